Background: an optimization exercise with open tools, aiming at small area and a short achievable clock period. Do not read the settings as production practice.
Function was checked by simulation only, so behaviour that the tests miss may differ from the original.
The runs stand in the order in which they began. Some may have run side by side, so a run need not build on the results above it, and the first need not be the original design.
The series may have gaps, and a smaller design here may also do less where the tests do not look.
Power figures rest on the tool's default switching activity, not on a simulated workload.

[flow/design.v]
module processor(clk,rst,start,data_in,data_out);
input clk;
input rst;
input start;
input [7:0]data_in;
output [7:0]data_out;
reg [7:0] mem [0:255];
reg [7:0] A;
reg [15:0] row;      
reg [15:0] col;      
reg state;           
reg c1, c2;          
reg [7:0] tq [0:3];  
reg [3:0] tqs;       
wire [7:0] temp = (tq[0] & {8{tqs[0]}}) | (tq[1] & {8{tqs[1]}}) |
                  (tq[2] & {8{tqs[2]}}) | (tq[3] & {8{tqs[3]}});
wire wr = rst & ~state & ~start & (c1 | c2);
reg [7:0] rd [0:3];
integer i, q;
always @* begin
    for (q = 0; q < 4; q = q + 1) begin
        rd[q] = 8'b0;
        for (i = 0; i < 64; i = i + 1)
            rd[q] = rd[q] | (mem[q*64+i] & {8{row[q*4+i/16] & col[i%16]}});
    end
end
integer j;
always @(posedge clk) begin
    for (j = 0; j < 256; j = j + 1)
        if (wr & row[j/16] & col[j%16]) mem[j] <= data_in;
    if (rst & state) begin
        for (q = 0; q < 4; q = q + 1) begin
            tq[q] <= rd[q];
            tqs[q] <= |row[q*4 +: 4];
        end
    end
end
always @(posedge clk) begin
    if (!rst) begin
        state <= 1'b0;
        A <= 8'b0;
        row <= 16'b1;
        col <= 16'b1;
        c1 <= 1'b0;
        c2 <= 1'b0;
    end else if (!state) begin
        if (start) begin
            state <= 1'b1;
        end else begin
            col <= {col[14:0], col[15]};
            if (col[15]) row <= {row[14:0], row[15]};
            c1 <= ~c1;
            c2 <= c1;
        end
    end else begin
        col <= {col[14:0], col[15]};
        if (col[15]) row <= {row[14:0], row[15]};
        if (c1) A <= temp;
        c1 <= ~c1 & ~c2;
        c2 <= c1;
    end
end
assign data_out = A;
endmodule
[flow/run.sh]
#!/bin/bash
# synth_recipe.tcl (not shown) runs the flow's synth.tcl, then flattens the netlist and writes it again
# the make line also repeats each setting of config.mk as NAME=value (left out here)
make -C /OpenROAD-flow-scripts/flow DESIGN_CONFIG=/design/flow/config.mk WORK_HOME=/design/flow/orfs CLKGATE_MAP_FILE= SYNTH_SCRIPT=/design/flow/synth_recipe.tcl finish
[flow/constraint.sdc]
create_clock -name core_clock -period 5.0 [get_ports {clk}]
set_input_delay 1.0000 -clock core_clock [delete_from_list [all_inputs] [get_ports {clk}]]
set_output_delay 1.0000 -clock core_clock [all_outputs]
set_load 0.01 [all_outputs]
[flow/config.mk]
export PLATFORM = sky130hd
export DESIGN_NAME = processor
export DESIGN_NICKNAME = processor
export VERILOG_FILES = /design/flow/design.v
export SDC_FILE = /design/flow/constraint.sdc
export NUM_CORES = 4
export LEC_CHECK = 0
export ABC_CLOCK_PERIOD_IN_PS = 2000
export CAP_MARGIN = 20
export CORE_MARGIN = 2
export CORE_UTILIZATION = 40
export CTS_BUF_LIST = sky130_fd_sc_hd__clkbuf_4 sky130_fd_sc_hd__clkbuf_8
export SETUP_SLACK_MARGIN = 2.7
export SLEW_MARGIN = 20
==> flow_summary_export.csv, run 1 <==
group,metric,value,unit
clock_network,cts_buffer_depth,4,
timing,tightest_slew,1.04,ns
synthesis,synth_compound_area_share,12.0,%
synthesis,synth_adder_area_share,0,%
critical_path,critPathMaxStageDelay,0.39,ns
drt,drt_iter0_markers,8318,
floorplanning,start_util,40.1,%
synthesis,yosysTopAreaCell,"edfxtp_1",
clock_network,h-tree-depth,5,
timing,hold_violations,0,
critical_path,cp_num_buf_inv,1,
floorplanning,die_height,448,um
timing,fin_crit_sh,51.1,%
drt,dr.pass1.iters,6,
cells_and_area,layout_common_cells,"edfxtp_1 (2084), a22oi_1 (565), clkbuf_8 (355)",
cells_and_area,drive_gt1_share,24.2,%
synthesis,async_flop_share,0,%
timing,hold_ws,0.451,ns
placement,io_buffers,18,
drt,wl_per_cell,32.6,um
worst_hold_path,min_path_cells,1,
critical_path,worst_path_max_delay_cell,"dfxtp_4",
timing,drv_slew,0,
clock_network,clock_latency,1.07,ns
power_and_ir_drop,p_switching,7.52,mW
drt,drtAntennaViolNets,0,
synthesis,yosys_warnings,4,
global_route,grt_pass1_wl,344000,um
synthesis,synth_top_family_by_area,"compound AO/OA/AOI/OAI gates",
critical_path,path_max_fanout,2,
timing,slew_headroom,30.4,%
critical_path,rr_worst_depth,7,
timing,setup_viol,0,
synthesis,synth_xor_area_share,0,%
critical_path,cp.required,4.00,ns
power_and_ir_drop,ir_drop,0.286,mV
global_route,grt_pass1_vias,45600,
synthesis,synthMuxAreaShare,0,%
power_and_ir_drop,power_density,384,nW/um2
critical_path,path_depth,1,
cells_and_area,synthToLayoutAreaGrowth,16.8,%
power_and_ir_drop,total_power,35.4,mW
critical_path,cp_cell_sequence,"buf_6",
global_route,grt_max_degree,130,
clock_network,cts_root_buf,"clkbuf_8",
synthesis,synth.cell_area,79000,um2
placement,gp_congestion,0.855,
power_and_ir_drop,swShare,21.2,%
critical_path,path_class,"flip-flop to primary output",
synthesis,yosys-top-cells-area,"edfxtp_1 (79%), a22oi_1 (5.8%), a22o_1 (2.2%)",
clock_network,hold_buffers,0,
clock_network,cts_tree,"yes",
synthesis,synth.distinct_cells,46,
floorplanning,fp.coreArea,197000,um2
critical_path,crit_family,"flip-flops",
flow_run,drv_cap,0,
timing,fin_crit,2.55,ns
floorplanning,dieWidth,448,um
global_route,antenna_found_initial,17,
floorplanning,floorplan.rows,163,
global_route,grt_overflow_total,0,
synthesis,synth_top_area_share,79.2,%
clock_network,cts_buffers,349,
timing,skew,0.0859,ns
synthesis,synth_cells,4492,
timing,final.setup.tns,0,ns
power_and_ir_drop,internal-power,27.9,mW
critical_path,crit_path_start_kind,"flip-flop",
floorplanning,dieArea,201000,um2
timing,rsz0062_at_grt,"true",
synthesis,yosysSeqAreaShare,80.3,%
power_and_ir_drop,power_frac_clock,42.0,%
power_and_ir_drop,p_comb_share,2.7,%
power_and_ir_drop,leakage,29.2,nW
cells_and_area,mostFrequentLayoutCell,"edfxtp_1",
drt,routed_wl,247000,um
critical_path,crit_arrival,1.55,ns
placement,dp_hpwl,127000,um
cells_and_area,nets,4716,
status,status,"no timing/DRC/antenna violations",
timing,fmax,0.392,GHz
worst_hold_path,hold_class,"input port to flip-flop",
global_route,grt_usage,24.0,%
clock_network,clk_pin_slew,0.07,ns
synthesis,synthSimpleGateAreaFrac,5.42,%
synthesis,synth-seq-cells,2127,
clock_network,clkSinkCount,2127,
synthesis,syn_avg_cell_area,17.6,um2
drt,route.detailed.drc,0,
synthesis,synth_nets,4503,
drt,vias,47400,
synthesis,synthFlopType,"edfxtp_1",
drt,viasPerCell,6.24,
synthesis,synth_edf_count,2084,
power_and_ir_drop,power_frac_seq,55.4,%
critical_path,worst_setup_path_end_kind,"primary output",
floorplanning,ios,19,
## through the flow
step                      util, %  instances  instance area [um2]  setup slack [ns]
after floorplan                 -       4492                79300              2.69
after global placement       41.8       6860                82200              1.76
after detailed placement     41.8       6860                82200              1.77
after CTS                    46.5       7567                91600              2.38
after global routing         46.9       7587                92200              2.40
final                        46.9       7589                92200              2.45
## area by class of cell
cell class / instances / area (um2)
fillers: 16300 / 105000
flip-flops and latches: 2127 / 63500
multi-input cells: 1966 / 15000
clock buffers: 453 / 5620
repair buffers: 251 / 3700
well taps: 2640 / 3300
clock inverters: 137 / 1020
inverters: 10 / 45.0
diodes: 5 / 12.5
## sequential cells by signal (all words and copies together) (netlist names)
register,count
A,8
c1,1
c2,1
col,16
mem,2048
row,16
state,1
tq,32
tqs,4
## per-layer routing
| layer | up-vias | GRT usage (%) | wire (um) |
|---|---|---|---|
| li1 | 19300 | - | - |
| met1 | 24300 | 34.1 | 96900 |
| met2 | 3276 | 36.4 | 112000 |
| met3 | 507 | 5.20 | 29000 |
| met4 | 8 | 8.65 | 9050 |
| met5 | - | 0 | 51 |
## final timing paths
| path | start | to | slack [ns] |
|---|---|---|---|
| setup reg to reg | col[13]$_SDFFE_PN0N_ | tq[1][4]$_DFFE_PP_ | 2.54 |
| setup / recovery | A[4]$_SDFFE_PN0P_ | data_out[4] | 2.45 |
| hold / removal | data_in[7] | mem[197][7]$_DFFE_PP_ | 0.45 |
| hold reg to reg | c2$_SDFFE_PN0N_ | c2$_SDFFE_PN0N_ | 0.50 |
## power by group through the flow
stage          Sequential (mW)  Clock [mW]  Combinational, mW
3_3_place_gp              20.0           0              0.818
6_report                  19.6        14.9              0.946
2_1_floorplan             20.0           0              0.255
4_1_cts                   19.6        15.0              0.926
5_1_grt                   19.6        15.8              0.977
3_5_place_dp              20.0           0              0.817
## what timing repair did
action / in CTS / in global routing
hold endpoints to repair: 0 / 0
gates resized for setup: 237 / 99
cloned: 11 / 3
setup buffers: 106 / 14
setup endpoints to repair: 144 / 41
pin swaps: 98 / 122
## cell usage after synthesis, drive strengths merged (4+ instances only)
cell,n
a211oi,7
inv,10
a31oi,14
and2,43
dfxtp,43
nand2,149
nor4,15
nor2,5
and3,252
clkbuf,229
a21boi,34
edfxtp,2084
a221oi,80
and4,17
or4,4
nand4,115
nand3,160
a32oi,44
o22a,15
a22oi,615
o21ai,54
a21oi,18
buf,160
a22o,202
a222oi,96
## kinds of logic after synthesis
group / after synthesis
AOI/OAI and AO/OA: 1196
buffers and inverters: 399
DFF: 2127
and+or+nand+nor: 770
==> inputs of run 2 (changes only) <==
--- a/flow/config.mk
+++ b/flow/config.mk
@@ -11,3 +11,5 @@
 export CORE_UTILIZATION = 40
-export CTS_BUF_LIST = sky130_fd_sc_hd__clkbuf_4 sky130_fd_sc_hd__clkbuf_8
+export CTS_BUF_LIST = sky130_fd_sc_hd__clkbuf_8 sky130_fd_sc_hd__clkbuf_16
+export CTS_CLUSTER_DIAMETER = 50
+export CTS_CLUSTER_SIZE = 20
 export SETUP_SLACK_MARGIN = 2.7
==> flow_summary_export.csv, run 2 <==
group,metric,value,unit
synthesis,synthFlopType,"edfxtp_1",
timing,tightest_slew,1.03,ns
global_route,antenna_found_initial,11,
clock_network,cts_tree,"yes",
power_and_ir_drop,ir_drop,0.387,mV
clock_network,cts_buffer_depth,3,
clock_network,hold_buffers,0,
synthesis,yosys_warnings,4,
floorplanning,fp.coreArea,197000,um2
critical_path,worst_setup_path_end_kind,"flip-flop",
critical_path,critPathMaxStageDelay,0.62,ns
global_route,grt_usage,23.2,%
global_route,grt_max_degree,130,
cells_and_area,utilization,46.4,%
critical_path,path_max_fanout,6,
cells_and_area,largest_register_ffs,2048,
worst_hold_path,min_path_cells,2,
drt,drtAntennaViolNets,0,
critical_path,worst_path_max_delay_cell,"a222oi_1",
critical_path,path_class,"flip-flop to flip-flop",
power_and_ir_drop,total_power,34.5,mW
synthesis,synth_top_area_share,79.2,%
floorplanning,dieWidth,448,um
timing,setup_viol,0,
worst_hold_path,hold_class,"flip-flop to flip-flop",
floorplanning,dieArea,201000,um2
status,status,"no timing/DRC/antenna violations",
placement,dp_hpwl,127000,um
cells_and_area,reg_top3,"mem: 2048 flops, tq: 32 flops",
clock_network,clk_pin_slew,0.07,ns
drt,routed_wl,246000,um
synthesis,synthTopCellsByCount,"edfxtp_1 (2084), a22oi_1 (615), and3_1 (252)",
critical_path,crit_arrival,3.02,ns
synthesis,async_flop_share,0,%
global_route,grt_overflow_total,0,
clock_network,clock_latency,0.84,ns
synthesis,synth.distinct_cells,46,
synthesis,yosys-top-cells-area,"edfxtp_1 (79%), a22oi_1 (5.8%), a22o_1 (2.2%)",
floorplanning,floorplan.rows,163,
cells_and_area,layout_common_cells,"edfxtp_1 (2084), a22oi_1 (578), a22o_1 (200)",
synthesis,synth_nets,4503,
power_and_ir_drop,leakage,28.4,nW
clock_network,clkSinkCount,2127,
clock_network,h-tree-depth,4,
synthesis,synth_edf_count,2084,
drt,dr.pass1.iters,8,
synthesis,synth-seq-cells,2127,
drt,viasPerCell,6.35,
global_route,grt_pass1_vias,43800,
critical_path,cp_cell_sequence,"buf_12 -> a222oi_1 -> nand3_1 -> a222oi_1 -> nand3_1",
drt,route.detailed.drc,0,
cells_and_area,synthToLayoutAreaGrowth,15.7,%
timing,hold_violations,0,
clock_network,cts_root_buf,"clkbuf_16",
drt,vias,46400,
timing,fin_crit,2.53,ns
timing,slew_headroom,31.2,%
critical_path,cp.required,5.49,ns
placement,io_buffers,18,
flow_run,drv_cap,0,
critical_path,crit_path_start_kind,"flip-flop",
synthesis,yosysTopAreaCell,"edfxtp_1",
timing,hold_ws,0.505,ns
cells_and_area,mostFrequentLayoutCell,"edfxtp_1",
cells_and_area,fillers,16300,
drt,wl_per_cell,33.6,um
global_route,grt_pass1_wl,333000,um
timing,fmax,0.396,GHz
synthesis,synth_cells,4492,
cells_and_area,nets,4550,
power_and_ir_drop,power_density,377,nW/um2
clock_network,cts_buffers,165,
floorplanning,die_height,448,um
floorplanning,ios,19,
drt,drt_iter0_markers,8273,
synthesis,synth.cell_area,79000,um2
critical_path,rr_worst_depth,5,
cells_and_area,regMostFlops,"mem",
timing,final.setup.tns,0,ns
cells_and_area,drive_gt1_share,20.7,%
timing,drv_slew,0,
timing,fin_crit_sh,50.6,%
placement,gp_congestion,0.855,
synthesis,syn_avg_cell_area,17.6,um2
timing,skew,0.0592,ns
floorplanning,start_util,40.1,%
synthesis,yosysMostFrequentCell,"edfxtp_1",
synthesis,yosysSeqAreaShare,80.3,%
timing,rsz0062_at_grt,"true",
## run 2: changes by cell type in the layout (fill, tap and decap cells not counted), moves of 22 or more
cell,previous run,this run
clkinv_2,43,11
buf_4,85,107
and3_4,13,53
inv_6,0,33
clkinv_1,71,9
clkbuf_8,355,4
clkbuf_16,3,181
and3_2,214,187
clkbuf_4,99,0
## run 2: worst max-delay path: cells and delay by family (launching register included)
family | cells | cell delay, ns
flops | 1 | 0.42
simple gates | 2 | 0.55
buf+inv | 1 | 0.16
compound gates | 2 | 1.04
## run 2: layout make-up
| type | count | area (um2) | area share, % |
|---|---|---|---|
| diodes | 4 | 10.0 | 0.0110 |
| clock buffers | 170 | 4220 | 4.62 |
| clock inverters | 132 | 1470 | 1.61 |
| inverters | 10 | 45.0 | 0.0493 |
| multi-input cells | 1966 | 15000 | 16.4 |
| flip-flops and latches | 2127 | 63600 | 69.6 |
| well taps | 2640 | 3300 | 3.62 |
| repair buffers | 269 | 3740 | 4.09 |
## run 2: logic make-up after synthesis
family          after synthesis  synth area share (%)
compound gates             1196                  12.0
buf+inv                     399                  2.20
flops                      2127                  80.3
simple gates                770                  5.42
## run 2: power by group
part | leakage, nW | total [mW] | internal, mW | switching [mW]
Sequential | 19.1 | 19.6 | 19.5 | 0.0346
Combinational | 6.58 | 0.996 | 0.235 | 0.760
Clock | 2.77 | 13.9 | 7.03 | 6.86
## run 2: path summary, 6_finish.rpt
check,to,startpoint,slack [ns]
worst min register to register,c2$_SDFFE_PN0N_,c2$_SDFFE_PN0N_,0.51
worst max-delay path,tq[0][0]$_DFFE_PP_,col[6]$_SDFFE_PN0N_,2.47
worst min-delay path,c2$_SDFFE_PN0N_,c2$_SDFFE_PN0N_,0.51
worst max register to register,tq[0][0]$_DFFE_PP_,col[6]$_SDFFE_PN0N_,2.47
## run 2: per-stage QoR
| stage | std cells | worst slack [ns] | area, um2 |
|---|---|---|---|
| 2_1_floorplan | 4492 | 2.69 | 79300 |
| 3_3_place_gp | 6860 | 1.76 | 82200 |
| 3_5_place_dp | 6860 | 1.77 | 82200 |
| 4_1_cts | 7251 | 2.60 | 89800 |
| 5_1_grt | 7315 | 2.47 | 91400 |
| 6_report | 7318 | 2.47 | 91400 |
## run 2: layer usage
layer	GRT usage, %	share of wire, %	vias to the layer above	routed length, um
met5	0	0.0045	-	11
li1	-	-	18900	-
met3	4.65	11	405	27600
met1	33.2	39	24100	96900
met2	35.4	46	3039	113000
met4	7.69	3.4	2	8330
## run 2: timing repair
item	CTS	global route
setup endpoints to repair	785	1109
setup buffers	86	46
pin swaps	54	117
resized for setup	173	189
gates cloned	3	17
==> inputs of run 3 (changes only) <==
--- a/flow/config.mk
+++ b/flow/config.mk
@@ -11,5 +11,5 @@
 export CORE_UTILIZATION = 40
-export CTS_BUF_LIST = sky130_fd_sc_hd__clkbuf_8 sky130_fd_sc_hd__clkbuf_16
-export CTS_CLUSTER_DIAMETER = 50
-export CTS_CLUSTER_SIZE = 20
+export CTS_BUF_LIST = sky130_fd_sc_hd__clkbuf_16
+export CTS_CLUSTER_DIAMETER = 60
+export CTS_CLUSTER_SIZE = 30
 export SETUP_SLACK_MARGIN = 2.7
==> flow_summary_export.csv, run 3 <==
group,metric,value,unit
worst_hold_path,min_from,"c2$_SDFFE_PN0N_",
clock_network,clock_latency,0.83,ns
placement,place_inst,6860,
floorplanning,ios,19,
critical_path,worst_path_max_delay_cell,"a222oi_1",
synthesis,yosys-top-cells-area,"edfxtp_1 (79%), a22oi_1 (5.8%), a22o_1 (2.2%)",
timing,fmax,0.395,GHz
floorplanning,floorplan.rows,163,
timing,hold_ws,0.508,ns
synthesis,synth.distinct_cells,46,
synthesis,synth.cell_area,79000,um2
synthesis,synth_cells,4492,
cells_and_area,reg_top3,"mem: 2048 flops, tq: 32 flops",
critical_path,cp-startpoint,"col[13]$_SDFFE_PN0N_",
cells_and_area,largest_register_ffs,2048,
timing,hold_violations,0,
power_and_ir_drop,power_density,363,nW/um2
timing,slew_headroom,33.4,%
drt,routed_wl,241000,um
cells_and_area,synthToLayoutAreaGrowth,14.4,%
worst_hold_path,hold_class,"flip-flop to flip-flop",
cells_and_area,drive_gt1_share,19.5,%
global_route,grt_pass1_vias,43300,
drt,drtAntennaViolNets,0,
global_route,grt_max_degree,130,
clock_network,clk_pin_slew,0.08,ns
clock_network,h-tree-depth,4,
critical_path,critPathMaxStageDelay,0.49,ns
placement,dp_hpwl,127000,um
synthesis,synth_nets,4503,
timing,skew,0.0516,ns
synthesis,synth_edf_count,2084,
synthesis,async_flop_share,0,%
power_and_ir_drop,leakage,27.9,nW
global_route,grt_pass1_wl,331000,um
critical_path,worst_setup_path_end_kind,"flip-flop",
synthesis,yosys_warnings,4,
synthesis,syn_avg_cell_area,17.6,um2
cells_and_area,mostFrequentLayoutCell,"edfxtp_1",
drt,wl_per_cell,33.2,um
drt,route.detailed.drc,0,
global_route,grt_overflow_total,0,
critical_path,path_max_fanout,54,
drt,vias,46000,
floorplanning,start_util,40.1,%
cells_and_area,regMostFlops,"mem",
critical_path,cp_cell_sequence,"buf_12 -> a22o_1 -> a221oi_2 -> nand4_1 -> a222oi_1 -> nand3_1",
synthesis,yosysMostFrequentCell,"edfxtp_1",
drt,dr.pass1.iters,12,
placement,io_buffers,18,
synthesis,synth-seq-cells,2127,
timing,setup_viol,0,
cells_and_area,nets,4516,
timing,rsz0062_at_grt,"true",
timing,tightest_slew,0.999,ns
power_and_ir_drop,ir_drop,0.373,mV
status,status,"no timing/DRC/antenna violations",
synthesis,yosysSeqAreaShare,80.3,%
clock_network,cts_buffer_depth,3,
floorplanning,dieWidth,448,um
timing,fin_crit,2.53,ns
timing,drv_slew,0,
critical_path,path_class,"flip-flop to flip-flop",
floorplanning,fp.coreArea,197000,um2
clock_network,cts_root_buf,"clkbuf_16",
placement,gp_congestion,0.855,
global_route,grt_usage,23.1,%
critical_path,regToRegStartpoint,"col[13]$_SDFFE_PN0N_",
critical_path,crit_path_start_kind,"flip-flop",
synthesis,yosysTopAreaCell,"edfxtp_1",
timing,fin_crit_sh,50.6,%
synthesis,synthTopCellsByCount,"edfxtp_1 (2084), a22oi_1 (615), and3_1 (252)",
flow_run,drv_cap,0,
floorplanning,dieArea,201000,um2
clock_network,cts_tree,"yes",
critical_path,crit_arrival,3.02,ns
synthesis,synthFlopType,"edfxtp_1",
floorplanning,die_height,448,um
global_route,antenna_found_initial,10,
clock_network,cts_buffers,133,
cells_and_area,layout_common_cells,"edfxtp_1 (2084), a22oi_1 (581), a22o_1 (200)",
cells_and_area,fin_cells,7257,
synthesis,synth_top_area_share,79.2,%
critical_path,cp.required,5.49,ns
timing,final.setup.tns,0,ns
drt,drt_iter0_markers,8018,
power_and_ir_drop,total_power,32.7,mW
drt,viasPerCell,6.34,
clock_network,clkSinkCount,2127,
run 3: cell counts after synthesis:
No cell type changed its count.
run 3: power by group:
part | total (mW) | switching, mW | internal [mW] | leakage, nW
clock network | 12.2 | 6.41 | 5.80 | 2.30
logic | 0.960 | 0.740 | 0.220 | 6.55
registers | 19.6 | 0.0362 | 19.5 | 19.1
total | 32.7 | 7.18 | 25.6 | 27.9
run 3: layer usage:
layer / wire length [um] / track usage (%) / vias up
li1: - / - / 18800
met1: 95800 / 33.2 / 23900
met2: 110000 / 35.3 / 2892
met3: 26200 / 4.58 / 409
met4: 8320 / 7.82 / 12
met5: 81 / 0 / -
run 3: layout make-up:
| class | count | area [um2] |
|---|---|---|
| inverters | 10 | 48.8 |
| multi-input cells | 1966 | 15000 |
| fillers | 16400 | 106000 |
| diodes | 3 | 7.51 |
| well taps | 2640 | 3300 |
| clock buffers | 139 | 3480 |
| repair buffers | 267 | 3680 |
| flip-flops and latches | 2127 | 63600 |
| clock inverters | 105 | 1210 |
run 3: what timing repair did:
| item | 4_1_cts | 5_1_grt |
|---|---|---|
| gates resized for setup | 174 | 189 |
| buffers inserted | 89 | 47 |
| pin swaps | 58 | 94 |
| setup endpoints to repair | 800 | 1210 |
| hold buffers | 0 | 0 |
| gates cloned | 4 | 10 |
run 3: critical path, delay by kind of cell, from the launching register on:
family / cells / cell delay (ns)
simple gates: 2 / 0.47
compound gates: 3 / 1.00
buf+inv: 1 / 0.20
flops: 1 / 0.44
run 3: kinds of logic (layout without fill, tap and decap cells):
family / count (synthesis) / after routing / synth area share [%]
compound gates: 1196 / 1196 / 12.0
other cells: 0 / 3 / 0
buf+inv: 399 / 521 / 2.20
simple gates: 770 / 770 / 5.42
flops: 2127 / 2127 / 80.3
run 3: stage by stage:
stage	instance area, um2	util (%)	worst slack [ns]
final	90300	45.9	2.47
after global routing	90300	45.9	2.50
after CTS	88900	45.2	2.60
after detailed placement	82200	41.8	1.77
after global placement	82200	41.8	1.76
after floorplan	79300	-	2.69
run 3: final timing paths:
check	cells after the start	slack, ns	endpoint
max	6	2.47	tq[0][1]$_DFFE_PP_
min	2	0.51	c2$_SDFFE_PN0N_
max reg2reg	6	2.47	tq[0][1]$_DFFE_PP_
min reg2reg	2	0.51	c2$_SDFFE_PN0N_
==> inputs of run 4 (changes only) <==
--- a/flow/config.mk
+++ b/flow/config.mk
@@ -10,3 +10,3 @@
 export CORE_MARGIN = 2
-export CORE_UTILIZATION = 40
+export CORE_UTILIZATION = 65
 export CTS_BUF_LIST = sky130_fd_sc_hd__clkbuf_16
@@ -14,2 +14,3 @@
 export CTS_CLUSTER_SIZE = 30
+export PLACE_DENSITY = 0.75
 export SETUP_SLACK_MARGIN = 2.7
==> flow_summary_export.csv, run 4 <==
group,metric,value,unit
drt,dr.pass1.iters,9,
timing,setup_viol,0,
cells_and_area,utilization,73.6,%
critical_path,worst_path_max_delay_cell,"a222oi_1",
placement,place_inst,5826,
cells_and_area,largest_register_ffs,2048,
floorplanning,dieArea,124000,um2
power_and_ir_drop,leakage,27.8,nW
floorplanning,floorplan.rows,127,
drt,drtAntennaViolNets,0,
global_route,grt_pass1_wl,314000,um
synthesis,synth.distinct_cells,46,
synthesis,async_flop_share,0,%
synthesis,syn_avg_cell_area,17.6,um2
critical_path,cp.required,5.45,ns
timing,drv_slew,0,
synthesis,yosysSeqAreaShare,80.3,%
clock_network,h-tree-depth,4,
clock_network,cts_buffer_depth,3,
synthesis,synth.cell_area,79000,um2
floorplanning,die_height,353,um
clock_network,cts_buffers,131,
placement,dp_hpwl,116000,um
critical_path,path_class,"flip-flop to flip-flop",
clock_network,hold_buffers,0,
cells_and_area,drive_gt1_share,19.1,%
critical_path,crit_arrival,3.08,ns
drt,wl_per_cell,36.3,um
critical_path,critPathMaxStageDelay,0.60,ns
cells_and_area,synthToLayoutAreaGrowth,12.2,%
synthesis,yosys-top-cells-area,"edfxtp_1 (79%), a22oi_1 (5.8%), a22o_1 (2.2%)",
cells_and_area,layout_common_cells,"edfxtp_1 (2084), a22oi_1 (584), and3_2 (216)",
cells_and_area,fin_cells,6184,
timing,tightest_slew,1.05,ns
power_and_ir_drop,power_density,368,nW/um2
worst_hold_path,hold_class,"flip-flop to flip-flop",
synthesis,synthFlopType,"edfxtp_1",
synthesis,synth_nets,4503,
placement,io_buffers,18,
drt,top_layer,"met5",
critical_path,cp_cell_sequence,"buf_12 -> a22o_1 -> a221oi_2 -> nand4_1 -> a222oi_1 -> nand3_1",
drt,drt_iter0_markers,9682,
placement,placed_area,80900,um2
floorplanning,fp.coreArea,120000,um2
synthesis,synth-seq-cells,2127,
synthesis,synth_top_area_share,79.2,%
drt,routed_wl,225000,um
timing,fmax,0.380,GHz
cells_and_area,nets,4471,
timing,rsz0062_at_grt,"true",
timing,fin_crit,2.63,ns
drt,met2_wirelength,102000,um
cells_and_area,regMostFlops,"mem",
global_route,antenna_found_initial,7,
timing,hold_violations,0,
clock_network,clk_pin_slew,0.11,ns
floorplanning,start_util,65.6,%
critical_path,worst_setup_path_end_kind,"flip-flop",
synthesis,yosysTopAreaCell,"edfxtp_1",
cells_and_area,regArea,63500,um2
synthesis,synthTopCellsByCount,"edfxtp_1 (2084), a22oi_1 (615), and3_1 (252)",
synthesis,synth_edf_count,2084,
cells_and_area,reg_top3,"mem: 2048 flops, tq: 32 flops",
cells_and_area,fillers,6778,
critical_path,regToRegStartpoint,"col[12]$_SDFFE_PN0N_",
drt,route.detailed.drc,0,
worst_hold_path,min_path_cells,2,
drt,met3WireLength,33200,um
drt,vias,47000,
critical_path,path_max_fanout,7,
timing,fin_ws,2.37,ns
synthesis,synth_cells,4492,
global_route,grt_max_degree,114,
status,status,"no timing/DRC/antenna violations",
cells_and_area,multi_input_area,15000,um2
timing,final.setup.tns,0,ns
clock_network,cts_tree,"yes",
global_route,grt_overflow_total,0,
power_and_ir_drop,ir_drop,0.467,mV
worst_hold_path,min_to,"row[10]$_SDFFE_PN0P_",
global_route,grt_usage,35.2,%
timing,slew_headroom,29.8,%
critical_path,rr_worst_depth,6,
synthesis,yosys_warnings,4,
clock_network,clkSinkCount,2127,
cells_and_area,stdcell_area,88600,um2
placement,gp_congestion,0.899,
clock_network,cts_root_buf,"clkbuf_16",
global_route,grt_pass1_vias,44000,
critical_path,reg2reg_to,"tq[1][7]$_DFFE_PP_",
critical_path,crit_path_start_kind,"flip-flop",
floorplanning,ios,19,
timing,hold_ws,0.470,ns
timing,skew,0.0702,ns
floorplanning,dieWidth,353,um
drt,wl_met1,78700,um
flow_run,drv_cap,0,
worst_hold_path,min_from,"row[9]$_SDFFE_PN0P_",
drt,viasPerCell,7.60,
timing,fin_crit_sh,52.7,%
clock_network,clock_latency,0.79,ns
cells_and_area,mostFrequentLayoutCell,"edfxtp_1",
placement,place_worst_setup_slack,1.19,ns
critical_path,reg2reg_slack,2.37,ns
synthesis,yosysMostFrequentCell,"edfxtp_1",
power_and_ir_drop,total_power,32.6,mW
-- run 4: cell counts after synthesis --
Identical to the previous run, type by type.
-- run 4: worst max-delay path, delay by kind of cell (launching register included) --
kind | cells | cell delay [ns]
DFF | 1 | 0.45
and+or+nand+nor | 2 | 0.58
AOI/OAI and AO/OA | 3 | 1.06
buffers and inverters | 1 | 0.20
-- run 4: metal layers --
metal	vias up	track usage (%)
met5	-	0
met4	2	14.5
met3	588	8.25
met2	4280	52.8
met1	23400	50.5
li1	18700	-
-- run 4: logic make-up after synthesis --
logic type	count (synthesis)	synth area share (%)
simple gates	770	5.42
buf+inv	399	2.20
flops	2127	80.3
compound gates	1196	12.0
-- run 4: layout make-up --
cell class	count	area share, %
repair buffers	223	3.65
multi-input cells	1967	17.0
diodes	7	0.0198
clock inverters	100	1.35
flip-flops and latches	2127	71.8
inverters	10	0.0593
clock buffers	138	3.90
well taps	1612	2.28
-- run 4: how the worst max path moves through the flow --
stage / from / endpoint / slack [ns] / depth (start not counted)
6_report: col[12]$_SDFFE_PN0N_ / tq[1][7]$_DFFE_PP_ / 2.37 / 6
5_1_grt: col[12]$_SDFFE_PN0N_ / tq[2][7]$_DFFE_PP_ / 2.46 / 7
4_1_cts: col[13]$_SDFFE_PN0N_ / tq[1][7]$_DFFE_PP_ / 2.54 / 6
3_5_place_dp: rst / mem[117][5]$_DFFE_PP_ / 1.19 / 5
3_3_place_gp: rst / mem[117][4]$_DFFE_PP_ / 1.19 / 5
2_1_floorplan: rst / mem[26][0]$_DFFE_PP_ / 2.69 / 5
-- run 4: report_power, final --
group / leakage (nW) / total, mW / internal, mW / switching, mW
sequential: 19.1 / 19.6 / 19.5 / 0.0361
combinational: 6.43 / 0.959 / 0.229 / 0.730
clock: 2.27 / 12.0 / 5.70 / 6.34
-- run 4: repair_timing --
item	4_1_cts	5_1_grt
gates cloned	9	6
gates resized for setup	224	95
pin swaps	78	87
setup endpoints to repair	2102	273
buffers inserted	78	20
==> inputs of run 5 (changes only) <==
--- a/flow/design.v
+++ b/flow/design.v
@@ -12,14 +12,19 @@
 reg c1, c2;          
-reg [7:0] tq [0:3];  
-reg [3:0] tqs;       
-wire [7:0] temp = (tq[0] & {8{tqs[0]}}) | (tq[1] & {8{tqs[1]}}) |
-                  (tq[2] & {8{tqs[2]}}) | (tq[3] & {8{tqs[3]}});
+reg [7:0] tq [0:7];  
+reg [7:0] tqs;       
+reg [7:0] temp;
+integer k;
+always @* begin
+    temp = 8'b0;
+    for (k = 0; k < 8; k = k + 1)
+        temp = temp | (tq[k] & {8{tqs[k]}});
+end
 wire wr = rst & ~state & ~start & (c1 | c2);
-reg [7:0] rd [0:3];
+reg [7:0] rd [0:7];
 integer i, q;
 always @* begin
-    for (q = 0; q < 4; q = q + 1) begin
+    for (q = 0; q < 8; q = q + 1) begin
         rd[q] = 8'b0;
-        for (i = 0; i < 64; i = i + 1)
-            rd[q] = rd[q] | (mem[q*64+i] & {8{row[q*4+i/16] & col[i%16]}});
+        for (i = 0; i < 32; i = i + 1)
+            rd[q] = rd[q] | (mem[q*32+i] & {8{row[q*2+i/16] & col[i%16]}});
     end
@@ -31,5 +36,5 @@
     if (rst & state) begin
-        for (q = 0; q < 4; q = q + 1) begin
+        for (q = 0; q < 8; q = q + 1) begin
             tq[q] <= rd[q];
-            tqs[q] <= |row[q*4 +: 4];
+            tqs[q] <= |row[q*2 +: 2];
         end
--- a/flow/config.mk
+++ b/flow/config.mk
@@ -7,6 +7,6 @@
 export LEC_CHECK = 0
-export ABC_CLOCK_PERIOD_IN_PS = 2000
+export ABC_CLOCK_PERIOD_IN_PS = 1500
 export CAP_MARGIN = 20
 export CORE_MARGIN = 2
-export CORE_UTILIZATION = 65
+export CORE_UTILIZATION = 40
 export CTS_BUF_LIST = sky130_fd_sc_hd__clkbuf_16
@@ -14,4 +14,3 @@
 export CTS_CLUSTER_SIZE = 30
-export PLACE_DENSITY = 0.75
-export SETUP_SLACK_MARGIN = 2.7
+export SETUP_SLACK_MARGIN = 3.2
 export SLEW_MARGIN = 20
==> flow_summary_export.csv, run 5 <==
group,metric,value,unit
drt,route.detailed.drc,0,
global_route,met1_usage,33.4,%
timing,fin_crit_sh,46.1,%
drt,dr.pass1.iters,6,
synthesis,synthTopCellsByCount,"edfxtp_1 (2120), a22o_1 (592), a221oi_1 (490)",
placement,place_worst_setup_slack,1.48,ns
timing,skew,0.0501,ns
synthesis,yosys_warnings,4,
critical_path,crit_family,"flip-flops",
synthesis,yosysMostFrequentCell,"edfxtp_1",
critical_path,worst_setup_path_end_kind,"primary output",
clock_network,clk_pin_slew,0.09,ns
synthesis,yosys-top-cells-area,"edfxtp_1 (80%), a22o_1 (6.5%), a221oi_1 (5.4%)",
timing,setup_viol,0,
cells_and_area,reg_top3,"mem: 2048 flops, tq: 64 flops",
global_route,grt_usage,24.6,%
critical_path,path_max_fanout,2,
critical_path,cp_cell_sequence,"buf_6",
drt,drtAntennaViolNets,0,
drt,routed_wl,262000,um
status,status,"no timing/DRC/antenna violations",
critical_path,crit_arrival,1.31,ns
placement,dp_hpwl,112000,um
power_and_ir_drop,ir_drop,0.391,mV
global_route,grt_pass1_wl,350000,um
global_route,grt.busiest_layer,"met2",
synthesis,yosysTopAreaCell,"edfxtp_1",
cells_and_area,drive_gt1_share,29.4,%
critical_path,reg2reg_slack,2.78,ns
drt,wl_per_cell,37.1,um
cells_and_area,largest_register_ffs,2048,
synthesis,async_flop_share,0,%
placement,io_buffers,18,
global_route,grt.met2_usage,38.0,%
synthesis,synthMuxAreaShare,0,%
synthesis,synth_top_area_share,80.4,%
floorplanning,dieArea,202000,um2
synthesis,synth-seq-cells,2163,
critical_path,cp.required,4.00,ns
power_and_ir_drop,total_power,33.7,mW
global_route,grt_overflow_total,0,
drt,vias,45700,
floorplanning,die_height,449,um
global_route,met3_usage,5.37,%
timing,tightest_slew,1.05,ns
cells_and_area,layout_common_cells,"edfxtp_1 (2120), a22o_1 (548), a221oi_2 (324)",
worst_hold_path,min_path_cells,2,
clock_network,clkSinkCount,2163,
cells_and_area,mostFrequentLayoutCell,"edfxtp_1",
flow_run,drv_cap,0,
critical_path,reg2reg_to,"tq[6][6]$_DFFE_PP_",
critical_path,rr_worst_depth,7,
timing,final.setup.tns,0,ns
timing,fin_crit,2.31,ns
worst_hold_path,hold_class,"flip-flop to flip-flop",
synthesis,synthFlopType,"edfxtp_1",
critical_path,critPathMaxStageDelay,0.38,ns
placement,gp_congestion,0.834,
clock_network,clock_latency,0.82,ns
critical_path,crit_path_start_kind,"flip-flop",
synthesis,synth_cells,4154,
global_route,grt_pass1_vias,43600,
cells_and_area,regMostFlops,"mem",
cells_and_area,nets,4306,
synthesis,synth_top_family_by_area,"compound AO/OA/AOI/OAI gates",
critical_path,path_class,"flip-flop to primary output",
floorplanning,start_util,40.2,%
synthesis,synth_compound_area_share,13.1,%
timing,drv_slew,0,
timing,fin_ws,2.69,ns
clock_network,cts_buffer_depth,3,
timing,hold_violations,0,
power_and_ir_drop,leakage,30.2,nW
floorplanning,fp.coreArea,197000,um2
timing,fmax,0.434,GHz
synthesis,synth_edf_count,2120,
worst_hold_path,min_from,"row[10]$_SDFFE_PN0P_",
power_and_ir_drop,power_density,349,nW/um2
clock_network,cts_buffers,136,
critical_path,worst_path_max_delay_cell,"dfxtp_4",
drt,drt_iter0_markers,6976,
cells_and_area,synthToLayoutAreaGrowth,22.0,%
timing,slew_headroom,29.9,%
synthesis,syn_avg_cell_area,19.1,um2
floorplanning,ios,19,
synthesis,synth_xor_area_share,0,%
synthesis,synthSimpleGateAreaFrac,3.48,%
synthesis,synth.cell_area,79200,um2
drt,viasPerCell,6.48,
worst_hold_path,min_to,"row[11]$_SDFFE_PN0P_",
floorplanning,dieWidth,449,um
clock_network,h-tree-depth,4,
global_route,antenna_found_initial,11,
floorplanning,floorplan.rows,163,
clock_network,cts_tree,"yes",
synthesis,synth_nets,4165,
synthesis,yosysSeqAreaShare,81.5,%
critical_path,regToRegStartpoint,"col[2]$_SDFFE_PN0N_",
global_route,grt_max_degree,105,
clock_network,cts_root_buf,"clkbuf_16",
synthesis,synth.distinct_cells,26,
synthesis,synth_adder_area_share,0,%
timing,rsz0062_at_grt,"true",
critical_path,cp_num_buf_inv,1,
[run 5: changes by cell type after synthesis, moves of 83 or more]
cell and change:
a221oi_1 +415, nand3_1 -158, a222oi_1 -96, nand2_1 -83, a22oi_1 -615, a22o_1 +390
[run 5: where the power goes]
part / switching, mW / internal (mW)
clock: 6.69 / 5.71
sequential: 0.0471 / 19.9
combinational: 0.931 / 0.460
[run 5: metal layers]
metal  share of wire [%]  vias up
met5              0.0073        -
met4                 5.1        4
met3                  11      554
met2                  46     2917
met1                  38    24000
li1                    -    18300
[run 5: kinds of logic after synthesis]
| family | after synthesis |
|---|---|
| AO/OA/AOI/OAI | 1169 |
| AND/OR/NAND/NOR | 468 |
| buffers and inverters | 354 |
| flip-flops | 2163 |
[run 5: metrics by stage]
stage	cells	hold WS, ns	area, um2	util, %
after detailed placement	6531	0.457	83500	42.4
after global placement	6531	0.467	83500	42.4
after global routing	7047	0.507	96600	49.0
final	7054	0.487	96600	49.0
after CTS	6990	0.476	95000	48.2
after floorplan	4154	0.468	80800	-
[run 5: worst max path at each step]
stage	startpoint	end	slack [ns]	cells after the start
4_1_cts	A[4]$_SDFFE_PN0P_	data_out[4]	2.65	1
2_1_floorplan	rst	tq[0][0]$_DFFE_PP_	2.77	3
3_3_place_gp	rst	mem[221][0]$_DFFE_PP_	1.52	5
6_report	A[7]$_SDFFE_PN0P_	data_out[7]	2.69	1
3_5_place_dp	rst	mem[193][1]$_DFFE_PP_	1.48	5
5_1_grt	A[1]$_SDFFE_PN0P_	data_out[1]	2.67	1
[run 5: area by class of cell]
| cell class | count | area, um2 |
|---|---|---|
| Sequential cell | 2163 | 64600 |
| Fill cell | 15600 | 100000 |
| Clock buffer | 141 | 3530 |
| Antenna cell | 7 | 17.5 |
| Multi-Input combinational cell | 1638 | 17200 |
| Tap cell | 2640 | 3300 |
| Timing Repair Buffer | 356 | 6730 |
| Clock inverter | 109 | 1230 |
[run 5: repair_timing]
action	CTS	global route
pin swaps	181	119
cloned	72	32
hold buffers	0	0
setup endpoints to repair	2212	1184
buffers inserted	137	25
resized for setup	564	102
==> inputs of run 6 (changes only) <==
--- a/flow/config.mk
+++ b/flow/config.mk
@@ -7,3 +7,3 @@
 export LEC_CHECK = 0
-export ABC_CLOCK_PERIOD_IN_PS = 1500
+export ABC_CLOCK_PERIOD_IN_PS = 2000
 export CAP_MARGIN = 20
@@ -14,3 +14,3 @@
 export CTS_CLUSTER_SIZE = 30
-export SETUP_SLACK_MARGIN = 3.2
+export SETUP_SLACK_MARGIN = 2.7
 export SLEW_MARGIN = 20
==> flow_summary_export.csv, run 6 <==
group,metric,value,unit
floorplanning,dieWidth,449,um
timing,fin_crit_sh,46.5,%
clock_network,cts_root_buf,"clkbuf_16",
clock_network,clk_pin_slew,0.09,ns
cells_and_area,reg_top3,"mem: 2048 flops, tq: 64 flops",
synthesis,synth.cell_area,79200,um2
synthesis,yosysMostFrequentCell,"edfxtp_1",
clock_network,clkSinkCount,2163,
power_and_ir_drop,p_switching,7.34,mW
cells_and_area,synthToLayoutAreaGrowth,11.8,%
power_and_ir_drop,power_frac_seq,60.1,%
synthesis,yosys_warnings,4,
cells_and_area,regArea,64600,um2
floorplanning,fp.coreArea,197000,um2
drt,route.detailed.drc,0,
timing,final.setup.tns,0,ns
cells_and_area,nets,4100,
synthesis,synthFlopType,"edfxtp_1",
cells_and_area,layout_common_cells,"edfxtp_1 (2120), a22o_1 (592), a221oi_1 (459)",
power_and_ir_drop,leakage,27.4,nW
cells_and_area,drive_gt1_share,17.4,%
critical_path,path_class,"flip-flop to flip-flop",
worst_hold_path,hold_class,"flip-flop to flip-flop",
timing,fin_ws,2.68,ns
drt,drt_iter0_markers,6167,
power_and_ir_drop,power_density,375,nW/um2
global_route,grt_pass1_vias,41400,
critical_path,path_max_fanout,74,
timing,drv_slew,0,
cells_and_area,multi_input_area,13800,um2
critical_path,reg2reg_to,"tq[7][0]$_DFFE_PP_",
synthesis,yosys-top-cells-area,"edfxtp_1 (80%), a22o_1 (6.5%), a221oi_1 (5.4%)",
synthesis,synthTopCellsByCount,"edfxtp_1 (2120), a22o_1 (592), a221oi_1 (490)",
synthesis,syn_avg_cell_area,19.1,um2
critical_path,critPathCapture,"tq[7][0]$_DFFE_PP_",
power_and_ir_drop,ir_drop,0.357,mV
cells_and_area,fillers,16500,
floorplanning,die_height,449,um
placement,place_worst_setup_slack,1.24,ns
drt,vias,42600,
status,status,"no timing/DRC/antenna violations",
clock_network,clock_latency,0.80,ns
power_and_ir_drop,internal-power,25.8,mW
cells_and_area,mostFrequentLayoutCell,"edfxtp_1",
clock_network,cts_buffers,131,
global_route,grt_max_degree,100,
synthesis,async_flop_share,0,%
synthesis,synth_top_area_share,80.4,%
synthesis,synth.distinct_cells,26,
power_and_ir_drop,swShare,22.1,%
placement,dp_hpwl,114000,um
timing,hold_ws,0.470,ns
floorplanning,floorplan.rows,163,
placement,gp_congestion,0.828,
timing,setup_viol,0,
critical_path,regToRegStartpoint,"col[6]$_SDFFE_PN0N_",
critical_path,reg2reg_slack,2.68,ns
timing,tightest_slew,1.21,ns
drt,wl_per_cell,32.1,um
timing,hold_violations,0,
flow_run,drv_cap,0,
synthesis,synth_cells,4154,
synthesis,yosysTopAreaCell,"edfxtp_1",
timing,fmax,0.430,GHz
power_and_ir_drop,power_frac_clock,36.6,%
placement,io_buffers,18,
drt,routed_wl,219000,um
cells_and_area,regMostFlops,"mem",
drt,drtAntennaViolNets,0,
timing,fin_crit,2.32,ns
critical_path,cp-startpoint,"col[6]$_SDFFE_PN0N_",
timing,rsz0062_at_grt,"true",
synthesis,yosysSeqAreaShare,81.5,%
synthesis,synth_nets,4165,
floorplanning,dieArea,202000,um2
global_route,grt_pass1_wl,308000,um
cells_and_area,largest_register_ffs,2048,
clock_network,cts_tree,"yes",
timing,slew_headroom,19.1,%
floorplanning,ios,19,
critical_path,cp.required,5.53,ns
clock_network,cts_buffer_depth,3,
critical_path,crit_path_start_kind,"flip-flop",
global_route,grt_overflow_total,0,
critical_path,worst_setup_path_end_kind,"flip-flop",
timing,skew,0.0328,ns
drt,dr.pass1.iters,7,
critical_path,crit_arrival,2.86,ns
global_route,grt_usage,21.0,%
power_and_ir_drop,p_comb_share,3.3,%
clock_network,h-tree-depth,4,
synthesis,synth-seq-cells,2163,
floorplanning,start_util,40.2,%
synthesis,synth_edf_count,2120,
drt,viasPerCell,6.23,
critical_path,rr_worst_depth,5,
global_route,antenna_found_initial,15,
## run 6: cell counts after synthesis
No cell type changed its count.
## run 6: layer usage
metal  vias to the layer above  part of all wire (%)  GRT usage [%]
met4                         2                   2.5           6.07
met5                         -                0.0032              0
met3                       292                   8.3           2.92
li1                      17800                     -              -
met1                     22200                    41           29.6
met2                      2277                    48           33.9
## run 6: critical path: stages (launching register included)
cell and delay (ns):
dfxtp_4 0.48, buf_12 0.25, a22o_1 0.31, a221oi_1 0.34, nand4_1 0.26, a22o_1 0.31
## run 6: kinds of logic after synthesis
family	synth area share, %
buffers and inverters	1.94
and+or+nand+nor	3.48
AOI/OAI and AO/OA	13.1
DFF	81.5
## run 6: power groups by stage
stage | combinational, mW | clock [mW] | sequential [mW]
final | 1.10 | 12.2 | 19.9
after global routing | 1.14 | 12.9 | 19.9
after CTS | 1.07 | 12.3 | 20.0
after detailed placement | 0.958 | 0 | 20.4
after global placement | 0.958 | 0 | 20.4
after floorplan | 0.367 | 0 | 20.3
## run 6: timing repair
item                       in CTS  in global routing
buffers inserted               28                 17
pin swaps                       6                 14
gates resized for setup       141                 23
setup endpoints to repair    2120                317
hold buffers                    0                  0
gates cloned                    7                  0
## run 6: how the worst min path moves through the flow
| stage | start | to | slack [ns] | depth (start not counted) |
|---|---|---|---|---|
| floorplan | c2$_SDFFE_PN0N_ | c2$_SDFFE_PN0N_ | 0.46 | 2 |
| global placement | row[8]$_SDFFE_PN0P_ | row[8]$_SDFFE_PN0P_ | 0.48 | 2 |
| detailed placement | row[8]$_SDFFE_PN0P_ | row[8]$_SDFFE_PN0P_ | 0.46 | 2 |
| CTS | row[8]$_SDFFE_PN0P_ | row[8]$_SDFFE_PN0P_ | 0.47 | 2 |
| global route | row[0]$_SDFFE_PN1P_ | row[0]$_SDFFE_PN1P_ | 0.50 | 2 |
| finish | row[8]$_SDFFE_PN0P_ | row[8]$_SDFFE_PN0P_ | 0.47 | 2 |
## run 6: final cells by class
type                            instances  share of cell area (%)
Multi-Input combinational cell       1639                    15.6
Sequential cell                      2163                    72.9
Timing Repair Buffer                  154                    2.52
Clock inverter                        103                    1.38
Clock buffer                          135                    3.81
Antenna cell                            1                 0.00283
Tap cell                             2640                    3.73
## run 6: stage by stage
step	util, %	area [um2]	power [mW]	instances
3_3_place_gp	41.9	82500	21.3	6544
5_1_grt	45.0	88600	34.0	6835
3_5_place_dp	41.9	82500	21.3	6544
2_1_floorplan	-	79500	20.7	4154
4_1_cts	44.8	88200	33.3	6817
6_report	45.0	88600	33.2	6835
==> inputs of run 7 (changes only) <==
--- a/flow/config.mk
+++ b/flow/config.mk
@@ -12,4 +12,4 @@
 export CTS_BUF_LIST = sky130_fd_sc_hd__clkbuf_16
-export CTS_CLUSTER_DIAMETER = 60
-export CTS_CLUSTER_SIZE = 30
+export CTS_CLUSTER_DIAMETER = 100
+export CTS_CLUSTER_SIZE = 24
 export SETUP_SLACK_MARGIN = 2.7
==> flow_summary_export.csv, run 7 <==
group,metric,value,unit
synthesis,synth.cell_area,79200,um2
timing,hold_violations,0,
critical_path,worst_path_max_delay_cell,"clkdlybuf4s50_1",
drt,drt_iter0_markers,6129,
floorplanning,dieArea,202000,um2
clock_network,clkSinkCount,2163,
floorplanning,fp.coreArea,197000,um2
drt,routed_wl,219000,um
synthesis,yosysTopAreaCell,"edfxtp_1",
synthesis,synth_nets,4165,
clock_network,clock_latency,0.77,ns
synthesis,synthFlopType,"edfxtp_1",
status,status,"no timing/DRC/antenna violations",
cells_and_area,largest_register_ffs,2048,
floorplanning,start_util,40.2,%
clock_network,cts_buffers,100,
critical_path,cp_cell_sequence,"clkdlybuf4s50_1 -> nor2_4 -> o211a_4 -> buf_4 -> buf_16 -> and3_2",
clock_network,cts_tree,"yes",
placement,dp_hpwl,114000,um
critical_path,path_class,"input port to flip-flop",
cells_and_area,fillers,16600,
synthesis,synth_top_area_share,80.4,%
timing,drv_slew,0,
flow_run,drv_cap,0,
cells_and_area,drive_gt1_share,15.3,%
synthesis,syn_avg_cell_area,19.1,um2
critical_path,crit_path_start_kind,"input port",
synthesis,yosysMostFrequentCell,"edfxtp_1",
synthesis,yosysSeqAreaShare,81.5,%
critical_path,cp_num_buf_inv,3,
floorplanning,floorplan.rows,163,
global_route,grt_max_degree,100,
placement,io_buffers,18,
timing,slew_headroom,19.2,%
cells_and_area,nets,4071,
drt,dr.pass1.iters,6,
synthesis,synth_cells,4154,
synthesis,synth_edf_count,2120,
global_route,grt_pass1_wl,304000,um
timing,rsz0062_at_grt,"true",
clock_network,h-tree-depth,3,
power_and_ir_drop,ir_drop,0.296,mV
synthesis,async_flop_share,0,%
clock_network,hold_buffers,0,
clock_network,cts_root_buf,"clkbuf_16",
cells_and_area,utilization,44.1,%
timing,skew,0.0342,ns
critical_path,worst_setup_path_end_kind,"flip-flop",
cells_and_area,synthToLayoutAreaGrowth,9.60,%
cells_and_area,reg_top3,"mem: 2048 flops, tq: 64 flops",
drt,drtAntennaViolNets,0,
cells_and_area,mostFrequentLayoutCell,"edfxtp_1",
global_route,grt_overflow_total,0,
drt,viasPerCell,6.27,
cells_and_area,regMostFlops,"mem",
critical_path,cp.required,5.46,ns
cells_and_area,layout_common_cells,"edfxtp_1 (2120), a22o_1 (591), a221oi_1 (463)",
timing,fmax,0.421,GHz
clock_network,cts_buffer_depth,3,
placement,gp_congestion,0.828,
critical_path,crit_family,"buffers and inverters",
drt,wl_per_cell,32.5,um
power_and_ir_drop,power_density,347,nW/um2
synthesis,yosys_warnings,4,
timing,fin_crit,2.37,ns
global_route,grt_pass1_vias,41000,
critical_path,path_max_fanout,39,
global_route,antenna_found_initial,9,
global_route,grt_usage,20.7,%
drt,route.detailed.drc,0,
timing,tightest_slew,1.21,ns
worst_hold_path,hold_class,"flip-flop to flip-flop",
floorplanning,ios,19,
drt,vias,42300,
floorplanning,die_height,449,um
critical_path,critPathMaxStageDelay,0.54,ns
synthesis,synth.distinct_cells,26,
synthesis,synth-seq-cells,2163,
synthesis,yosys-top-cells-area,"edfxtp_1 (80%), a22o_1 (6.5%), a221oi_1 (5.4%)",
timing,final.setup.tns,0,ns
timing,fin_crit_sh,47.5,%
clock_network,clk_pin_slew,0.09,ns
timing,setup_viol,0,
critical_path,crit_arrival,2.84,ns
power_and_ir_drop,leakage,26.6,nW
synthesis,synthTopCellsByCount,"edfxtp_1 (2120), a22o_1 (592), a221oi_1 (490)",
floorplanning,dieWidth,449,um
-- run 7: worst reg2reg max path: cells and delay by family, from the launching register on --
family	cells	cell delay [ns]
compound gates	3	1.09
flops	1	0.47
buf+inv	1	0.25
simple gates	1	0.25
-- run 7: repair_timing --
item	4_1_cts	5_1_grt
resized for setup	103	82
buffers inserted	28	19
gates cloned	6	1
endpoints found under the setup margin	2120	862
pin swaps	5	8
-- run 7: stage by stage --
| stage | total power [mW] | instance area (um2) | cells | hold WS [ns] | worst slack (ns) |
|---|---|---|---|---|---|
| final | 30.1 | 86800 | 6741 | 0.477 | 2.63 |
| after global routing | 30.8 | 86800 | 6739 | 0.502 | 2.63 |
| after CTS | 30.2 | 86200 | 6717 | 0.472 | 2.66 |
| after detailed placement | 21.3 | 82500 | 6544 | 0.459 | 1.24 |
| after global placement | 21.3 | 82500 | 6544 | 0.476 | 1.29 |
| after floorplan | 20.7 | 79500 | 4154 | 0.457 | 2.69 |
-- run 7: power by group --
part	total, mW	leakage [nW]	switching (mW)	internal, mW
clock network	9.08	1.46	5.38	3.70
registers	19.9	19.4	0.0569	19.9
logic	1.10	5.77	0.808	0.294
total	30.1	26.6	6.24	23.9
-- run 7: logic make-up after synthesis --
| group | share of synthesized area [%] |
|---|---|
| and+or+nand+nor | 3.48 |
| buffers and inverters | 1.94 |
| AOI/OAI and AO/OA | 13.1 |
| DFF | 81.5 |
-- run 7: final timing paths --
| path | slack [ns] | endpoint | cells after the start | startpoint |
|---|---|---|---|---|
| max | 2.63 | mem[101][3]$_DFFE_PP_ | 6 | start |
| min | 0.48 | row[8]$_SDFFE_PN0P_ | 2 | row[8]$_SDFFE_PN0P_ |
| max reg2reg | 2.67 | tq[7][0]$_DFFE_PP_ | 5 | col[6]$_SDFFE_PN0N_ |
| min reg2reg | 0.48 | row[8]$_SDFFE_PN0P_ | 2 | row[8]$_SDFFE_PN0P_ |
-- run 7: cell type report --
cell class	instances	area, um2	area share [%]
sequential	2163	64600	74.4
multi-input combinational	1639	13900	16.0
tap	2640	3300	3.80
clock buffer	102	2550	2.94
timing repair buffer	156	2260	2.60
clock inverter	37	195	0.225
antenna	4	10.0	0.0115
-- run 7: routing by layer --
metal  up-vias  track usage (%)  wire, um
met5         -                0        13
li1      17600                -         -
met2      2104             33.7    105000
met4         2             5.69      5660
met3       263             2.71     17700
met1     22300             29.4     90400
==> inputs of run 8 (changes only) <==
--- a/flow/config.mk
+++ b/flow/config.mk
@@ -14,3 +14,3 @@
 export CTS_CLUSTER_SIZE = 24
-export SETUP_SLACK_MARGIN = 2.7
+export SETUP_SLACK_MARGIN = 2.5
 export SLEW_MARGIN = 20
==> flow_summary_export.csv, run 8 <==
group,metric,value,unit
status,status,"no timing/DRC/antenna violations",
synthesis,synthFlopType,"edfxtp_1",
global_route,antenna_found_initial,10,
drt,drt_iter0_markers,6046,
clock_network,clkSinkCount,2163,
floorplanning,die_height,449,um
global_route,grt_pass1_vias,40200,
cells_and_area,reg_top3,"mem: 2048 flops, tq: 64 flops",
floorplanning,fp.coreArea,197000,um2
power_and_ir_drop,ir_drop,0.259,mV
timing,fin_crit_sh,49.4,%
timing,skew,0.0396,ns
synthesis,yosys-top-cells-area,"edfxtp_1 (80%), a22o_1 (6.5%), a221oi_1 (5.4%)",
drt,drtAntennaViolNets,0,
synthesis,yosysSeqAreaShare,81.5,%
timing,fin_crit,2.47,ns
critical_path,crit_arrival,2.95,ns
placement,gp_congestion,0.847,
critical_path,worst_path_max_delay_cell,"dfxtp_4",
cells_and_area,largest_register_ffs,2048,
timing,fmax,0.405,GHz
critical_path,path_class,"flip-flop to flip-flop",
synthesis,yosysMostFrequentCell,"edfxtp_1",
synthesis,synth.distinct_cells,26,
timing,drv_slew,0,
floorplanning,ios,19,
clock_network,cts_root_buf,"clkbuf_16",
synthesis,synth-seq-cells,2163,
worst_hold_path,hold_class,"flip-flop to flip-flop",
critical_path,crit_top_cell,"a22o_1",
synthesis,async_flop_share,0,%
critical_path,cp.required,5.48,ns
drt,vias,41500,
clock_network,clk_pin_slew,0.10,ns
clock_network,cts_buffer_depth,3,
clock_network,cts_tree,"yes",
drt,route.detailed.drc,0,
timing,tightest_slew,1.01,ns
critical_path,crit_family,"compound AO/OA/AOI/OAI gates",
cells_and_area,regMostFlops,"mem",
timing,final.setup.tns,0,ns
cells_and_area,nets,4022,
critical_path,critPathMaxStageDelay,0.58,ns
synthesis,synth.cell_area,79200,um2
synthesis,synth_edf_count,2120,
synthesis,synth_nets,4165,
power_and_ir_drop,leakage,26.4,nW
critical_path,cp_num_buf_inv,1,
drt,viasPerCell,6.18,
critical_path,worst_setup_path_end_kind,"flip-flop",
cells_and_area,mostFrequentLayoutCell,"edfxtp_1",
flow_run,drv_cap,0,
clock_network,h-tree-depth,3,
placement,io_buffers,18,
drt,routed_wl,207000,um
floorplanning,dieWidth,449,um
critical_path,cp_cell_sequence,"buf_12 -> a22o_1 -> a221oi_1 -> nand4_1 -> a22o_1",
synthesis,synth_cells,4154,
floorplanning,start_util,40.2,%
synthesis,yosys_warnings,4,
global_route,grt_max_degree,120,
drt,wl_per_cell,30.9,um
critical_path,path_max_fanout,63,
floorplanning,floorplan.rows,163,
timing,hold_ws,0.482,ns
cells_and_area,synthToLayoutAreaGrowth,8.34,%
floorplanning,dieArea,202000,um2
cells_and_area,drive_gt1_share,12.9,%
synthesis,syn_avg_cell_area,19.1,um2
global_route,grt_usage,19.6,%
clock_network,cts_buffers,100,
power_and_ir_drop,power_density,350,nW/um2
timing,hold_violations,0,
timing,setup_viol,0,
clock_network,clock_latency,0.75,ns
global_route,grt_pass1_wl,291000,um
cells_and_area,layout_common_cells,"edfxtp_1 (2120), a22o_1 (592), a221oi_1 (487)",
timing,slew_headroom,32.5,%
synthesis,yosysTopAreaCell,"edfxtp_1",
synthesis,synth_top_area_share,80.4,%
placement,dp_hpwl,112000,um
drt,dr.pass1.iters,8,
timing,rsz0062_at_grt,"false",
critical_path,crit_path_start_kind,"flip-flop",
clock_network,hold_buffers,0,
synthesis,synthTopCellsByCount,"edfxtp_1 (2120), a22o_1 (592), a221oi_1 (490)",
global_route,grt_overflow_total,0,
run 8: worst paths after layout:
path / start / slack, ns / to / cells after the start
worst max-delay path: col[0]$_SDFFE_PN1N_ / 2.53 / tq[3][0]$_DFFE_PP_ / 5
worst min-delay path: row[8]$_SDFFE_PN0P_ / 0.48 / row[8]$_SDFFE_PN0P_ / 2
worst max register to register: col[0]$_SDFFE_PN1N_ / 2.53 / tq[3][0]$_DFFE_PP_ / 5
worst min register to register: row[8]$_SDFFE_PN0P_ / 0.48 / row[8]$_SDFFE_PN0P_ / 2
run 8: cells by family (layout without fill, tap and decap cells):
| kind of cell | count (synthesis) | after routing | synth area share [%] |
|---|---|---|---|
| compound gates | 1169 | 1170 | 13.1 |
| buf+inv | 354 | 261 | 1.94 |
| flops | 2163 | 2163 | 81.5 |
| other cells | 0 | 3 | 0 |
| simple gates | 468 | 468 | 3.48 |
run 8: layout make-up:
type                            count  area [um2]
Multi-Input combinational cell   1638       13500
Fill cell                       16900      111000
Timing Repair Buffer              108        1590
Antenna cell                        3        7.51
Clock buffer                      103        2580
Clock inverter                     50         239
Sequential cell                  2163       64600
Tap cell                         2640        3300
run 8: report_power, final:
| group | internal (mW) | switching (mW) | leakage (nW) |
|---|---|---|---|
| logic | 0.259 | 0.722 | 5.47 |
| clock network | 3.75 | 5.36 | 1.54 |
| registers | 19.9 | 0.0720 | 19.4 |
run 8: worst min-delay path: stages, from the launching register on:
cell and delay (ns):
dfxtp_1 0.32, nand2_1 0.05, a21boi_0 0.06
run 8: stage by stage:
stage	util [%]	std cells	area (um2)	setup slack (ns)	power [mW]
global route	43.6	6703	85800	2.50	30.8
global placement	41.7	6527	82200	1.45	21.3
CTS	43.3	6695	85400	2.44	30.2
detailed placement	41.7	6527	82200	1.37	21.3
floorplan	-	4154	79200	2.53	20.7
finish	43.6	6705	85800	2.53	30.1
run 8: layer usage:
metal  global-route usage [%]  vias to the layer above  part of all wire (%)
met2                     32.1                     1969                    49
li1                         -                    17500                     -
met5                        0                        -                     0
met4                     4.76                        0                   2.0
met3                     2.16                      210                   7.5
met1                     28.0                    21800                    42
run 8: timing repair:
action,4_1_cts,5_1_grt
cloned,3,0
pin swaps,0,2
setup buffers,12,6
endpoints found under the setup margin,1913,1765
gates resized for setup,76,200
==> inputs of run 9 (changes only) <==
--- a/flow/config.mk
+++ b/flow/config.mk
@@ -12,5 +12,6 @@
 export CTS_BUF_LIST = sky130_fd_sc_hd__clkbuf_16
-export CTS_CLUSTER_DIAMETER = 100
-export CTS_CLUSTER_SIZE = 24
-export SETUP_SLACK_MARGIN = 2.5
+export CTS_CLUSTER_DIAMETER = 60
+export CTS_CLUSTER_SIZE = 30
+export PLACE_DENSITY = 0.72
+export SETUP_SLACK_MARGIN = 2.7
 export SLEW_MARGIN = 20
==> flow_summary_export.csv, run 9 <==
group,metric,value,unit
status,status,"no timing/DRC/antenna violations",
clock_network,clk_pin_slew,0.10,ns
timing,setup_viol,0,
cells_and_area,drive_gt1_share,17.2,%
critical_path,path_class,"flip-flop to primary output",
floorplanning,floorplan.rows,163,
timing,fin_crit_sh,47.4,%
cells_and_area,regMostFlops,"mem",
drt,dr.pass1.iters,6,
power_and_ir_drop,leakage,27.4,nW
timing,slew_headroom,25.2,%
floorplanning,start_util,40.2,%
synthesis,yosys_warnings,4,
synthesis,yosys-top-cells-area,"edfxtp_1 (80%), a22o_1 (6.5%), a221oi_1 (5.4%)",
cells_and_area,fin_cells,6834,
timing,hold_violations,0,
drt,vias,43300,
timing,tightest_slew,1.12,ns
timing,skew,0.0573,ns
critical_path,worst_setup_path_end_kind,"primary output",
global_route,grt_usage,19.6,%
cells_and_area,fillers,16200,
synthesis,synth_top_area_share,80.4,%
cells_and_area,layout_common_cells,"edfxtp_1 (2120), a22o_1 (592), a221oi_1 (465)",
timing,drv_slew,0,
placement,io_buffers,18,
clock_network,cts_root_buf,"clkbuf_16",
clock_network,clock_latency,0.80,ns
cells_and_area,multi_input_area,13700,um2
worst_hold_path,hold_class,"flip-flop to flip-flop",
synthesis,syn_avg_cell_area,19.1,um2
synthesis,yosysTopAreaCell,"edfxtp_1",
clock_network,h-tree-depth,3,
placement,placed_area,82400,um2
synthesis,synthFlopType,"edfxtp_1",
placement,dp_hpwl,108000,um
synthesis,async_flop_share,0,%
drt,wl_per_cell,30.7,um
cells_and_area,stdcell_area,88300,um2
synthesis,synth_nets,4165,
drt,drt_iter0_markers,6959,
synthesis,yosysMostFrequentCell,"edfxtp_1",
global_route,grt_pass1_wl,293000,um
cells_and_area,reg_top3,"mem: 2048 flops, tq: 64 flops",
critical_path,worst_path_max_delay_cell,"dfxtp_4",
global_route,antenna_found_initial,8,
global_route,grt_overflow_total,0,
synthesis,synth.distinct_cells,26,
timing,hold_ws,0.513,ns
synthesis,synth_cells,4154,
clock_network,cts_tree,"yes",
drt,routed_wl,210000,um
synthesis,synthTopCellsByCount,"edfxtp_1 (2120), a22o_1 (592), a221oi_1 (490)",
critical_path,crit_arrival,1.37,ns
power_and_ir_drop,power_density,370,nW/um2
critical_path,cp_num_buf_inv,1,
timing,final.setup.tns,0,ns
floorplanning,ios,19,
cells_and_area,regArea,64600,um2
synthesis,synth.cell_area,79200,um2
critical_path,crit_family,"flip-flops",
synthesis,yosysSeqAreaShare,81.5,%
synthesis,synth_edf_count,2120,
placement,place_worst_setup_slack,1.15,ns
flow_run,drv_cap,0,
cells_and_area,largest_register_ffs,2048,
cells_and_area,nets,4096,
critical_path,crit_path_start_kind,"flip-flop",
placement,gp_congestion,0.868,
clock_network,hold_buffers,0,
timing,rsz0062_at_grt,"true",
power_and_ir_drop,ir_drop,0.297,mV
global_route,grt_pass1_vias,41400,
global_route,met3_usage,3.97,%
floorplanning,die_height,449,um
drt,route.detailed.drc,0,
timing,fin_ws,2.63,ns
floorplanning,dieWidth,449,um
global_route,grt_max_degree,112,
drt,drtAntennaViolNets,0,
synthesis,synth-seq-cells,2163,
cells_and_area,mostFrequentLayoutCell,"edfxtp_1",
timing,fmax,0.422,GHz
critical_path,cp.required,4.00,ns
drt,viasPerCell,6.33,
clock_network,cts_buffer_depth,3,
clock_network,cts_buffers,118,
global_route,grt.met2_usage,31.8,%
critical_path,cp_cell_sequence,"buf_6",
timing,fin_crit,2.37,ns
floorplanning,dieArea,202000,um2
placement,place_inst,6534,
floorplanning,fp.coreArea,197000,um2
cells_and_area,synthToLayoutAreaGrowth,11.5,%
critical_path,critPathMaxStageDelay,0.46,ns
global_route,met1_usage,26.3,%
clock_network,clkSinkCount,2163,
critical_path,path_max_fanout,2,
global_route,grt.busiest_layer,"met2",
[run 9: cell counts after synthesis]
No cell type changed its count.
[run 9: tightest hold or removal path: stages (launching register included)]
cell      delay, ns
dfxtp_1        0.34
nand2_1        0.06
a21boi_0       0.07
[run 9: kinds of logic (layout without fill, tap and decap cells)]
family	after synthesis	in the layout	synth area share, %
buf+inv	354	387	1.94
simple gates	468	468	3.48
flops	2163	2163	81.5
other cells	0	5	0
compound gates	1169	1171	13.1
[run 9: power breakdown]
group	switching (mW)	leakage (nW)	total [mW]	internal (mW)
logic	0.758	5.88	1.04	0.280
clock network	6.51	2.14	11.7	5.15
registers	0.0552	19.4	19.9	19.9
total	7.32	27.4	32.6	25.3
[run 9: cell type report]
cell class	instances	area share, %
repair buffers	163	2.60
flip-flops and latches	2163	73.2
diodes	5	0.0142
clock inverters	105	1.61
well taps	2640	3.74
clock buffers	119	3.37
multi-input cells	1639	15.5
[run 9: per-stage QoR]
step	util (%)	power (mW)
3_5_place_dp	41.8	21.3
3_3_place_gp	41.8	21.3
6_report	44.8	32.6
5_1_grt	44.8	33.3
4_1_cts	44.6	32.6
2_1_floorplan	-	20.7
[run 9: path summary, 6_finish.rpt]
kind	start	endpoint	slack (ns)	depth (start not counted)
max	A[3]$_SDFFE_PN0P_	data_out[3]	2.63	1
min	row[0]$_SDFFE_PN1P_	row[1]$_SDFFE_PN0P_	0.51	2
max reg2reg	col[7]$_SDFFE_PN0N_	tq[7][5]$_DFFE_PP_	2.66	5
min reg2reg	row[0]$_SDFFE_PN1P_	row[1]$_SDFFE_PN0P_	0.51	2
[run 9: metal layers]
metal  vias up  part of all wire [%]
met5         -                0.0062
met4         2                   3.9
met3       430                    11
met2      2992                    48
met1     22100                    37
li1      17700                     -
[run 9: repair_timing]
action	4_1_cts	5_1_grt
pin swaps	9	13
endpoints found under the setup margin	2136	70
endpoints found under the hold margin	0	0
buffers inserted	34	32
gates resized for setup	94	25
gates cloned	4	1
==> inputs of run 10 (changes only) <==
--- a/flow/config.mk
+++ b/flow/config.mk
@@ -14,4 +14,3 @@
 export CTS_CLUSTER_SIZE = 30
-export PLACE_DENSITY = 0.72
-export SETUP_SLACK_MARGIN = 2.7
+export SETUP_SLACK_MARGIN = 2.9
 export SLEW_MARGIN = 20
==> flow_summary_export.csv, run 10 <==
group,metric,value,unit
status,status,"no timing/DRC/antenna violations",
drt,viasPerCell,6.23,
critical_path,rr_worst_depth,6,
power_and_ir_drop,swShare,22.5,%
synthesis,synthMuxAreaShare,0,%
placement,gp_congestion,0.863,
synthesis,synth_nets,4165,
synthesis,synth_xor_area_share,0,%
synthesis,synth_top_family_by_area,"compound AO/OA/AOI/OAI gates",
cells_and_area,reg_top3,"mem: 2048 flops, tq: 64 flops",
critical_path,path_class,"flip-flop to primary output",
global_route,grt_usage,22.2,%
synthesis,synthFlopType,"edfxtp_1",
floorplanning,die_height,449,um
global_route,grt_max_degree,96,
power_and_ir_drop,power_frac_clock,37.2,%
global_route,grt_pass1_wl,322000,um
critical_path,path_max_fanout,2,
clock_network,clk_pin_slew,0.09,ns
clock_network,cts_buffer_depth,3,
timing,setup_viol,0,
floorplanning,fp.coreArea,197000,um2
synthesis,synth_cells,4154,
cells_and_area,mostFrequentLayoutCell,"edfxtp_1",
drt,routed_wl,231000,um
synthesis,async_flop_share,0,%
cells_and_area,regMostFlops,"mem",
synthesis,synth-seq-cells,2163,
global_route,grt_overflow_total,0,
synthesis,synth_edf_count,2120,
synthesis,synthSimpleGateAreaFrac,3.48,%
power_and_ir_drop,p_switching,7.55,mW
drt,vias,43000,
placement,place_inst,6539,
critical_path,path_depth,1,
cells_and_area,nets,4161,
clock_network,clkSinkCount,2163,
worst_hold_path,min_path_cells,2,
synthesis,syn_avg_cell_area,19.1,um2
critical_path,crit_path_start_kind,"flip-flop",
synthesis,yosysSeqAreaShare,81.5,%
clock_network,clock_latency,0.79,ns
cells_and_area,synthToLayoutAreaGrowth,16.2,%
global_route,antenna_found_initial,12,
placement,placed_area,83500,um2
floorplanning,start_util,40.2,%
critical_path,crit_arrival,1.36,ns
critical_path,cp.required,4.00,ns
floorplanning,dieArea,202000,um2
flow_run,drv_cap,0,
cells_and_area,stdcell_area,92100,um2
power_and_ir_drop,p_comb_share,3.5,%
synthesis,yosys_warnings,4,
critical_path,critPathMaxStageDelay,0.45,ns
floorplanning,dieWidth,449,um
drt,dr.pass1.iters,6,
synthesis,yosysMostFrequentCell,"edfxtp_1",
critical_path,cp_num_buf_inv,1,
synthesis,synth_adder_area_share,0,%
timing,fmax,0.423,GHz
power_and_ir_drop,leakage,28.3,nW
drt,wl_met1,93300,um
placement,io_buffers,18,
synthesis,synth.distinct_cells,26,
drt,top_layer,"met5",
timing,fin_ws,2.64,ns
drt,drt_iter0_markers,5605,
placement,dp_hpwl,114000,um
cells_and_area,layout_common_cells,"edfxtp_1 (2120), a22o_1 (579), a221oi_1 (296)",
synthesis,synthTopCellsByCount,"edfxtp_1 (2120), a22o_1 (592), a221oi_1 (490)",
clock_network,cts_tree,"yes",
power_and_ir_drop,internal-power,26.1,mW
critical_path,worst_setup_path_end_kind,"primary output",
timing,fin_crit,2.36,ns
drt,drtAntennaViolNets,0,
timing,tightest_slew,1.06,ns
drt,route.detailed.drc,0,
cells_and_area,drive_gt1_share,23.1,%
floorplanning,floorplan.rows,163,
placement,place_worst_setup_slack,1.56,ns
synthesis,synth_compound_area_share,13.1,%
timing,slew_headroom,29.4,%
clock_network,cts_buffers,138,
synthesis,yosys-top-cells-area,"edfxtp_1 (80%), a22o_1 (6.5%), a221oi_1 (5.4%)",
cells_and_area,fin_cells,6905,
clock_network,h-tree-depth,4,
synthesis,synth.cell_area,79200,um2
cells_and_area,utilization,46.7,%
timing,skew,0.0405,ns
critical_path,cp_cell_sequence,"buf_6",
power_and_ir_drop,power_frac_seq,59.3,%
cells_and_area,largest_register_ffs,2048,
timing,drv_slew,0,
timing,hold_violations,0,
critical_path,worst_path_max_delay_cell,"dfxtp_4",
drt,wl_per_cell,33.5,um
cells_and_area,fillers,16100,
drt,met2_wirelength,110000,um
worst_hold_path,hold_class,"flip-flop to flip-flop",
synthesis,synth_top_area_share,80.4,%
drt,met3WireLength,20700,um
power_and_ir_drop,total_power,33.6,mW
global_route,grt_pass1_vias,41700,
power_and_ir_drop,ir_drop,0.260,mV
critical_path,crit_family,"flip-flops",
synthesis,yosysTopAreaCell,"edfxtp_1",
timing,hold_ws,0.491,ns
power_and_ir_drop,power_density,365,nW/um2
timing,rsz0062_at_grt,"true",
clock_network,cts_root_buf,"clkbuf_16",
floorplanning,ios,19,
timing,fin_crit_sh,47.2,%
timing,final.setup.tns,0,ns
==> run 10: logic make-up after synthesis <==
family / after synthesis
compound gates: 1169
buf+inv: 354
simple gates: 468
flops: 2163
==> run 10: what timing repair did <==
item | in CTS | in global routing
pin swaps | 44 | 33
hold buffers | 0 | 0
setup buffers | 63 | 18
endpoints found under the setup margin | 1986 | 703
gates cloned | 22 | 8
gates resized for setup | 229 | 117
==> run 10: power by group through the flow <==
| stage | registers, mW | clock network (mW) | logic [mW] |
|---|---|---|---|
| 6_report | 19.9 | 12.5 | 1.18 |
| 5_1_grt | 19.9 | 13.3 | 1.23 |
| 4_1_cts | 19.9 | 12.6 | 1.14 |
| 3_5_place_dp | 20.4 | 0 | 0.961 |
| 3_3_place_gp | 20.4 | 0 | 0.955 |
| 2_1_floorplan | 20.3 | 0 | 0.395 |
==> run 10: routing by layer <==
layer / up-vias / global-route usage (%)
met5: - / 0
met4: 2 / 6.92
met3: 344 / 3.99
met2: 2261 / 35.7
met1: 22500 / 30.7
li1: 18000 / -
==> run 10: cell type report <==
type / instances / area (um2) / area share, %
Antenna cell: 4 / 10.0 / 0.0109
Timing Repair Buffer: 210 / 3510 / 3.81
Clock buffer: 145 / 3630 / 3.94
Clock inverter: 106 / 1250 / 1.36
Sequential cell: 2163 / 64600 / 70.2
Tap cell: 2640 / 3300 / 3.59
Multi-Input combinational cell: 1637 / 15700 / 17.1
==> run 10: worst paths after layout <==
check / slack (ns) / end / startpoint
hold / removal: 0.49 / row[0]$_SDFFE_PN1P_ / row[15]$_SDFFE_PN0P_
setup reg to reg: 2.86 / tq[2][6]$_DFFE_PP_ / col[2]$_SDFFE_PN0N_
hold reg to reg: 0.49 / row[0]$_SDFFE_PN1P_ / row[15]$_SDFFE_PN0P_
setup / recovery: 2.64 / data_out[2] / A[2]$_SDFFE_PN0P_

what the ideal ports hide:
The results above use ideal ports. As a check the final layouts listed here were re-extracted and re-timed, cells and wires unchanged. Step 1, drivers: a clkbuf_16 drives clk and a buf_2 each remaining input, both assumed. Step 2, shift: input delay + t, output delay - t, t = (earliest + latest rising clock arrival at the registers) / 2. This alone moves slack from input paths to output paths. a / b / c = no drivers / after step 1 / after step 2; a / b = the first two.
run	t, ns	setup WS [ns]	worst data-port slew with drivers (ns)
run 1	1.101	2.447 / 2.365 / 1.670	0.10
run 2	0.904	2.472 / 2.472 / 1.825	0.10
run 3	0.895	2.470 / 2.470 / 1.826	0.10
run 4	0.830	2.366 / 2.366 / 1.970	0.04
run 5	0.879	2.693 / 2.608 / 2.267	0.11
run 6	0.864	2.676 / 2.621 / 1.924	0.10
run 7	0.833	2.627 / 2.636 / 1.804	0.10
run 8	0.818	2.528 / 2.471 / 1.744	0.10
run 9	0.852	2.632 / 2.551 / 1.954	0.09
run 10	0.873	2.638 / 2.546 / 2.038	0.11
After both steps every run listed still meets setup and hold. For run 7, which loses most, drivers alone change the setup slack by +0.009 ns; drivers and shift together by -0.823 ns.
